Background: an optimization exercise with open tools, aiming at small area. Do not read the settings as production practice. In this exercise RTL edits were held to simulation tests only and were not proved equivalent to the original. The runs stand in the order in which they began. Some may have run side by side, so a run need not build on the results above it, and the first need not be the original design. Some runs may be left out. An edit can pass the tests and still lose a function that they never use. Power and IR drop assume default switching activity.

===== flow/constraint.sdc =====
create_clock -name core_clock -period 5.0 [get_ports {clk}]
set_input_delay 1.0000 -clock core_clock [delete_from_list [all_inputs] [get_ports {clk}]]
set_output_delay 1.0000 -clock core_clock [all_outputs]
set_load 0.01 [all_outputs]

===== flow/run.sh =====
#!/bin/bash
# synth_recipe.tcl (not shown) runs the flow's synth.tcl, then flattens the netlist and writes it again
# the make line also repeats each setting of config.mk as NAME=value (left out here)
make -C /OpenROAD-flow-scripts/flow DESIGN_CONFIG=/design/flow/config.mk WORK_HOME=/design/flow/orfs CLKGATE_MAP_FILE= SYNTH_SCRIPT=/design/flow/synth_recipe.tcl finish

===== flow/design.v =====
module sync_fifo 
    #(
        parameter FIFO_WIDTH       = 10'd32,
        parameter FIFO_WIDTH_BIT   = 10'd5,
        parameter FIFO_DEPTH       = 10'd64,
        parameter FIFO_DEPTH_BIT   = 10'd6
    )
    (
        input                           clk,
        input                           rst,
        input                           w_en,
        input                           r_en,
        input [FIFO_WIDTH-1:0]          data_write,
        output                          flag_full,
        output                          flag_empty,
        output reg [FIFO_WIDTH-1:0]     data_read
    );
    reg [9:0]                   count;  
    reg [FIFO_DEPTH_BIT:0]      index;
    reg [FIFO_DEPTH_BIT-1:0]    write_addr;  
    reg [FIFO_DEPTH_BIT-1:0]    read_addr;  
    reg [FIFO_WIDTH-1:0]        memory [FIFO_DEPTH-1:0];  
    always @(posedge clk or posedge rst) begin  
        if (rst) begin
            write_addr <= 0;
            for(index=0; index<=FIFO_DEPTH-1; index=index+1'b1)
                memory[index] = 0;  
        end
        else if (w_en && (!flag_full)) begin
            memory[write_addr] <= data_write;
            write_addr         <= write_addr + 1'b1;
        end
        else ;
    end
    always @(posedge clk or posedge rst) begin  
        if (rst) begin
            read_addr  <= 0;
        end
        else if (r_en && (!flag_empty)) begin
            data_read  <= memory[read_addr];
            read_addr <= read_addr + 1'b1;
        end
        else ;
    end
    always @(posedge clk or posedge rst) begin 
        if(rst) 
            count <= 0;
        else if( (w_en && (!flag_full)) &&  !(r_en && (!flag_empty)) )
            count <= count + 1'b1;
        else if( (r_en && (!flag_empty)) &&  !(w_en && (!flag_full)) ) 
            count <= count - 1'b1;
        else
            count <= count;
    end
    assign flag_empty = (count==0);
    assign flag_full  = (count==(FIFO_DEPTH));
endmodule

===== flow/config.mk =====
export PLATFORM = sky130hd
export DESIGN_NAME = sync_fifo
export DESIGN_NICKNAME = sync_fifo
export VERILOG_FILES = /design/flow/design.v
export SDC_FILE = /design/flow/constraint.sdc
export NUM_CORES = 4
export LEC_CHECK = 0
export CAP_MARGIN = 20
export CORE_MARGIN = 2
export CORE_UTILIZATION = 40
export SLEW_MARGIN = 20

==> notes.md, run 1 <==
# TYPE chip_impl_metric gauge
chip_impl_metric{name="final-setup-viol-count",unit=""} 0
chip_impl_metric{name="postSynthRegisterBits",unit=""} 2102
chip_impl_info{name="netlist.top_cell.by_area",value="sky130_fd_sc_hd__dfrtp_1"} 1
chip_impl_metric{name="fin_crit_sh",unit="%"} 85.5
chip_impl_metric{name="globalRoute.totalOverflow",unit=""} 0
chip_impl_metric{name="path_max_fanout",unit=""} 26
chip_impl_metric{name="total_via_count_in_the_routed_design",unit=""} 63794
chip_impl_metric{name="crit_path_max_incr_delay",unit="ns"} 0.96
chip_impl_info{name="cts_tree",value="yes"} 1
chip_impl_metric{name="cts.sinks",unit=""} 2102
chip_impl_metric{name="postSynthNetCount",unit=""} 6744
chip_impl_metric{name="cp_data_required_time",unit="ns"} 5.57
chip_impl_metric{name="timing.max_slew.rel_slack",unit="%"} 17.1
chip_impl_metric{name="fp.dieH",unit="µm"} 485
chip_impl_info{name="status",value="no timing/DRC/antenna violations"} 1
chip_impl_metric{name="filler_cell_count",unit=""} 20253
chip_impl_info{name="unrepaired_setup_endpoints_after_global_routing",value="false"} 1
chip_impl_metric{name="first_global_vias",unit=""} 63301
chip_impl_metric{name="pin_count",unit=""} 70
chip_impl_metric{name="instances_no_fill",unit=""} 9873
chip_impl_info{name="most_frequent_cells_after_synthesis",value="2,070 x sky130_fd_sc_hd__dfrtp_1, 1,809 x sky130_fd_sc_hd__mux2_2, 848 x sky130_fd_sc_hd__a22oi_1, 317 x sky130_fd_sc_hd__clkbuf_1, 214 x sky130_fd_sc_hd__nand2_1"} 1
chip_impl_metric{name="clock_insertion_delay_at_the_later_pin_of_the_skew_report",unit="ns"} 0.90
chip_impl_metric{name="dr.first_iter.drc_count",unit=""} 7755
chip_impl_metric{name="cts_setup_buffers",unit=""} 0
chip_impl_metric{name="achievable-frequency",unit="GHz"} 0.234
chip_impl_metric{name="pin_count_of_the_biggest_net_entering_global_routing",unit=""} 143
chip_impl_metric{name="timing_worst_slew_pin_value",unit="ns"} 1.24
chip_impl_info{name="slowest_stage_cell_crit_path",value="sky130_fd_sc_hd__dfrtp_1"} 1
chip_impl_info{name="cpLargestDelayFamily",value="simple AND/OR/NAND/NOR gates"} 1
chip_impl_metric{name="floorplan.die_area",unit="µm²"} 235000
chip_impl_metric{name="postSynth.asyncResetShare",unit="%"} 98.5
chip_impl_metric{name="dp_hpwl",unit="mm"} 214
chip_impl_metric{name="final_period_minus_worst_setup_slack",unit="ns"} 4.28
chip_impl_metric{name="wl_per_cell",unit="µm"} 36.9
chip_impl_info{name="cts_root_buf",value="sky130_fd_sc_hd__clkbuf_16"} 1
chip_impl_metric{name="p_per_area",unit="nW/µm²"} 536
chip_impl_metric{name="hold_viol",unit=""} 0
chip_impl_metric{name="cts-root-to-sink-buffers",unit=""} 3
chip_impl_metric{name="slew_viol_final",unit=""} 0
chip_impl_metric{name="ys_seq_area_share",unit="%"} 57.0
chip_impl_metric{name="antenna_found_initial",unit=""} 19
chip_impl_metric{name="routed_via_density",unit=""} 6.46
chip_impl_metric{name="final_layout_size_suffix_gt1_share",unit="%"} 41.9
chip_impl_metric{name="fin_worst_skew",unit="ns"} 0.0708
chip_impl_metric{name="mappedNetlistArea",unit="µm²"} 92500
chip_impl_metric{name="cts_hold_buf",unit=""} 0
chip_impl_metric{name="ant_nets",unit=""} 0
chip_impl_metric{name="cts.repair.resized",unit=""} 0
chip_impl_metric{name="final_routed_drc_violation_total",unit=""} 0
chip_impl_metric{name="critical_path.n_buffers_inverters",unit=""} 1
chip_impl_metric{name="flow.area_growth_from_synthesis",unit="%"} 14.0
chip_impl_info{name="timing.critical_path.from_type",value="flop"} 1
chip_impl_metric{name="floorplan.core_area",unit="µm²"} 230000
chip_impl_metric{name="worst_ir_drop_vdd",unit="mV"} 0.419
chip_impl_info{name="synth-main-ff-cell",value="sky130_fd_sc_hd__dfrtp_1"} 1
chip_impl_metric{name="drt_pre_antenna_iters",unit=""} 6
chip_impl_metric{name="htree_num_levels",unit=""} 4
chip_impl_metric{name="track_usage",unit="%"} 30.4
chip_impl_metric{name="drv.max_cap_violation_count",unit=""} 0
chip_impl_metric{name="post_synth_num_cell_types",unit=""} 80
chip_impl_metric{name="final.setup.tns",unit="ns"} 0
chip_impl_metric{name="synth_enable_flop_cells",unit=""} 32
chip_impl_metric{name="synth_cells",unit=""} 6690
chip_impl_metric{name="initial_core_util",unit="%"} 40.2
chip_impl_metric{name="horizontal_die_dimension",unit="µm"} 485
chip_impl_metric{name="place.gp.congestion",unit=""} 0.875
chip_impl_metric{name="numPlacedInstances",unit=""} 9461
chip_impl_metric{name="cts.clk_slew.worst_paths",unit="ns"} 0.06
chip_impl_metric{name="placement_rows",unit=""} 176
chip_impl_metric{name="final_nets",unit=""} 6708
chip_impl_metric{name="critical_path_at",unit="ns"} 4.84
chip_impl_info{name="timing.hold.worst.class",value="reg -> reg"} 1
chip_impl_metric{name="synth-warning-count",unit=""} 2
chip_impl_metric{name="routed_wirelength",unit="mm"} 364
chip_impl_metric{name="power.static_leakage",unit="nW"} 49.8
chip_impl_info{name="synth.most_common_cell",value="sky130_fd_sc_hd__dfrtp_1"} 1
chip_impl_metric{name="share_of_the_synthesized_area_in_the_top_cell_type",unit="%"} 56.0
chip_impl_metric{name="fin_worst_hold_slack",unit="ns"} 0.488
chip_impl_info{name="post_synth_main_area_contributors",value="sky130_fd_sc_hd__dfrtp_1 56%, sky130_fd_sc_hd__mux2_2 22%, sky130_fd_sc_hd__a22oi_1 6.9%"} 1
chip_impl_info{name="crit_chain",value="nand3b_1 -> nor2_4 -> buf_4 -> a22oi_1 -> nand3_1 -> nor4_1 -> a41oi_1"} 1
chip_impl_info{name="critPathCaptureType",value="flop"} 1
chip_impl_metric{name="cts_made_buffers",unit=""} 217
chip_impl_metric{name="numPortBuffers",unit=""} 69
chip_impl_metric{name="post_synth.cell_area_avg",unit="µm²"} 13.8
chip_impl_metric{name="grt_pass1_wl",unit="mm"} 505
chip_impl_metric{name="total_power",unit="mW"} 56.6
chip_impl_info{name="setup.worst_path.class",value="reg -> reg"} 1
## flip-flops by register name (all words and copies together), names as in the netlist
name,cells
count,10
memory,2048
read_addr,6
data_read,32
write_addr,6
## area by class of cell
| cell class | instances | area, µm² | share of cell area, % |
|---|---|---|---|
| repair buffers | 410 | 4240 | 4.02 |
| diodes | 5 | 12.5 | 0.0119 |
| well taps | 3026 | 3790 | 3.59 |
| flip-flops and latches | 2102 | 52800 | 50.0 |
| clock buffers | 331 | 6490 | 6.16 |
| multi-input cells | 3908 | 37300 | 35.3 |
| inverters | 15 | 60.1 | 0.0569 |
| clock inverters | 76 | 862 | 0.817 |
## stage by stage
stage / area [µm²] / worst slack, ns / util (%)
finish: 105000 / 0.724 / 45.9
global route: 105000 / 0.805 / 45.9
CTS: 105000 / 0.896 / 45.8
detailed placement: 98000 / 0.623 / 42.6
global placement: 97800 / 0.506 / 42.5
floorplan: 92500 / -24.74 / -
## kinds of logic (layout without fill, tap and decap cells)
| logic type | after synthesis | in the layout | share of synthesized area, % |
|---|---|---|---|
| AO/OA/AOI/OAI | 1067 | 1067 | 8.79 |
| flip-flops | 2102 | 2102 | 57.0 |
| buffers and inverters | 680 | 832 | 3.69 |
| AND/OR/NAND/NOR | 737 | 737 | 4.11 |
| other | 0 | 5 | 0 |
| adder cells (fa/ha/maj) | 18 | 18 | 0.252 |
| multiplexers | 2068 | 2068 | 25.9 |
| XOR/XNOR | 18 | 18 | 0.170 |
## layer usage
| metal | vias to the layer above | global-route usage, % | part of all wire (%) | wire length [µm] |
|---|---|---|---|---|
| met5 | - | 0 | 0.040 | 146 |
| met1 | 34325 | 41.1 | 40 | 146000 |
| met2 | 3613 | 45.6 | 44 | 160000 |
| li1 | 24804 | - | - | - |
| met4 | 18 | 15.2 | 5.9 | 21400 |
| met3 | 1034 | 7.60 | 10 | 36600 |
## report_power, final
part | internal, mW | total, mW | switching, mW
Clock | 9.62 | 16.8 | 7.17
Combinational | 6.56 | 14.0 | 7.43
Sequential | 22.8 | 25.8 | 2.97
## cell usage in the layout, fill, tap and decap left out, drive strengths merged, types with 37 or more instances in the layout
cell type / count
clkbuf: 331
nand4: 123
a221oi: 53
nand3: 121
mux2: 2064
clkdlybuf4s50: 37
dfrtp: 2070
a22oi: 849
nand2: 218
nor3: 55
clkinv: 46
nor4: 44
buf: 373
nor2: 85
a22o: 54
## path summary, 6_finish.rpt
path | start | slack (ns) | endpoint | depth (start not counted)
max in group asynchronous | rst | 2.82 | memory[33][22] | 4
min | memory[57][14] | 0.49 | memory[57][14] | 1
min reg2reg | memory[57][14] | 0.49 | memory[57][14] | 1
max reg2reg | read_addr[5] | 0.72 | data_read[30] | 7
min in group asynchronous | rst | 0.72 | memory[36][2] | 2
max | read_addr[5] | 0.72 | data_read[30] | 7
==> run 2: changes to the inputs <==
==> flow/design.v (replaced) <==
module sync_fifo
    #(
        parameter FIFO_WIDTH       = 10'd32,
        parameter FIFO_WIDTH_BIT   = 10'd5,
        parameter FIFO_DEPTH       = 10'd64,
        parameter FIFO_DEPTH_BIT   = 10'd6
    )
    (
        input                           clk,
        input                           rst,
        input                           w_en,
        input                           r_en,
        input [FIFO_WIDTH-1:0]          data_write,
        output                          flag_full,
        output                          flag_empty,
        output     [FIFO_WIDTH-1:0]     data_read
    );
    reg [FIFO_DEPTH_BIT:0]      count;   
    reg                         phase;   
    reg [FIFO_WIDTH-1:0]        memory [FIFO_DEPTH:0];
    assign flag_empty = (count == 0);
    assign flag_full  = count[FIFO_DEPTH_BIT];
    wire push = w_en & ~flag_full;
    wire pop  = r_en & ~flag_empty;
    wire [FIFO_DEPTH+1:1] valid;
    genvar g, b;
    generate
        for (g = 1; g <= FIFO_DEPTH + 1; g = g + 1) begin : g_valid
            assign valid[g] = (count >= g);
        end
    endgenerate
    wire [FIFO_WIDTH-1:0] data_in = data_write ^ {FIFO_WIDTH{phase}};
    generate
        for (g = 1; g < FIFO_DEPTH; g = g + 1) begin : g_mem
            wire sel_shift = pop & valid[g+1];
            wire sel_hold  = ~pop & valid[g];
            wire sel_in    = ~(sel_shift | sel_hold);
            wire [FIFO_WIDTH-1:0] next;
            for (b = 0; b < FIFO_WIDTH; b = b + 1) begin : g_bit
                sync_fifo_aoi222 u_sel (
                    .a1(sel_in),    .a2(data_in[b]),
                    .b1(sel_shift), .b2(memory[g+1][b]),
                    .c1(sel_hold),  .c2(memory[g][b]),
                    .y(next[b])
                );
            end
            always @(posedge clk)
                memory[g] <= next;
        end
    endgenerate
    wire top_hold = ~pop & valid[FIFO_DEPTH];
    wire [FIFO_WIDTH-1:0] top_next;
    wire [FIFO_WIDTH-1:0] out_next;
    generate
        for (b = 0; b < FIFO_WIDTH; b = b + 1) begin : g_edge
            sync_fifo_oai22 u_top (
                .a1(memory[FIFO_DEPTH][b]), .a2(~top_hold),
                .b1(data_in[b]),            .b2(top_hold),
                .y(top_next[b])
            );
            sync_fifo_oai22 u_out (
                .a1(memory[1][b]), .a2(~pop),
                .b1(memory[0][b]), .b2(pop),
                .y(out_next[b])
            );
        end
    endgenerate
    always @(posedge clk) begin
        memory[FIFO_DEPTH] <= top_next;
        memory[0]          <= out_next;
    end
    assign data_read = memory[0] ^ {FIFO_WIDTH{phase}};
    always @(posedge clk or posedge rst) begin
        if (rst) begin
            count <= 0;
            phase <= 1'b0;
        end else begin
            phase <= ~phase;
            if (push && !pop)
                count <= count + 1'b1;
            else if (pop && !push)
                count <= count - 1'b1;
        end
    end
endmodule
module sync_fifo_aoi222 (
    input  a1, a2, b1, b2, c1, c2,
    output y
);
    assign y = ~((a1 & a2) | (b1 & b2) | (c1 & c2));
endmodule
module sync_fifo_oai22 (
    input  a1, a2, b1, b2,
    output y
);
    assign y = ~((a1 | a2) & (b1 | b2));
endmodule
--- a/flow/config.mk
+++ b/flow/config.mk
@@ -8,4 +8,9 @@
 export CAP_MARGIN = 20
 export CORE_MARGIN = 2
 export CORE_UTILIZATION = 40
+export CTS_CLUSTER_DIAMETER = 60
+export CTS_CLUSTER_SIZE = 30
+export PLACE_DENSITY = 0.55
 export SLEW_MARGIN = 20
+export SYNTH_HIERARCHICAL = 1
+export SYNTH_MINIMUM_KEEP_SIZE = 0
==> notes.md, run 2 <==
# TYPE chip_impl_metric gauge
chip_impl_metric{name="place.gp.congestion",unit=""} 0.859
chip_impl_metric{name="cts.sinks",unit=""} 2088
chip_impl_metric{name="cts_hold_buf",unit=""} 0
chip_impl_metric{name="cts_setup_buffers",unit=""} 0
chip_impl_metric{name="cts-root-to-sink-buffers",unit=""} 3
chip_impl_metric{name="postSynthNetCount",unit=""} 4708
chip_impl_metric{name="routed_wirelength",unit="mm"} 218
chip_impl_metric{name="final_period_minus_worst_setup_slack",unit="ns"} 4.26
chip_impl_metric{name="postSynthRegisterBits",unit=""} 2088
chip_impl_metric{name="post_synth.cell_area_avg",unit="µm²"} 14.0
chip_impl_metric{name="cts.clk_slew.worst_paths",unit="ns"} 0.09
chip_impl_metric{name="worst_ir_drop_vdd",unit="mV"} 0.512
chip_impl_info{name="post_synth_main_area_contributors",value="sky130_fd_sc_hd__dfxtp_1 64%, sky130_fd_sc_hd__a222oi_1 31%, sky130_fd_sc_hd__xor2_1 0.94%"} 1
chip_impl_info{name="cts_root_buf",value="sky130_fd_sc_hd__clkbuf_16"} 1
chip_impl_metric{name="filler_cell_count",unit=""} 14739
chip_impl_info{name="synth-main-ff-cell",value="sky130_fd_sc_hd__dfxtp_1"} 1
chip_impl_info{name="slowest_stage_cell_crit_path",value="sky130_fd_sc_hd__clkdlybuf4s50_1"} 1
chip_impl_info{name="leading_cell_type_in_the_layout_fill_and_taps_excluded",value="sky130_fd_sc_hd__dfxtp_1"} 1
chip_impl_metric{name="crit_path_max_incr_delay",unit="ns"} 0.67
chip_impl_metric{name="cellInternalPower",unit="mW"} 40.6
chip_impl_metric{name="final_nets",unit=""} 5064
chip_impl_info{name="final_cell_mix",value="2,080 x sky130_fd_sc_hd__dfxtp_1, 2,016 x sky130_fd_sc_hd__a222oi_1, 208 x sky130_fd_sc_hd__buf_4"} 1
chip_impl_metric{name="swShare",unit="%"} 37.4
chip_impl_metric{name="total_power",unit="mW"} 64.8
chip_impl_metric{name="dp_hpwl",unit="mm"} 127
chip_impl_metric{name="p_comb_share",unit="%"} 32.7
chip_impl_metric{name="pin_count_of_the_biggest_net_entering_global_routing",unit=""} 74
chip_impl_metric{name="p_seq_share",unit="%"} 49.0
chip_impl_metric{name="cts.repair.resized",unit=""} 0
chip_impl_metric{name="cp_data_required_time",unit="ns"} 4.00
chip_impl_metric{name="horizontal_die_dimension",unit="µm"} 408
chip_impl_info{name="timing.critical_path.from_type",value="flop"} 1
chip_impl_info{name="top_regs",value="memory: 2080 flops, count: 7 flops, phase: 1 flops"} 1
chip_impl_metric{name="postSynth.asyncResetShare",unit="%"} 0.383
chip_impl_info{name="unrepaired_setup_endpoints_after_global_routing",value="false"} 1
chip_impl_metric{name="synth_cells",unit=""} 4666
chip_impl_metric{name="achievable-frequency",unit="GHz"} 0.234
chip_impl_metric{name="critical_path.n_buffers_inverters",unit=""} 2
chip_impl_metric{name="floorplan.die_area",unit="µm²"} 166000
chip_impl_metric{name="initial_core_util",unit="%"} 40.1
chip_impl_info{name="cts_tree",value="yes"} 1
chip_impl_info{name="netlist.top_cell.by_area",value="sky130_fd_sc_hd__dfxtp_1"} 1
chip_impl_metric{name="fp.dieH",unit="µm"} 408
chip_impl_metric{name="clockPowerShare",unit="%"} 18.4
chip_impl_metric{name="first_global_vias",unit=""} 51526
chip_impl_metric{name="routed_via_density",unit=""} 7.42
chip_impl_info{name="critPathCaptureType",value="output port"} 1
chip_impl_metric{name="ant_nets",unit=""} 0
chip_impl_metric{name="grt_pass1_wl",unit="mm"} 329
chip_impl_metric{name="critical_path_at",unit="ns"} 3.26
chip_impl_metric{name="pin_count",unit=""} 70
chip_impl_metric{name="final_routed_drc_violation_total",unit=""} 0
chip_impl_metric{name="final.setup.tns",unit="ns"} 0
chip_impl_metric{name="fin_worst_skew",unit="ns"} 0.0392
chip_impl_metric{name="track_usage",unit="%"} 24.8
chip_impl_metric{name="hold_viol",unit=""} 0
chip_impl_metric{name="cts_made_buffers",unit=""} 131
chip_impl_metric{name="total_switching_power",unit="mW"} 24.2
chip_impl_metric{name="timing_worst_slew_pin_value",unit="ns"} 1.20
chip_impl_metric{name="numPortBuffers",unit=""} 69
chip_impl_metric{name="path_max_fanout",unit=""} 15
chip_impl_metric{name="synth_enable_flop_cells",unit=""} 0
chip_impl_info{name="regMostFlops",value="memory"} 1
chip_impl_info{name="most_frequent_cells_after_synthesis",value="2,080 x sky130_fd_sc_hd__dfxtp_1, 2,016 x sky130_fd_sc_hd__a222oi_1, 123 x sky130_fd_sc_hd__nor2_1, 86 x sky130_fd_sc_hd__a21oi_1, 70 x sky130_fd_sc_hd__xor2_1"} 1
chip_impl_metric{name="drv.max_cap_violation_count",unit=""} 0
chip_impl_metric{name="placement_rows",unit=""} 148
chip_impl_metric{name="power.static_leakage",unit="nW"} 27.0
chip_impl_metric{name="globalRoute.totalOverflow",unit=""} 0
chip_impl_metric{name="ys_seq_area_share",unit="%"} 64.2
chip_impl_metric{name="floorplan.core_area",unit="µm²"} 162000
chip_impl_metric{name="timing.max_slew.rel_slack",unit="%"} 19.8
chip_impl_metric{name="critical_path_cell_count",unit=""} 4
chip_impl_metric{name="fin_crit_sh",unit="%"} 85.3
chip_impl_info{name="status",value="no timing/DRC/antenna violations"} 1
chip_impl_metric{name="largest_reg_flops",unit=""} 2080
chip_impl_metric{name="p_per_area",unit="nW/µm²"} 852
chip_impl_info{name="setup.worst_path.class",value="reg -> out"} 1
chip_impl_metric{name="total_via_count_in_the_routed_design",unit=""} 54160
chip_impl_metric{name="antenna_found_initial",unit=""} 4
chip_impl_metric{name="share_of_the_synthesized_area_in_the_top_cell_type",unit="%"} 63.9
chip_impl_metric{name="synth-warning-count",unit=""} 9
chip_impl_info{name="cpLargestDelayFamily",value="simple AND/OR/NAND/NOR gates"} 1
chip_impl_metric{name="reg2reg_setup_slack",unit="ns"} 1.45
chip_impl_metric{name="r2r_cells",unit=""} 8
chip_impl_metric{name="final-setup-viol-count",unit=""} 0
chip_impl_metric{name="layout.core_utilization",unit="%"} 46.9
chip_impl_metric{name="final_layout_size_suffix_gt1_share",unit="%"} 13.1
chip_impl_metric{name="drt_pre_antenna_iters",unit=""} 14
chip_impl_metric{name="htree_num_levels",unit=""} 4
chip_impl_metric{name="holdPathStages",unit=""} 1
chip_impl_metric{name="mappedNetlistArea",unit="µm²"} 65200
chip_impl_info{name="synth.most_common_cell",value="sky130_fd_sc_hd__dfxtp_1"} 1
chip_impl_metric{name="post_synth_num_cell_types",unit=""} 49
chip_impl_metric{name="flow.area_growth_from_synthesis",unit="%"} 16.7
chip_impl_metric{name="wl_per_cell",unit="µm"} 29.9
chip_impl_info{name="crit_chain",value="nor3_2 -> buf_4 -> and3_1 -> clkdlybuf4s50_1"} 1
chip_impl_metric{name="slew_viol_final",unit=""} 0
chip_impl_metric{name="dr.first_iter.drc_count",unit=""} 13193
chip_impl_metric{name="clock_insertion_delay_at_the_later_pin_of_the_skew_report",unit="ns"} 0.80
chip_impl_info{name="timing.hold.worst.class",value="reg -> reg"} 1
[run 2: cell count changes after synthesis, sizes merged, moves of 317 or more]
cell	delta
dfxtp	+2080
dfrtp	-2062
mux2	-2057
a222oi	+1997
a22oi	-849
buf	-317
[run 2: power groups by stage]
stage | sequential [mW] | clock (mW) | combinational, mW
global placement | 31.9 | 0 | 20.3
finish | 31.7 | 11.9 | 21.2
global route | 32.6 | 12.8 | 23.0
floorplan | 29.5 | 0 | 14.4
CTS | 31.6 | 12.2 | 20.9
detailed placement | 31.9 | 0 | 20.9
[run 2: routing by layer]
layer  track usage, %  wire [µm]  part of all wire, %  vias to the layer above
met1             31.9      86700                   40                    28046
met5                0         15               0.0069                        -
met3             4.06      17800                  8.2                      353
li1                 -          -                    -                    23406
met2             41.8     107000                   49                     2353
met4             8.97       6810                  3.1                        2
[run 2: worst paths after layout]
check | from | to
max in group asynchronous | rst | count[6]
worst max-delay path | count[3] | flag_empty
worst min-delay path | memory[30][17] | memory[29][17]
worst max register to register | count[1] | memory[43][12]
min in group asynchronous | rst | phase
worst min register to register | memory[30][17] | memory[29][17]
[run 2: kinds of logic (layout without fill, tap and decap cells)]
| family | Yosys count | after routing | synth area share [%] |
|---|---|---|---|
| compound gates | 2223 | 2223 | 32.8 |
| flops | 2088 | 2088 | 64.2 |
| buf+inv | 70 | 526 | 0.439 |
| simple gates | 198 | 198 | 1.33 |
| mux | 10 | 10 | 0.167 |
| other cells | 0 | 1 | 0 |
| fa+ha+maj | 6 | 6 | 0.115 |
| xor+xnor | 71 | 71 | 0.954 |
[run 2: stage by stage]
stage / worst slack, ns / cells / area (µm²) / hold WS, ns
4_1_cts: 0.744 / 7293 / 76000 / 0.411
2_1_floorplan: 0.487 / 4666 / 65200 / 0.416
3_3_place_gp: 1.38 / 7060 / 71300 / 0.422
5_1_grt: 0.700 / 7297 / 76100 / 0.431
3_5_place_dp: 1.31 / 7060 / 71400 / 0.425
6_report: 0.735 / 7298 / 76100 / 0.420
[run 2: final cells by class]
| type | count | area (µm²) | share of cell area, % |
|---|---|---|---|
| well taps | 2175 | 2720 | 3.58 |
| repair buffers | 284 | 2420 | 3.18 |
| clock inverters | 81 | 1020 | 1.34 |
| clock buffers | 152 | 3540 | 4.66 |
| flip-flops and latches | 2088 | 41800 | 55.0 |
| inverters | 9 | 35.0 | 0.0460 |
| diodes | 1 | 2.50 | 0.00329 |
| multi-input cells | 2508 | 24500 | 32.2 |
[run 2: worst reg2reg max path: stages, from the launching register on]
cell and delay, ns:
sky130_fd_sc_hd__dfrtp_1 0.38, sky130_fd_sc_hd__buf_4 0.25, sky130_fd_sc_hd__ha_1 0.29, sky130_fd_sc_hd__a21oi_2 0.59, sky130_fd_sc_hd__nand2b_1 0.19, sky130_fd_sc_hd__buf_4 0.22
sky130_fd_sc_hd__a31oi_1 0.41, sky130_fd_sc_hd__mux2_2 0.76, sky130_fd_sc_hd__a222oi_1 0.28
[run 2: Yosys stat by module, one instance, submodules excluded]
| module | area (µm²) | flops+latches | copies in the design | cells inside |
|---|---|---|---|---|
| sync_fifo | 44600 | 2088 | 1 | 2586 |
| sync_fifo_aoi222 | 10.0 | 0 | 2016 | 1 |
| sync_fifo_oai22 | 6.26 | 0 | 64 | 1 |
==> run 3: changes to the inputs <==
==> flow/flow/run.sh (new file) <==
#!/bin/bash
# The standard layout (standard.sh, which runs the standard synthesis and
# ORFS to finish), with two changes passed to ORFS through its own variables:
#  - port buffers are sky130_fd_sc_hd__buf_1 instead of ORFS's default pick;
#  - clock tree synthesis inserts no dummy loads.
# The full make output goes to flow.log in this folder.
set -euo pipefail
export BUFFER_PORTS_ARGS="-buffer_cell sky130_fd_sc_hd__buf_1"
export CTS_ARGS="-sink_clustering_enable -repair_clock_nets -sink_clustering_size 24 -sink_clustering_max_diameter 60 -dont_use_dummy_load"
bash standard.sh > flow.log 2>&1
==> flow/standard.sh (new file) <==
#!/bin/bash
# synth_recipe.tcl (not shown) runs the flow's synth.tcl, then flattens the netlist and writes it again
# the make line also repeats each setting of config.mk as NAME=value (left out here)
make -C /OpenROAD-flow-scripts/flow DESIGN_CONFIG=/design/flow/config.mk WORK_HOME=/design/flow/orfs CLKGATE_MAP_FILE= SYNTH_SCRIPT=/design/flow/synth_recipe.tcl "${@:-finish}"
==> flow/config.mk (replaced) <==
export PLATFORM = sky130hd
export DESIGN_NAME = sync_fifo
export DESIGN_NICKNAME = sync_fifo
export VERILOG_FILES = /design/flow/design.v
export SDC_FILE = /design/flow/constraint.sdc
export NUM_CORES = 4
export LEC_CHECK = 0
export CAP_MARGIN = 0
export CELL_PAD_IN_SITES_DETAIL_PLACEMENT = 1
export CELL_PAD_IN_SITES_GLOBAL_PLACEMENT = 1
export CORE_MARGIN = 2
export CORE_UTILIZATION = 40
export CTS_CLUSTER_DIAMETER = 60
export CTS_CLUSTER_SIZE = 24
export PLACE_DENSITY = 0.55
export SLEW_MARGIN = 0
export SYNTH_HIERARCHICAL = 1
export SYNTH_MINIMUM_KEEP_SIZE = 0
removed: flow/run.sh
==> notes.md, run 3 <==
# TYPE chip_impl_metric gauge
chip_impl_info{name="status",value="no timing/DRC/antenna violations"} 1
chip_impl_metric{name="pin_count_of_the_biggest_net_entering_global_routing",unit=""} 74
chip_impl_info{name="cts_root_buf",value="sky130_fd_sc_hd__clkbuf_16"} 1
chip_impl_metric{name="fp.dieH",unit="µm"} 408
chip_impl_metric{name="final-setup-viol-count",unit=""} 0
chip_impl_metric{name="ys_seq_area_share",unit="%"} 64.2
chip_impl_metric{name="cts_setup_buffers",unit=""} 0
chip_impl_info{name="crit_chain",value="nor3_2 -> and3_1 -> buf_1"} 1
chip_impl_metric{name="total_via_count_in_the_routed_design",unit=""} 54492
chip_impl_metric{name="final_cell_area",unit="µm²"} 74800
chip_impl_metric{name="total_power",unit="mW"} 64.2
chip_impl_metric{name="horizontal_die_dimension",unit="µm"} 408
chip_impl_info{name="leading_cell_type_in_the_layout_fill_and_taps_excluded",value="sky130_fd_sc_hd__dfxtp_1"} 1
chip_impl_metric{name="mappedNetlistArea",unit="µm²"} 65200
chip_impl_metric{name="initial_core_util",unit="%"} 40.1
chip_impl_metric{name="p_per_area",unit="nW/µm²"} 858
chip_impl_metric{name="fin_crit_sh",unit="%"} 78.8
chip_impl_metric{name="globalRoute.totalOverflow",unit=""} 0
chip_impl_info{name="critPathCaptureType",value="output port"} 1
chip_impl_metric{name="fin_worst_skew",unit="ns"} 0.0997
chip_impl_info{name="post_synth_main_area_contributors",value="sky130_fd_sc_hd__dfxtp_1 64%, sky130_fd_sc_hd__a222oi_1 31%, sky130_fd_sc_hd__xor2_1 0.94%"} 1
chip_impl_metric{name="clockPowerShare",unit="%"} 16.7
chip_impl_metric{name="place.gp.congestion",unit=""} 0.829
chip_impl_metric{name="cts.repair.resized",unit=""} 0
chip_impl_metric{name="postSynthNetCount",unit=""} 4708
chip_impl_info{name="r2r-start",value="count[1]"} 1
chip_impl_metric{name="antenna_found_initial",unit=""} 3
chip_impl_info{name="most_frequent_cells_after_synthesis",value="2,080 x sky130_fd_sc_hd__dfxtp_1, 2,016 x sky130_fd_sc_hd__a222oi_1, 123 x sky130_fd_sc_hd__nor2_1, 86 x sky130_fd_sc_hd__a21oi_1, 70 x sky130_fd_sc_hd__xor2_1"} 1
chip_impl_metric{name="post_synth_num_cell_types",unit=""} 49
chip_impl_metric{name="final_layout_size_suffix_gt1_share",unit="%"} 11.9
chip_impl_metric{name="track_usage",unit="%"} 27.2
chip_impl_metric{name="synth-simple-area-share",unit="%"} 1.33
chip_impl_metric{name="postSynth.asyncResetShare",unit="%"} 0.383
chip_impl_info{name="regMostFlops",value="memory"} 1
chip_impl_info{name="final_cell_mix",value="2,080 x sky130_fd_sc_hd__dfxtp_1, 2,016 x sky130_fd_sc_hd__a222oi_1, 216 x sky130_fd_sc_hd__buf_4"} 1
chip_impl_metric{name="share_of_the_synthesized_area_in_the_top_cell_type",unit="%"} 63.9
chip_impl_metric{name="ant_nets",unit=""} 0
chip_impl_metric{name="placement_rows",unit=""} 148
chip_impl_metric{name="dp_hpwl",unit="mm"} 142
chip_impl_metric{name="synth-warning-count",unit=""} 9
chip_impl_metric{name="synth_xor_xnor_area_share",unit="%"} 0.954
chip_impl_metric{name="routed_via_density",unit=""} 7.54
chip_impl_metric{name="sequential_cell_area",unit="µm²"} 41800
chip_impl_metric{name="clock_insertion_delay_at_the_later_pin_of_the_skew_report",unit="ns"} 0.81
chip_impl_info{name="timing.hold.worst.class",value="in -> async"} 1
chip_impl_info{name="unrepaired_setup_endpoints_after_global_routing",value="false"} 1
chip_impl_metric{name="cts_hold_buf",unit=""} 0
chip_impl_info{name="top_regs",value="memory: 2080 flops, count: 7 flops, phase: 1 flops"} 1
chip_impl_metric{name="synth_cells",unit=""} 4666
chip_impl_metric{name="placed_cell_area",unit="µm²"} 71100
chip_impl_info{name="worstReg2RegEnd",value="memory[21][0]"} 1
chip_impl_metric{name="floorplan.core_area",unit="µm²"} 162000
chip_impl_metric{name="largest_reg_flops",unit=""} 2080
chip_impl_metric{name="cts.sinks",unit=""} 2088
chip_impl_metric{name="first_global_vias",unit=""} 53804
chip_impl_metric{name="final_nets",unit=""} 5092
chip_impl_info{name="cpLargestDelayFamily",value="simple AND/OR/NAND/NOR gates"} 1
chip_impl_metric{name="muxShareOfSynthArea",unit="%"} 0.167
chip_impl_metric{name="post_synth.cell_area_avg",unit="µm²"} 14.0
chip_impl_metric{name="p_comb_share",unit="%"} 33.3
chip_impl_metric{name="achievable-frequency",unit="GHz"} 0.254
chip_impl_metric{name="timing.final.ws_setup",unit="ns"} 1.06
chip_impl_metric{name="cp_data_required_time",unit="ns"} 4.00
chip_impl_metric{name="hold_viol",unit=""} 0
chip_impl_metric{name="routed_wirelength",unit="mm"} 239
chip_impl_metric{name="wl_per_cell",unit="µm"} 33.1
chip_impl_metric{name="cts.clk_slew.worst_paths",unit="ns"} 0.06
chip_impl_metric{name="worst_ir_drop_vdd",unit="mV"} 0.410
chip_impl_info{name="synth-main-ff-cell",value="sky130_fd_sc_hd__dfxtp_1"} 1
chip_impl_metric{name="pin_count",unit=""} 70
chip_impl_metric{name="htree_num_levels",unit=""} 4
chip_impl_metric{name="synth-adder-area-share",unit="%"} 0.115
chip_impl_metric{name="floorplan.die_area",unit="µm²"} 166000
chip_impl_metric{name="final_routed_drc_violation_total",unit=""} 0
chip_impl_metric{name="postSynthRegisterBits",unit=""} 2088
chip_impl_metric{name="path_max_fanout",unit=""} 16
chip_impl_metric{name="crit_path_max_incr_delay",unit="ns"} 0.65
chip_impl_metric{name="synth_compound_gate_area_share",unit="%"} 32.8
chip_impl_metric{name="critical_path.n_buffers_inverters",unit=""} 1
chip_impl_metric{name="cts_made_buffers",unit=""} 147
chip_impl_metric{name="multi_input_comb_area",unit="µm²"} 24400
chip_impl_metric{name="critical_path_at",unit="ns"} 2.94
chip_impl_metric{name="cts-root-to-sink-buffers",unit=""} 3
chip_impl_metric{name="numPortBuffers",unit=""} 69
chip_impl_metric{name="drv.max_cap_violation_count",unit=""} 0
chip_impl_metric{name="r2r_cells",unit=""} 7
chip_impl_metric{name="layout.core_utilization",unit="%"} 46.1
chip_impl_info{name="slowest_stage_cell_crit_path",value="sky130_fd_sc_hd__nor3_2"} 1
chip_impl_metric{name="p_seq_share",unit="%"} 49.9
chip_impl_metric{name="dr.first_iter.drc_count",unit=""} 11572
chip_impl_metric{name="filler_cell_count",unit=""} 16254
chip_impl_metric{name="power.static_leakage",unit="nW"} 26.5
chip_impl_info{name="cts_tree",value="yes"} 1
chip_impl_info{name="timing.critical_path.from_type",value="flop"} 1
chip_impl_metric{name="pre_cts_ws",unit="ns"} 1.34
chip_impl_metric{name="num_antenna_cells",unit=""} 0
chip_impl_metric{name="drt_pre_antenna_iters",unit=""} 11
chip_impl_info{name="setup.worst_path.class",value="reg -> out"} 1
chip_impl_metric{name="reg2reg_setup_slack",unit="ns"} 1.49
chip_impl_metric{name="total_switching_power",unit="mW"} 24.2
chip_impl_metric{name="synth_enable_flop_cells",unit=""} 0
chip_impl_info{name="netlist.top_cell.by_area",value="sky130_fd_sc_hd__dfxtp_1"} 1
chip_impl_metric{name="slew_viol_final",unit=""} 0
chip_impl_metric{name="flow.area_growth_from_synthesis",unit="%"} 14.7
chip_impl_metric{name="final_period_minus_worst_setup_slack",unit="ns"} 3.94
chip_impl_info{name="main_combinational_cell_family_by_area_after_synthesis",value="compound AO/OA/AOI/OAI gates"} 1
chip_impl_info{name="synth.most_common_cell",value="sky130_fd_sc_hd__dfxtp_1"} 1
chip_impl_metric{name="swShare",unit="%"} 37.7
chip_impl_metric{name="grt_pass1_wl",unit="mm"} 355
chip_impl_metric{name="final.setup.tns",unit="ns"} 0
chip_impl_metric{name="cellInternalPower",unit="mW"} 40.0
chip_impl_metric{name="timing_worst_slew_pin_value",unit="ns"} 1.38
chip_impl_metric{name="timing.max_slew.rel_slack",unit="%"} 7.89
## run 3: cell counts after synthesis
Identical to the previous run, type by type.
## run 3: worst reg2reg max path, cell delays in order (launching register included)
cell and delay, ns:
sky130_fd_sc_hd__dfrtp_1 0.42, sky130_fd_sc_hd__buf_4 0.23, sky130_fd_sc_hd__inv_1 0.08, sky130_fd_sc_hd__ha_1 0.23, sky130_fd_sc_hd__or3_1 0.60, sky130_fd_sc_hd__a31oi_1 0.66
sky130_fd_sc_hd__mux2_2 0.88, sky130_fd_sc_hd__a222oi_1 0.27
## run 3: cell families (layout without fill, tap and decap cells)
kind of cell / count (synthesis) / in the layout
compound gates: 2223 / 2223
xor+xnor: 71 / 71
fa+ha+maj: 6 / 6
buf+inv: 70 / 452
flops: 2088 / 2088
mux: 10 / 10
simple gates: 198 / 198
## run 3: layout make-up
cell class / count / share of cell area (%)
clock buffer: 147 / 4.92
inverter: 9 / 0.0468
multi-input combinational: 2508 / 32.7
sequential: 2088 / 55.9
tap: 2175 / 3.64
timing repair buffer: 296 / 2.80
## run 3: power groups by stage
stage	clock network, mW	registers (mW)	logic, mW
floorplan	0	29.5	14.4
global placement	0	32.2	20.7
detailed placement	0	32.2	21.3
CTS	11.0	32.0	21.3
global route	11.7	32.9	23.2
finish	10.7	32.0	21.4
## run 3: worst max-delay path by stage
stage / from / end / cells after the start
final: count[3] / flag_empty / 3
after CTS: count[3] / flag_empty / 3
after global placement: r_en / memory[56][8] / 8
after global routing: count[3] / flag_empty / 3
after detailed placement: r_en / memory[56][8] / 8
after floorplan: count[1] / memory[48][0] / 8
## run 3: modules after synthesis (local to each module, per instance)
module,cells inside,flip-flops and latches,times used,area [µm²]
sync_fifo_aoi222,1,0,2016,10.0
sync_fifo,2586,2088,1,44600
sync_fifo_oai22,1,0,64,6.26
## run 3: layer usage
| metal | GRT usage, % | part of all wire [%] |
|---|---|---|
| met1 | 34.6 | 41 |
| met2 | 47.5 | 50 |
| met3 | 3.29 | 5.9 |
| met4 | 9.49 | 3.2 |
| met5 | 0 | 0.0071 |
## run 3: stage by stage
stage	std cells	hold slack, ns
finish	7223	0.235
global route	7223	0.235
CTS	7221	0.223
detailed placement	7074	0.426
global placement	7074	0.420
floorplan	4666	0.416
==> run 4: changes to the inputs <==
--- a/flow/flow/run.sh
+++ b/flow/flow/run.sh
@@ -6,5 +6,5 @@
 # The full make output goes to flow.log in this folder.
 set -euo pipefail
 export BUFFER_PORTS_ARGS="-buffer_cell sky130_fd_sc_hd__buf_1"
-export CTS_ARGS="-sink_clustering_enable -repair_clock_nets -sink_clustering_size 24 -sink_clustering_max_diameter 60 -dont_use_dummy_load"
+export CTS_ARGS="-sink_clustering_enable -repair_clock_nets -sink_clustering_size 25 -sink_clustering_max_diameter 120 -dont_use_dummy_load"
 bash standard.sh > flow.log 2>&1
--- a/flow/config.mk
+++ b/flow/config.mk
@@ -10,8 +10,8 @@
 export CELL_PAD_IN_SITES_GLOBAL_PLACEMENT = 1
 export CORE_MARGIN = 2
 export CORE_UTILIZATION = 40
-export CTS_CLUSTER_DIAMETER = 60
-export CTS_CLUSTER_SIZE = 24
+export CTS_CLUSTER_DIAMETER = 120
+export CTS_CLUSTER_SIZE = 25
 export PLACE_DENSITY = 0.55
 export SLEW_MARGIN = 0
 export SYNTH_HIERARCHICAL = 1
==> notes.md, run 4 <==
# TYPE chip_impl_metric gauge
chip_impl_metric{name="horizontal_die_dimension",unit="µm"} 408
chip_impl_info{name="top_regs",value="memory: 2080 flops, count: 7 flops, phase: 1 flops"} 1
chip_impl_metric{name="floorplan.core_area",unit="µm²"} 162000
chip_impl_metric{name="routed_wirelength",unit="mm"} 238
chip_impl_metric{name="placement_rows",unit=""} 148
chip_impl_metric{name="muxShareOfSynthArea",unit="%"} 0.167
chip_impl_metric{name="postSynthNetCount",unit=""} 4708
chip_impl_metric{name="p_per_area",unit="nW/µm²"} 842
chip_impl_metric{name="final_layout_size_suffix_gt1_share",unit="%"} 11.0
chip_impl_metric{name="grt_pass1_wl",unit="mm"} 353
chip_impl_metric{name="timing.max_slew.rel_slack",unit="%"} 7.71
chip_impl_info{name="synth.most_common_cell",value="sky130_fd_sc_hd__dfxtp_1"} 1
chip_impl_metric{name="fin_worst_hold_slack",unit="ns"} 0.292
chip_impl_metric{name="synth_enable_flop_cells",unit=""} 0
chip_impl_metric{name="dr.first_iter.drc_count",unit=""} 11538
chip_impl_metric{name="place.gp.congestion",unit=""} 0.829
chip_impl_info{name="cts_root_buf",value="sky130_fd_sc_hd__clkbuf_16"} 1
chip_impl_info{name="worstReg2RegEnd",value="memory[21][18]"} 1
chip_impl_metric{name="cellInternalPower",unit="mW"} 38.1
chip_impl_metric{name="numPortBuffers",unit=""} 69
chip_impl_metric{name="achievable-frequency",unit="GHz"} 0.252
chip_impl_metric{name="swShare",unit="%"} 38.5
chip_impl_metric{name="final.setup.tns",unit="ns"} 0
chip_impl_metric{name="power.static_leakage",unit="nW"} 25.8
chip_impl_info{name="r2r-start",value="count[1]"} 1
chip_impl_metric{name="total_switching_power",unit="mW"} 23.8
chip_impl_metric{name="placed_cell_area",unit="µm²"} 71100
chip_impl_metric{name="drt_pre_antenna_iters",unit=""} 14
chip_impl_metric{name="num_antenna_cells",unit=""} 0
chip_impl_metric{name="reg2reg_setup_slack",unit="ns"} 1.47
chip_impl_metric{name="flow.area_growth_from_synthesis",unit="%"} 12.6
chip_impl_metric{name="post_synth_num_cell_types",unit=""} 49
chip_impl_metric{name="share_of_the_synthesized_area_in_the_top_cell_type",unit="%"} 63.9
chip_impl_info{name="final_cell_mix",value="2,080 x sky130_fd_sc_hd__dfxtp_1, 2,016 x sky130_fd_sc_hd__a222oi_1, 216 x sky130_fd_sc_hd__buf_4"} 1
chip_impl_metric{name="layout.core_utilization",unit="%"} 45.2
chip_impl_metric{name="htree_num_levels",unit=""} 3
chip_impl_metric{name="synth_cells",unit=""} 4666
chip_impl_metric{name="worst_ir_drop_vdd",unit="mV"} 0.410
chip_impl_metric{name="fin_worst_skew",unit="ns"} 0.0900
chip_impl_metric{name="path_max_fanout",unit=""} 16
chip_impl_info{name="regMostFlops",value="memory"} 1
chip_impl_metric{name="postSynth.asyncResetShare",unit="%"} 0.383
chip_impl_metric{name="total_power",unit="mW"} 61.9
chip_impl_metric{name="final_period_minus_worst_setup_slack",unit="ns"} 3.97
chip_impl_metric{name="dp_hpwl",unit="mm"} 142
chip_impl_info{name="post_synth_main_area_contributors",value="sky130_fd_sc_hd__dfxtp_1 64%, sky130_fd_sc_hd__a222oi_1 31%, sky130_fd_sc_hd__xor2_1 0.94%"} 1
chip_impl_metric{name="final_routed_drc_violation_total",unit=""} 0
chip_impl_metric{name="numPlacedInstances",unit=""} 7074
chip_impl_info{name="synth-main-ff-cell",value="sky130_fd_sc_hd__dfxtp_1"} 1
chip_impl_metric{name="antenna_found_initial",unit=""} 3
chip_impl_metric{name="timing_worst_slew_pin_value",unit="ns"} 1.38
chip_impl_metric{name="p_seq_share",unit="%"} 51.8
chip_impl_metric{name="sequential_cell_area",unit="µm²"} 41800
chip_impl_metric{name="pin_count",unit=""} 70
chip_impl_info{name="timing.critical_path.from_type",value="flop"} 1
chip_impl_metric{name="final_nets",unit=""} 5037
chip_impl_metric{name="mappedNetlistArea",unit="µm²"} 65200
chip_impl_metric{name="multi_input_comb_area",unit="µm²"} 24400
chip_impl_metric{name="instances_no_fill",unit=""} 7168
chip_impl_metric{name="floorplan.die_area",unit="µm²"} 166000
chip_impl_metric{name="synth_compound_gate_area_share",unit="%"} 32.8
chip_impl_metric{name="final-setup-viol-count",unit=""} 0
chip_impl_info{name="unrepaired_setup_endpoints_after_global_routing",value="false"} 1
chip_impl_info{name="most_frequent_cells_after_synthesis",value="2,080 x sky130_fd_sc_hd__dfxtp_1, 2,016 x sky130_fd_sc_hd__a222oi_1, 123 x sky130_fd_sc_hd__nor2_1, 86 x sky130_fd_sc_hd__a21oi_1, 70 x sky130_fd_sc_hd__xor2_1"} 1
chip_impl_metric{name="synth_xor_xnor_area_share",unit="%"} 0.954
chip_impl_info{name="netlist.top_cell.by_area",value="sky130_fd_sc_hd__dfxtp_1"} 1
chip_impl_metric{name="cts_setup_buffers",unit=""} 0
chip_impl_metric{name="fin_crit_sh",unit="%"} 79.4
chip_impl_info{name="main_combinational_cell_family_by_area_after_synthesis",value="compound AO/OA/AOI/OAI gates"} 1
chip_impl_info{name="crit_chain",value="nor3_2 -> and3_1 -> buf_1"} 1
chip_impl_metric{name="timing.final.ws_setup",unit="ns"} 1.03
chip_impl_metric{name="postSynthRegisterBits",unit=""} 2088
chip_impl_info{name="timing.hold.worst.class",value="in -> async"} 1
chip_impl_metric{name="clock_insertion_delay_at_the_later_pin_of_the_skew_report",unit="ns"} 0.77
chip_impl_metric{name="filler_cell_count",unit=""} 16344
chip_impl_info{name="setup.worst_path.class",value="reg -> out"} 1
chip_impl_info{name="leading_cell_type_in_the_layout_fill_and_taps_excluded",value="sky130_fd_sc_hd__dfxtp_1"} 1
chip_impl_metric{name="drv.max_cap_violation_count",unit=""} 0
chip_impl_metric{name="wl_per_cell",unit="µm"} 33.1
chip_impl_metric{name="p_comb_share",unit="%"} 34.5
chip_impl_metric{name="fp.dieH",unit="µm"} 408
chip_impl_metric{name="critical_path_at",unit="ns"} 2.97
chip_impl_info{name="slowest_stage_cell_crit_path",value="sky130_fd_sc_hd__nor3_2"} 1
chip_impl_metric{name="synth-warning-count",unit=""} 9
chip_impl_metric{name="cp_data_required_time",unit="ns"} 4.00
chip_impl_metric{name="synth-adder-area-share",unit="%"} 0.115
chip_impl_metric{name="cts.repair.resized",unit=""} 0
chip_impl_info{name="critPathCaptureType",value="output port"} 1
chip_impl_metric{name="slew_viol_final",unit=""} 0
chip_impl_metric{name="initial_core_util",unit="%"} 40.1
chip_impl_metric{name="hold_viol",unit=""} 0
chip_impl_metric{name="r2r_cells",unit=""} 7
chip_impl_metric{name="final_cell_area",unit="µm²"} 73400
chip_impl_metric{name="crit_path_max_incr_delay",unit="ns"} 0.64
chip_impl_metric{name="cts_made_buffers",unit=""} 93
chip_impl_metric{name="cts.sinks",unit=""} 2088
chip_impl_metric{name="total_via_count_in_the_routed_design",unit=""} 54054
chip_impl_metric{name="cts.clk_slew.worst_paths",unit="ns"} 0.10
chip_impl_metric{name="pre_cts_ws",unit="ns"} 1.34
chip_impl_metric{name="ant_nets",unit=""} 0
chip_impl_metric{name="cts-root-to-sink-buffers",unit=""} 3
chip_impl_metric{name="track_usage",unit="%"} 27.0
chip_impl_metric{name="synth-simple-area-share",unit="%"} 1.33
chip_impl_metric{name="pin_count_of_the_biggest_net_entering_global_routing",unit=""} 74
chip_impl_metric{name="largest_reg_flops",unit=""} 2080
chip_impl_metric{name="ys_seq_area_share",unit="%"} 64.2
chip_impl_info{name="status",value="no timing/DRC/antenna violations"} 1
chip_impl_metric{name="post_synth.cell_area_avg",unit="µm²"} 14.0
chip_impl_info{name="cts_tree",value="yes"} 1
chip_impl_metric{name="routed_via_density",unit=""} 7.54
chip_impl_metric{name="clockPowerShare",unit="%"} 13.8
chip_impl_metric{name="globalRoute.totalOverflow",unit=""} 0
chip_impl_metric{name="cts_hold_buf",unit=""} 0
chip_impl_metric{name="first_global_vias",unit=""} 53219
## run 4: cell counts after synthesis
Identical to the previous run, type by type.
## run 4: cell type report
cell class,instances,area share (%)
Multi-Input combinational cell,2508,33.3
Clock buffer,93,3.17
Inverter,9,0.0477
Timing Repair Buffer,295,2.83
Sequential cell,2088,57.0
Tap cell,2175,3.71
## run 4: modules after synthesis (local to each module, per instance)
module	copies in the design	cells	area (µm²)
sync_fifo	1	2586	44600
sync_fifo_aoi222	2016	1	10.0
sync_fifo_oai22	64	1	6.26
## run 4: kinds of logic (layout without fill, tap and decap cells)
family | count (synthesis) | count (layout)
and+or+nand+nor | 198 | 198
adders and majority gates | 6 | 6
xor gates and xnor gates | 71 | 71
muxes | 10 | 10
AOI/OAI and AO/OA | 2223 | 2223
buffers and inverters | 70 | 397
DFF | 2088 | 2088
## run 4: critical path: cells and delay by family (launching register included)
family	cells	cell delay (ns)
buf+inv	1	0.45
flops	1	0.60
simple gates	2	1.21
## run 4: power by group through the flow
stage | clock network (mW) | registers (mW) | logic (mW)
after floorplan | 0 | 29.5 | 14.4
after global placement | 0 | 32.2 | 20.7
after detailed placement | 0 | 32.2 | 21.3
after CTS | 8.80 | 31.9 | 21.3
after global routing | 9.35 | 32.8 | 23.2
final | 8.51 | 32.0 | 21.3
## run 4: per-layer routing
metal | track usage, % | share of wire [%] | up-vias
li1 | - | - | 23171
met1 | 34.6 | 41 | 28621
met2 | 47.4 | 50 | 1917
met3 | 2.84 | 5.8 | 343
met4 | 9.04 | 3.2 | 2
met5 | 0 | 0.0072 | -
## run 4: worst max-delay path by stage
stage	start	slack [ns]	depth (start not counted)	endpoint
after floorplan	count[1]	0.49	8	memory[48][0]
after global placement	r_en	1.39	8	memory[56][8]
after detailed placement	r_en	1.34	8	memory[56][8]
after CTS	count[3]	1.06	3	flag_empty
after global routing	count[3]	0.93	3	flag_empty
final	count[3]	1.03	3	flag_empty
==> run 5: changes to the inputs <==
--- a/flow/flow/run.sh
+++ b/flow/flow/run.sh
@@ -6,5 +6,5 @@
 # The full make output goes to flow.log in this folder.
 set -euo pipefail
 export BUFFER_PORTS_ARGS="-buffer_cell sky130_fd_sc_hd__buf_1"
-export CTS_ARGS="-sink_clustering_enable -repair_clock_nets -sink_clustering_size 25 -sink_clustering_max_diameter 120 -dont_use_dummy_load"
+export CTS_ARGS="-sink_clustering_enable -repair_clock_nets -sink_clustering_size 28 -sink_clustering_max_diameter 150 -dont_use_dummy_load"
 bash standard.sh > flow.log 2>&1
--- a/flow/config.mk
+++ b/flow/config.mk
@@ -10,8 +10,8 @@
 export CELL_PAD_IN_SITES_GLOBAL_PLACEMENT = 1
 export CORE_MARGIN = 2
 export CORE_UTILIZATION = 40
-export CTS_CLUSTER_DIAMETER = 120
-export CTS_CLUSTER_SIZE = 25
+export CTS_CLUSTER_DIAMETER = 150
+export CTS_CLUSTER_SIZE = 28
 export PLACE_DENSITY = 0.55
 export SLEW_MARGIN = 0
 export SYNTH_HIERARCHICAL = 1
==> notes.md, run 5 <==
# TYPE chip_impl_metric gauge
chip_impl_info{name="timing.critical_path.from_type",value="flop"} 1
chip_impl_metric{name="final_layout_size_suffix_gt1_share",unit="%"} 10.8
chip_impl_metric{name="dr.first_iter.drc_count",unit=""} 11578
chip_impl_metric{name="achievable-frequency",unit="GHz"} 0.252
chip_impl_metric{name="ys_seq_area_share",unit="%"} 64.2
chip_impl_metric{name="fp.dieH",unit="µm"} 408
chip_impl_metric{name="largest_reg_flops",unit=""} 2080
chip_impl_metric{name="reg2reg_setup_slack",unit="ns"} 1.45
chip_impl_metric{name="cts_setup_buffers",unit=""} 0
chip_impl_metric{name="fin_crit_sh",unit="%"} 79.4
chip_impl_info{name="synth-main-ff-cell",value="sky130_fd_sc_hd__dfxtp_1"} 1
chip_impl_info{name="r2r-start",value="count[1]"} 1
chip_impl_metric{name="path_max_fanout",unit=""} 16
chip_impl_metric{name="initial_core_util",unit="%"} 40.1
chip_impl_metric{name="post_synth_num_cell_types",unit=""} 49
chip_impl_info{name="cts_root_buf",value="sky130_fd_sc_hd__clkbuf_16"} 1
chip_impl_metric{name="horizontal_die_dimension",unit="µm"} 408
chip_impl_metric{name="final_nets",unit=""} 5028
chip_impl_metric{name="total_via_count_in_the_routed_design",unit=""} 54125
chip_impl_metric{name="synth-warning-count",unit=""} 9
chip_impl_metric{name="synth_enable_flop_cells",unit=""} 0
chip_impl_info{name="regMostFlops",value="memory"} 1
chip_impl_metric{name="cp_data_required_time",unit="ns"} 4.00
chip_impl_metric{name="globalRoute.totalOverflow",unit=""} 0
chip_impl_metric{name="cts.sinks",unit=""} 2088
chip_impl_info{name="final_cell_mix",value="2,080 x sky130_fd_sc_hd__dfxtp_1, 2,016 x sky130_fd_sc_hd__a222oi_1, 216 x sky130_fd_sc_hd__buf_4"} 1
chip_impl_info{name="critPathCaptureType",value="output port"} 1
chip_impl_info{name="most_frequent_cells_after_synthesis",value="2,080 x sky130_fd_sc_hd__dfxtp_1, 2,016 x sky130_fd_sc_hd__a222oi_1, 123 x sky130_fd_sc_hd__nor2_1, 86 x sky130_fd_sc_hd__a21oi_1, 70 x sky130_fd_sc_hd__xor2_1"} 1
chip_impl_metric{name="slew_viol_final",unit=""} 0
chip_impl_metric{name="cts.clk_slew.worst_paths",unit="ns"} 0.12
chip_impl_metric{name="placement_rows",unit=""} 148
chip_impl_metric{name="numPortBuffers",unit=""} 69
chip_impl_metric{name="postSynth.asyncResetShare",unit="%"} 0.383
chip_impl_metric{name="final.setup.tns",unit="ns"} 0
chip_impl_metric{name="antenna_found_initial",unit=""} 3
chip_impl_metric{name="first_global_vias",unit=""} 53109
chip_impl_metric{name="mappedNetlistArea",unit="µm²"} 65200
chip_impl_metric{name="num_antenna_cells",unit=""} 0
chip_impl_info{name="leading_cell_type_in_the_layout_fill_and_taps_excluded",value="sky130_fd_sc_hd__dfxtp_1"} 1
chip_impl_info{name="setup.worst_path.class",value="reg -> out"} 1
chip_impl_metric{name="postSynthRegisterBits",unit=""} 2088
chip_impl_metric{name="postSynthNetCount",unit=""} 4708
chip_impl_info{name="timing.hold.worst.class",value="in -> async"} 1
chip_impl_metric{name="multi_input_comb_area",unit="µm²"} 24400
chip_impl_info{name="status",value="no timing/DRC/antenna violations"} 1
chip_impl_metric{name="ant_nets",unit=""} 0
chip_impl_metric{name="final-setup-viol-count",unit=""} 0
chip_impl_metric{name="share_of_the_synthesized_area_in_the_top_cell_type",unit="%"} 63.9
chip_impl_metric{name="cts-root-to-sink-buffers",unit=""} 3
chip_impl_info{name="post_synth_main_area_contributors",value="sky130_fd_sc_hd__dfxtp_1 64%, sky130_fd_sc_hd__a222oi_1 31%, sky130_fd_sc_hd__xor2_1 0.94%"} 1
chip_impl_metric{name="sequential_cell_area",unit="µm²"} 41800
chip_impl_info{name="top_regs",value="memory: 2080 flops, count: 7 flops, phase: 1 flops"} 1
chip_impl_metric{name="pin_count",unit=""} 70
chip_impl_metric{name="flow.area_growth_from_synthesis",unit="%"} 12.3
chip_impl_metric{name="routed_wirelength",unit="mm"} 238
chip_impl_metric{name="htree_num_levels",unit=""} 3
chip_impl_metric{name="floorplan.die_area",unit="µm²"} 166000
chip_impl_metric{name="fin_worst_skew",unit="ns"} 0.0604
chip_impl_metric{name="cts_hold_buf",unit=""} 0
chip_impl_metric{name="clock_insertion_delay_at_the_later_pin_of_the_skew_report",unit="ns"} 0.75
chip_impl_metric{name="track_usage",unit="%"} 27.0
chip_impl_info{name="critPathLaunch",value="count[3]"} 1
chip_impl_metric{name="cts.repair.resized",unit=""} 0
chip_impl_info{name="unrepaired_setup_endpoints_after_global_routing",value="false"} 1
chip_impl_metric{name="grt_pass1_wl",unit="mm"} 353
chip_impl_metric{name="floorplan.core_area",unit="µm²"} 162000
chip_impl_metric{name="post_synth.cell_area_avg",unit="µm²"} 14.0
chip_impl_metric{name="power.static_leakage",unit="nW"} 25.7
chip_impl_metric{name="final_period_minus_worst_setup_slack",unit="ns"} 3.97
chip_impl_metric{name="hold_viol",unit=""} 0
chip_impl_metric{name="p_per_area",unit="nW/µm²"} 841
chip_impl_metric{name="routed_via_density",unit=""} 7.56
chip_impl_metric{name="filler_cell_count",unit=""} 16377
chip_impl_info{name="cts_tree",value="yes"} 1
chip_impl_metric{name="timing.max_slew.rel_slack",unit="%"} 9.09
chip_impl_metric{name="place.gp.congestion",unit=""} 0.829
chip_impl_metric{name="timing_worst_slew_pin_value",unit="ns"} 1.36
chip_impl_info{name="netlist.top_cell.by_area",value="sky130_fd_sc_hd__dfxtp_1"} 1
chip_impl_metric{name="final_routed_drc_violation_total",unit=""} 0
chip_impl_metric{name="worst_ir_drop_vdd",unit="mV"} 0.411
chip_impl_info{name="synth.most_common_cell",value="sky130_fd_sc_hd__dfxtp_1"} 1
chip_impl_metric{name="synth_cells",unit=""} 4666
chip_impl_metric{name="wl_per_cell",unit="µm"} 33.2
chip_impl_metric{name="pin_count_of_the_biggest_net_entering_global_routing",unit=""} 74
chip_impl_metric{name="drv.max_cap_violation_count",unit=""} 0
chip_impl_metric{name="dp_hpwl",unit="mm"} 142
chip_impl_metric{name="cts_made_buffers",unit=""} 84
chip_impl_metric{name="fin_worst_hold_slack",unit="ns"} 0.255
chip_impl_metric{name="drt_pre_antenna_iters",unit=""} 15
chip_impl_metric{name="critical_path_at",unit="ns"} 2.97
==> run 5: final timing paths <==
kind	depth (start not counted)	end
setup / recovery	3	flag_empty
hold / removal	2	count[1]
setup reg to reg	7	memory[21][28]
hold reg to reg	1	memory[53][17]
max in group asynchronous	2	phase
min in group core_clock	1	memory[53][17]
==> run 5: cells by family (layout without fill, tap and decap cells) <==
kind of cell               after synthesis  count (layout)  synth area share, %
buffers and inverters                   70             388                0.439
DFF                                   2088            2088                 64.2
adders and majority gates                6               6                0.115
xor gates and xnor gates                71              71                0.954
and+or+nand+nor                        198             198                 1.33
muxes                                   10              10                0.167
AOI/OAI and AO/OA                     2223            2223                 32.8
==> run 5: critical path: stages (launching register included) <==
cell and delay (ns):
sky130_fd_sc_hd__dfrtp_1 0.60, sky130_fd_sc_hd__nor3_2 0.65, sky130_fd_sc_hd__and3_1 0.55, sky130_fd_sc_hd__buf_1 0.46
==> run 5: modules after synthesis, one instance, submodules excluded <==
module / flops+latches / cells inside
sync_fifo_oai22: 0 / 1
sync_fifo: 2088 / 2586
sync_fifo_aoi222: 0 / 1
==> run 5: layout make-up <==
cell class,count,area share (%)
Multi-Input combinational cell,2508,33.4
Inverter,9,0.0479
Sequential cell,2088,57.2
Timing Repair Buffer,295,2.84
Tap cell,2175,3.72
Clock buffer,84,2.87
==> run 5: stage by stage <==
step	utilization [%]	setup WS, ns	instances	cell area, µm²	total power [mW]
after floorplan	-	0.487	4666	65200	44.0
after detailed placement	43.8	1.34	7074	71100	53.5
final	45.1	1.03	7159	73200	61.5
after CTS	45.1	1.06	7158	73200	61.6
after global placement	43.8	1.39	7074	71100	52.9
after global routing	45.1	0.928	7159	73200	65.0
==> run 5: metal layers <==
layer	global-route usage [%]	vias up	part of all wire [%]
met1	34.8	28755	41
met2	47.5	1897	50
li1	-	23148	-
met3	2.62	323	5.4
met5	0	-	0.0072
met4	8.67	2	3.1
==> run 5: where the power goes <==
| group | total [mW] | internal [mW] | switching, mW |
|---|---|---|---|
| logic | 21.4 | 8.76 | 12.6 |
| registers | 32.0 | 26.0 | 6.06 |
| clock network | 8.16 | 3.04 | 5.12 |
==> run 6: changes to the inputs <==
--- a/flow/flow/run.sh
+++ b/flow/flow/run.sh
@@ -6,5 +6,5 @@
 # The full make output goes to flow.log in this folder.
 set -euo pipefail
 export BUFFER_PORTS_ARGS="-buffer_cell sky130_fd_sc_hd__buf_1"
-export CTS_ARGS="-sink_clustering_enable -repair_clock_nets -sink_clustering_size 28 -sink_clustering_max_diameter 150 -dont_use_dummy_load"
+export CTS_ARGS="-sink_clustering_enable -repair_clock_nets -sink_clustering_size 25 -sink_clustering_max_diameter 120 -dont_use_dummy_load"
 bash standard.sh > flow.log 2>&1
--- a/flow/config.mk
+++ b/flow/config.mk
@@ -10,9 +10,9 @@
 export CELL_PAD_IN_SITES_GLOBAL_PLACEMENT = 1
 export CORE_MARGIN = 2
 export CORE_UTILIZATION = 40
-export CTS_CLUSTER_DIAMETER = 150
-export CTS_CLUSTER_SIZE = 28
-export PLACE_DENSITY = 0.55
+export CTS_CLUSTER_DIAMETER = 120
+export CTS_CLUSTER_SIZE = 25
+export PLACE_DENSITY = 0.62
 export SLEW_MARGIN = 0
 export SYNTH_HIERARCHICAL = 1
 export SYNTH_MINIMUM_KEEP_SIZE = 0
==> notes.md, run 6 <==
# TYPE chip_impl_metric gauge
chip_impl_info{name="status",value="no timing/DRC/antenna violations"} 1
chip_impl_metric{name="clockPowerShare",unit="%"} 13.8
chip_impl_metric{name="pin_count_of_the_biggest_net_entering_global_routing",unit=""} 65
chip_impl_metric{name="final-setup-viol-count",unit=""} 0
chip_impl_info{name="critPathCaptureType",value="output port"} 1
chip_impl_metric{name="synth-warning-count",unit=""} 9
chip_impl_metric{name="timing.final.ws_setup",unit="ns"} 1.21
chip_impl_info{name="final_cell_mix",value="2,080 x sky130_fd_sc_hd__dfxtp_1, 2,016 x sky130_fd_sc_hd__a222oi_1, 216 x sky130_fd_sc_hd__buf_4"} 1
chip_impl_metric{name="flow.area_growth_from_synthesis",unit="%"} 12.5
chip_impl_metric{name="drt_pre_antenna_iters",unit=""} 14
chip_impl_metric{name="p_per_area",unit="nW/µm²"} 837
chip_impl_metric{name="layout.core_utilization",unit="%"} 45.2
chip_impl_info{name="unrepaired_setup_endpoints_after_global_routing",value="false"} 1
chip_impl_info{name="slowest_stage_cell_crit_path",value="sky130_fd_sc_hd__nor3_2"} 1
chip_impl_metric{name="drv.max_cap_violation_count",unit=""} 0
chip_impl_metric{name="grt_pass1_wl",unit="mm"} 340
chip_impl_metric{name="critical_path_at",unit="ns"} 2.79
chip_impl_metric{name="track_usage",unit="%"} 25.6
chip_impl_info{name="leading_cell_type_in_the_layout_fill_and_taps_excluded",value="sky130_fd_sc_hd__dfxtp_1"} 1
chip_impl_metric{name="floorplan.core_area",unit="µm²"} 162000
chip_impl_metric{name="fin_crit_sh",unit="%"} 75.8
chip_impl_info{name="regMostFlops",value="memory"} 1
chip_impl_metric{name="final_routed_drc_violation_total",unit=""} 0
chip_impl_metric{name="floorplan.die_area",unit="µm²"} 166000
chip_impl_metric{name="cts.repair.resized",unit=""} 0
chip_impl_metric{name="p_seq_share",unit="%"} 52.0
chip_impl_metric{name="crit_path_max_incr_delay",unit="ns"} 0.60
chip_impl_info{name="crit_chain",value="nor3_2 -> and3_1 -> buf_1"} 1
chip_impl_metric{name="ant_nets",unit=""} 0
chip_impl_metric{name="dr.first_iter.drc_count",unit=""} 12487
chip_impl_metric{name="total_via_count_in_the_routed_design",unit=""} 54019
chip_impl_metric{name="synth_cells",unit=""} 4666
chip_impl_metric{name="post_synth.cell_area_avg",unit="µm²"} 14.0
chip_impl_metric{name="dp_hpwl",unit="mm"} 137
chip_impl_metric{name="cts_setup_buffers",unit=""} 0
chip_impl_metric{name="slew_viol_final",unit=""} 0
chip_impl_metric{name="horizontal_die_dimension",unit="µm"} 408
chip_impl_metric{name="final.setup.tns",unit="ns"} 0
chip_impl_metric{name="place.gp.congestion",unit=""} 0.858
chip_impl_info{name="cts_root_buf",value="sky130_fd_sc_hd__clkbuf_16"} 1
chip_impl_metric{name="timing.max_slew.rel_slack",unit="%"} 7.40
chip_impl_metric{name="cp_data_required_time",unit="ns"} 4.00
chip_impl_info{name="timing.hold.worst.class",value="in -> async"} 1
chip_impl_metric{name="final_period_minus_worst_setup_slack",unit="ns"} 3.79
chip_impl_metric{name="fp.dieH",unit="µm"} 408
chip_impl_metric{name="cts.clk_slew.worst_paths",unit="ns"} 0.10
chip_impl_metric{name="wl_per_cell",unit="µm"} 31.5
chip_impl_metric{name="hold_viol",unit=""} 0
chip_impl_metric{name="numPortBuffers",unit=""} 69
chip_impl_metric{name="critical_path.n_buffers_inverters",unit=""} 1
chip_impl_metric{name="power.static_leakage",unit="nW"} 25.8
chip_impl_metric{name="path_max_fanout",unit=""} 15
chip_impl_metric{name="total_switching_power",unit="mW"} 23.3
chip_impl_info{name="top_regs",value="memory: 2080 flops, count: 7 flops, phase: 1 flops"} 1
chip_impl_metric{name="ys_seq_area_share",unit="%"} 64.2
chip_impl_metric{name="first_global_vias",unit=""} 52564
chip_impl_metric{name="cts.sinks",unit=""} 2088
chip_impl_metric{name="fin_worst_skew",unit="ns"} 0.0602
chip_impl_metric{name="htree_num_levels",unit=""} 3
chip_impl_metric{name="pin_count",unit=""} 70
chip_impl_metric{name="routed_via_density",unit=""} 7.54
chip_impl_metric{name="cts_made_buffers",unit=""} 93
chip_impl_metric{name="post_synth_num_cell_types",unit=""} 49
chip_impl_metric{name="synth_enable_flop_cells",unit=""} 0
chip_impl_metric{name="timing_worst_slew_pin_value",unit="ns"} 1.37
chip_impl_metric{name="final_nets",unit=""} 5036
chip_impl_info{name="synth.most_common_cell",value="sky130_fd_sc_hd__dfxtp_1"} 1
chip_impl_metric{name="num_antenna_cells",unit=""} 0
chip_impl_info{name="setup.worst_path.class",value="reg -> out"} 1
chip_impl_metric{name="cts-root-to-sink-buffers",unit=""} 3
chip_impl_metric{name="p_comb_share",unit="%"} 34.2
chip_impl_metric{name="clock_insertion_delay_at_the_later_pin_of_the_skew_report",unit="ns"} 0.75
chip_impl_info{name="cpLargestDelayFamily",value="simple AND/OR/NAND/NOR gates"} 1
chip_impl_metric{name="routed_wirelength",unit="mm"} 226
chip_impl_metric{name="placement_rows",unit=""} 148
chip_impl_metric{name="postSynthRegisterBits",unit=""} 2088
chip_impl_info{name="cts_tree",value="yes"} 1
chip_impl_metric{name="largest_reg_flops",unit=""} 2080
chip_impl_metric{name="initial_core_util",unit="%"} 40.1
chip_impl_metric{name="cellInternalPower",unit="mW"} 38.1
chip_impl_info{name="netlist.top_cell.by_area",value="sky130_fd_sc_hd__dfxtp_1"} 1
chip_impl_metric{name="pre_cts_ws",unit="ns"} 1.19
chip_impl_metric{name="achievable-frequency",unit="GHz"} 0.264
chip_impl_metric{name="worst_ir_drop_vdd",unit="mV"} 0.464
chip_impl_metric{name="postSynth.asyncResetShare",unit="%"} 0.383
chip_impl_metric{name="mappedNetlistArea",unit="µm²"} 65200
chip_impl_info{name="most_frequent_cells_after_synthesis",value="2,080 x sky130_fd_sc_hd__dfxtp_1, 2,016 x sky130_fd_sc_hd__a222oi_1, 123 x sky130_fd_sc_hd__nor2_1, 86 x sky130_fd_sc_hd__a21oi_1, 70 x sky130_fd_sc_hd__xor2_1"} 1
chip_impl_info{name="synth-main-ff-cell",value="sky130_fd_sc_hd__dfxtp_1"} 1
chip_impl_info{name="timing.critical_path.from_type",value="flop"} 1
chip_impl_metric{name="globalRoute.totalOverflow",unit=""} 0
chip_impl_metric{name="swShare",unit="%"} 38.0
chip_impl_metric{name="cts_hold_buf",unit=""} 0
chip_impl_info{name="post_synth_main_area_contributors",value="sky130_fd_sc_hd__dfxtp_1 64%, sky130_fd_sc_hd__a222oi_1 31%, sky130_fd_sc_hd__xor2_1 0.94%"} 1
chip_impl_metric{name="postSynthNetCount",unit=""} 4708
chip_impl_metric{name="share_of_the_synthesized_area_in_the_top_cell_type",unit="%"} 63.9
chip_impl_metric{name="antenna_found_initial",unit=""} 1
chip_impl_metric{name="final_layout_size_suffix_gt1_share",unit="%"} 10.9
==> run 6: kinds of logic (layout without fill, tap and decap cells) <==
| logic type | count (synthesis) | after routing | synth area share, % |
|---|---|---|---|
| multiplexers | 10 | 10 | 0.167 |
| adder cells (fa/ha/maj) | 6 | 6 | 0.115 |
| flip-flops | 2088 | 2088 | 64.2 |
| AO/OA/AOI/OAI | 2223 | 2223 | 32.8 |
| XOR/XNOR | 71 | 71 | 0.954 |
| AND/OR/NAND/NOR | 198 | 198 | 1.33 |
| buffers and inverters | 70 | 396 | 0.439 |
==> run 6: worst paths after layout <==
kind,cells past startpoint,to,slack (ns),start
min,2,count[4],0.26,rst
max in group asynchronous,2,phase,4.33,rst
max reg2reg,6,memory[36][23],1.28,count[3]
min reg2reg,1,memory[14][2],0.40,memory[15][2]
min in group core_clock,1,memory[14][2],0.40,memory[15][2]
max,3,flag_empty,1.21,count[3]
==> run 6: worst register-to-register path, stage by stage, from the launching register on <==
cell                       delay [ns]
sky130_fd_sc_hd__dfrtp_1         0.58
sky130_fd_sc_hd__buf_4           0.34
sky130_fd_sc_hd__or2_2           0.39
sky130_fd_sc_hd__a21oi_1         0.51
sky130_fd_sc_hd__o21ai_0         0.34
sky130_fd_sc_hd__o21ai_2         1.07
sky130_fd_sc_hd__a222oi_1        0.32
==> run 6: final cells by class <==
type | instances | area, µm²
Inverter | 9 | 35.0
Timing Repair Buffer | 294 | 2050
Sequential cell | 2088 | 41800
Fill cell | 16369 | 89000
Clock buffer | 93 | 2330
Tap cell | 2175 | 2720
Multi-Input combinational cell | 2508 | 24400
==> run 6: power groups by stage <==
stage               Clock, mW  Sequential, mW  Combinational, mW
detailed placement          0            32.1               20.8
global route             9.27            32.7               22.8
CTS                      8.69            31.8               20.8
finish                   8.45            31.9               21.0
global placement            0            32.0               20.0
floorplan                   0            29.5               14.4
==> run 6: per-stage QoR <==
| step | hold WS (ns) | instance area [µm²] | power, mW | cells |
|---|---|---|---|---|
| final | 0.260 | 73400 | 61.4 | 7167 |
| after global routing | 0.246 | 73400 | 64.8 | 7167 |
| after CTS | 0.223 | 73300 | 61.4 | 7163 |
| after detailed placement | 0.427 | 71000 | 52.9 | 7070 |
| after global placement | 0.423 | 70900 | 52.1 | 7068 |
| after floorplan | 0.416 | 65200 | 44.0 | 4666 |
==> run 6: metal layers <==
layer  up-vias  routed length [µm]  track usage, %  share of wire, %
li1      23201                   -               -                 -
met5         -                  13               0            0.0058
met4         2                7540            8.95               3.3
met2      2075              112000            44.1                50
met1     28386               92100            33.2                41
met3       355               14100            2.92               6.3
==> run 6: per-module statistics from Yosys, one instance, submodules excluded <==
module            cells inside  cell area, µm²  flops+latches  times used
sync_fifo_aoi222             1            10.0              0        2016
sync_fifo_oai22              1            6.26              0          64
sync_fifo                 2586           44600           2088           1

afterwards: timing with drivers on the ports:
How much do the figures lean on ideal ports? The routed layouts below were timed once more, with nothing changed but the port constraints. Step 1: set_driving_cell puts a clkbuf_16 on clk and a buf_2 on each other input, an assumption about the parent block. Step 2 adds t to the input delays and takes it off the output delays; t is the mean of the earliest and latest rising clock arrival at the registers after step 1. Input paths then give back, and output paths get back, about the clock's delay inside the block. a / b / c = ideal ports / drivers / drivers and shift; a / b = the first two.
| run | shift t [ns] | setup WS [ns] | worst setup path after step 2 |
|---|---|---|---|
| run 1 | 0.957 | 0.724 / 0.724 / 0.575 | input to register |
| run 2 | 0.861 | 0.735 / 0.655 / 1.160 | input to register |
| run 3 | 0.853 | 1.058 / 0.968 / 1.184 | input to register |
| run 4 | 0.809 | 1.030 / 0.950 / 1.190 | input to register |
| run 5 | 0.805 | 1.028 / 0.938 / 1.190 | input to register |
| run 6 | 0.810 | 1.209 / 1.125 / 0.996 | input to register |
After both steps setup and hold are still met in every run listed. For run 6, which loses most, drivers alone change the setup slack by -0.084 ns; drivers and shift together by -0.213 ns.
